From an optimization exercise on the open Yosys and OpenROAD flow, aimed at small area; shortcuts taken in it are not production practice. Only simulation tests tie the RTL to the original design; equivalence was not proved. Order is by start time. A run may have started before the one above it ended, and the first run may already hold edits. Not every run is shown, and edits may drop behaviour that the tests do not exercise. No activity file was given, so power comes from the tool's default toggle rates.

===== design/flow/run.sh =====
#!/bin/bash
# synth_recipe.tcl (not shown) runs the flow's synth.tcl, then flattens the netlist and writes it again
# the make line also repeats each setting of config.mk as NAME=value (left out here)
make -C /OpenROAD-flow-scripts/flow DESIGN_CONFIG=/design/flow/config.mk WORK_HOME=/design/flow/orfs CLKGATE_MAP_FILE= SYNTH_SCRIPT=/design/flow/synth_recipe.tcl finish

===== design/flow/config.mk =====
export PLATFORM = sky130hd
export DESIGN_NAME = ted
export DESIGN_NICKNAME = ted
export VERILOG_FILES = /design/flow/design.v
export SDC_FILE = /design/flow/constraint.sdc
export NUM_CORES = 4
export LEC_CHECK = 0
export CAP_MARGIN = 20
export CORE_MARGIN = 2
export CORE_UTILIZATION = 40
export SLEW_MARGIN = 20

===== design/flow/constraint.sdc =====
create_clock -name core_clock -period 10.0 [get_ports {clk}]
set_input_delay 2.0000 -clock core_clock [delete_from_list [all_inputs] [get_ports {clk}]]
set_output_delay 2.0000 -clock core_clock [all_outputs]
set_load 0.01 [all_outputs]

===== design/flow/design.v =====
`timescale 1ns / 1ps
module ted
(
	input         clk,				 
	input         reset,
	input  [15:0] addr_in,
	output [15:0] addr_out,
	input   [7:0] data_in,
	output  [7:0] data_out,
	input         rw,
	output        cpuclk,			 
	output  [6:0] color,				 
	output        csync,
	output reg    hsync,
	output reg    vsync,
	output reg    hblank,
	output reg    vblank_out,
	input         wide,
	output        ce_pix,
	output        irq,
	output        ba,
	output reg    cs_io,
	output reg    cs_ram,
	output reg    cs0,
	output reg    cs1,
	output reg    aec,
	output  [4:0] snd,
	output        pal,
	input   [7:0] k,
	input   [1:0] tvmode,
	output        cpuenable			 
);
parameter TIMER1LO=6'h00;
parameter TIMER1HI=6'h01;
parameter TIMER2LO=6'h02;
parameter TIMER2HI=6'h03;
parameter TIMER3LO=6'h04;
parameter TIMER3HI=6'h05;
parameter CONTROL1=6'h06;
parameter CONTROL2=6'h07;
parameter KEYLATCH=6'h08;
parameter IRQ		=6'h09;
parameter IRQEN	=6'h0A;
parameter RASTER	=6'h0B;
parameter CURPOSHI=6'h0C;
parameter CURPOSLO=6'h0D;
parameter CH1FREQLO=6'h0E;
parameter CH2FREQLO=6'h0F;
parameter CH2FREQHI=6'h10;
parameter SOUNDCTRL=6'h11;
parameter BMAPBASE=6'h12;
parameter CHARBASE=6'h13;
parameter VIDEOBASE=6'h14;
parameter BGCOLOR0=6'h15;
parameter BGCOLOR1=6'h16;
parameter BGCOLOR2=6'h17;
parameter BGCOLOR3=6'h18;
parameter EXCOLOR=6'h19;
parameter CHARPOSRELOADHI=6'h1A;
parameter CHARPOSRELOADLO=6'h1B;
parameter VSCANPOSHI=6'h1C;
parameter VSCANPOSLO=6'h1D;
parameter HSCANPOS=6'h1E;
parameter FLASH_VERTSUB=6'h1F;
parameter ROMEN=6'h3E;
parameter RAMEN=6'h3F;
localparam IDLE=3'b000,THALT1=3'b001,THALT2=3'b010,THALT3=3'b011,TDMA=3'b100;
reg [2:0] dma_state,dma_nextstate;			 
reg [15:0] timer1,timer1_reload;													 
reg [15:0] timer2;																			 
reg [15:0] timer3;																			 
reg test,ecm,bmm,den,rsel;										 
reg [2:0] yscroll;																				 
reg bmm_reg,ecm_reg;																	 
reg reverse,stop,mcm,csel;									          
reg [2:0] xscroll;																				 
reg reverse_reg,mcm_reg;																 
reg [7:0] keylatch;																			 
reg Cnt1Irq,Cnt2Irq,Cnt3Irq,RasterIrq;
wire LPIrq=1'b1;				 
reg enCnt1Irq,enCnt2Irq,enCnt3Irq,enRasterIrq;
wire enLPIrq=1'b0; 	 
reg [8:0] RasterCmp;																			 
reg [9:0] CursorPos;																			 
reg [9:0] Ch1Freq;																			 
reg [9:0] Ch2Freq;																			 
reg damode,ch2noise,ch2en,ch1en;										 
reg [3:0] volume;																				 
reg [2:0] bmapbase;																			 
reg charrom;																						 
reg [5:0] charbase;																			 
reg clkmode;																						 
reg [4:0] vmbase;																				 
reg [6:0] bgcolor0,bgcolor1,bgcolor2,bgcolor3,excolor;	 
reg [9:0] CharPosReload;																	 
reg [8:0] vcounter;							   											 
reg [8:0] hcounter;							   											 
reg [4:0] FlashCount;																			 
reg [2:0] VertSubCount;																		 
reg [7:0] refreshcounter;
reg refresh;
reg [3:0] phicounter;				    			 
reg phi;												 
reg singleclock;									 
reg [8:0] hcounter_next;
reg [8:0] vcounter_next;
reg [8:0] videoline;								 
reg [7:0] dataout_reg;							 
reg [7:0] data_in_reg;									 
reg [5:0] addr_in_reg;									 
reg [6:0] colorreg;								 
reg ramen;											 
reg t1stop,t2stop,t3stop;			 
reg resetRasterIrq, resetCnt1Irq,resetCnt2Irq,resetCnt3Irq;  
reg RasterIrqDone;									 
reg enabledisplay;									 
reg badline2;										 
reg ext_fetch;										 
reg char_fetch;										 
reg dma_window;										 
reg char_window;									 
reg inc_flashcount_window;						 
reg inc_vertsub_window;							 
reg inc_vertline_window;							 
reg hpos_0,hpos_8,hpos_154,hpos_172,hpos_288,hpos_295,hpos_296,hpos_303,hpos_304;
reg hpos_312,hpos_320,hpos_336,hpos_343,hpos_348,hpos_352,hpos_359,hpos_380,hpos_382;
reg hpos_384,hpos_391,hpos_392,hpos_400,hpos_407,hpos_424,hpos_431,hpos_432,hpos_440,hpos_1,hpos_321;
reg inc_charpos;									 
reg [15:0] addr_out_reg;								 
reg [15:0] tedaddress;									 
reg datahold;										 
reg VertSubActive;									 
reg tedwrite_delay;								 
reg csyncreg,palreg,equalization,eq1,eq2;		 
reg [9:0] videocounter;							 
reg inc_videocounter;								 
reg [9:0] videocounter_reload;				 
reg [9:0] CharPosition;							 
reg CharPosLatch;									 
reg latch_window;									 
reg latch_charposition;							 
reg [7:0] attr_buf [0:39];								 
reg [7:0] char_buf [0:39];								 
reg [7:0] nextchar,currentchar,waitingchar,pixelchar;	 
reg [7:0] nextattr,currentattr,waitingattr,pixelattr;	
reg [7:0] nextpixels,currentpixels,waitingpixels;
reg [7:0] pixelshiftreg;							 
reg [5:0] shiftcount;								 
reg verticalscreen;								 
reg widescreen,narrowscreen;				 
reg videoshift;										 
reg nextcursor,currentcursor,waitingcursor;   
reg [6:0] pixelcolor;									 
reg doubleshift;									 
reg dotfetch;												 
reg dotfetch_reg;									 
reg [2:0] xscroll_latch;							 
reg [2:0] yscroll_latch;							 
reg vblank;							 
reg refresh_inc;									 
reg stopreg;											 
reg [1:0] audiocycle;								 
reg [9:0] ch1count,ch2count;			 
reg ch1state,ch2state;						 
reg ch1stateclk_prev,ch2stateclk_prev;
reg [7:0] noisegen;								 
reg [4:0] digivolume;								 
reg [17:0] watchdog_ch1,watchdog_ch2;	 
integer i;
integer j;
integer n;
wire dphi;													 
wire [8:0] EOS,VS_START,VS_STOP,EQ_START,EQ_STOP,VBLANK_START,VBLANK_STOP;		 
wire tick8;													 
wire blanking;												 
wire lowrom,highrom;										 
wire irqpos;												 
wire io,tedreg,tedwrite;								 
wire badline;												 
wire attr_fetch_line;									 
wire tedlatch;												 
wire [7:0] charpointer,attrpointer;
wire multicolor;											 
wire pixelscreen;											 
wire ch1clk,ch2clk;										 
wire ch1stateclk,ch2stateclk;							 
wire ch1audio,ch2audio;									 
wire noise;													 
wire watchdog_ch1max,watchdog_ch2max;				 
wire cycle_end=(phicounter==15)?1'b1:1'b0;				 
wire single_cycle_end=(cycle_end & phi)?1'b1:1'b0;	 
always @(posedge clk) begin									 
	phicounter<=phicounter+1'd1;
	if(reset) begin								 
		phicounter<=4'b0;
	end
end
assign cpuclk = singleclock?phi:dphi;						 
assign dphi = phicounter[3];									 
assign cpuenable=(single_cycle_end)?1'b1:					 
						(cycle_end && !singleclock)?1'b1:
						1'b0;
always @(posedge clk) begin									 
	if (cycle_end)	phi<=~phi;											
	if(reset) begin								 
		phi<=1'b0;
	end
end
always @(posedge clk)											 
	begin
	if(single_cycle_end)											 
		singleclock<=((enabledisplay & ext_fetch) | refresh | clkmode | stop);		 
		if(reset) begin								 
		singleclock<=1'b0;
	end
end
always @(posedge clk)
	begin
	if(single_cycle_end)
		stopreg<=stop;
		if(reset) begin								 
		stopreg<=1'b0;
	end
end
always @(posedge clk)											 
	begin
	if(hpos_296)
		ext_fetch<=0;
	else if(hpos_400)
		ext_fetch<=1;
		if(reset) begin								 
		ext_fetch<=1'b0;
	end
end
assign attr_fetch_line=(videoline>=0 && videoline<203);
always @(posedge clk)											 
	begin
	if(hpos_336)
		refresh<=0;
	else if(hpos_296)
		refresh<=1;
		if(reset) begin								 
		refresh<=1'b0;
	end
end
always @(posedge clk)											 
	begin
	if(hpos_343)
		refresh_inc<=0;
	else if(hpos_303)
		refresh_inc<=1;
		if(reset) begin								 
		refresh_inc<=1'b0;
	end
end
always @(posedge clk)
	begin
		if(single_cycle_end & (refresh_inc|stopreg))
					refreshcounter<=refreshcounter+1'd1;
		else	if(hpos_431 & (videoline==0|refresh_inc|stopreg))
			refreshcounter<=8'h00;
		if(reset) begin								 
		refreshcounter<=8'h00;
	end
end
assign tick8=(phicounter[1:0]==3)?1'b1:1'b0;  
assign ce_pix = tick8;
always @(posedge clk)
	begin
		hcounter<=hcounter_next;
		vcounter<=vcounter_next;
		if(hpos_392)
			videoline<=vcounter;
		if(reset) begin								 
		hcounter<=9'b0;
		vcounter<=9'b0;
		videoline<=9'b0;
	end
end
always @*									 
	begin
	hcounter_next=hcounter;
		if (tedlatch & addr_in_reg[5:0]==HSCANPOS)								 
			begin
				hcounter_next=hcounter+1'd1;
				hcounter_next[8:3]=~data_in_reg[7:2];		 
			end
		else if (tick8 & ~stopreg)
			begin
				if (hcounter==9'd455)
					hcounter_next=9'd0;
				else
					hcounter_next=hcounter+1'd1;
			end
	end
always @*									 
	begin
	vcounter_next=vcounter;
		if(tedwrite & addr_in[5:1]==5'b01110)								 
			begin
			if(addr_in[0]==0)
				vcounter_next={data_in[0],vcounter[7:0]};
			else vcounter_next={vcounter[8],data_in};
			end
		else if(inc_vertline_window & single_cycle_end)
				begin
					if (vcounter==EOS)
							vcounter_next=0;
					else	vcounter_next=vcounter+1'd1;
				end
	end
always @(posedge clk)
	begin
	if(hpos_384)
		inc_vertline_window<=1;
	else if (single_cycle_end)
		inc_vertline_window<=0;
		if(reset) begin								 
		inc_vertline_window<=1'b0;
	end
end
always @(posedge clk) begin
	if(tedwrite)												 
		begin
		if (addr_in[5:0]==TIMER1LO)
			begin
				timer1[7:0]<=data_in;
				timer1_reload[7:0]<=data_in;
				t1stop<=1;
			end
		if (addr_in[5:0]==TIMER1HI)
			begin
				timer1[15:8]<=data_in;
				timer1_reload[15:8]<=data_in;
				t1stop<=0;
			end
		end
	if(phicounter==7 && ~phi & ~t1stop & ~stopreg)			 
		begin															
		if(timer1==0)											
			timer1<=timer1_reload-1'd1;
		else
			timer1<=timer1-1'd1;
		end
	if(reset) begin
		t1stop <= 1;
		timer1 <= 16'hFFFF;
	end
	if(reset) begin								 
		timer1_reload<=16'b0;
	end
end
always @(posedge clk) begin
	if(tedwrite)													 
		begin
		if (addr_in[5:0]==TIMER2LO)
			begin
				timer2[7:0]<=data_in;
				t2stop<=1;
			end
		if (addr_in[5:0]==TIMER2HI)
			begin
				timer2[15:8]<=data_in;
				t2stop<=0;
			end
		end
	else if(phicounter==15 && phi==0 && t2stop==0 && stopreg==0)		 
	begin
		timer2<=timer2-1'd1;
	end
	if(reset) begin
		t2stop <= 1;
		timer2 <= 16'hFFFF;
	end
end
always @(posedge clk) begin
	if(tedwrite)
		begin
		if (addr_in[5:0]==TIMER3LO)							 
			begin
				timer3[7:0]<=data_in;
				t3stop<=1;
			end
		if (addr_in[5:0]==TIMER3HI)
			begin
				timer3[15:8]<=data_in;
				t3stop<=0;
			end
		end
	if(phicounter==7 && phi==1 && t3stop==0 && stopreg==0)				 
		begin
		timer3<=timer3-1'd1;
		end
	if(reset) begin
		t3stop <= 1;
		timer3 <= 16'hFFFF;
	end
end
assign irqpos=(phicounter==4 & ~phi)?1'b1:1'b0;
always @(posedge clk)
	begin
	if(reset|resetCnt1Irq)
		Cnt1Irq<=0;
	else if(irqpos && timer1==0)
		Cnt1Irq<=1;
	end
always @(posedge clk)
	begin
	if(reset|resetCnt2Irq)
		Cnt2Irq<=0;
	else if(irqpos && timer2==0)
		Cnt2Irq<=1;
	end
always @(posedge clk)
	begin
	if(reset|resetCnt3Irq)
		Cnt3Irq<=0;
	else if(irqpos && timer3==0) 
		Cnt3Irq<=1;
	end
always @(posedge clk)
	begin
	if (reset|resetRasterIrq)
		RasterIrq<=0;
	else	if (RasterCmp==vcounter)
		begin
		if(~RasterIrqDone & tick8)			 
			begin
			RasterIrq<=1;
			RasterIrqDone<=1;
			end
		end
	else RasterIrqDone<=0;
		if(reset) begin								 
		RasterIrqDone<=1'b0;
	end
end
assign irq=~((enCnt1Irq & Cnt1Irq)|(enCnt2Irq & Cnt2Irq)| (enCnt3Irq & Cnt3Irq) | (enRasterIrq & RasterIrq) | (enLPIrq & LPIrq));
always @(posedge clk)
	begin
		if((singleclock & ~phi) | (dma_state==TDMA))
			aec<=0;
		else aec<=1;
		if(reset) begin								 
		aec<=0;
	end
end
assign ba=(dma_state==IDLE)?1'b1:1'b0;
assign badline=((yscroll_latch==videoline[2:0]) & enabledisplay & attr_fetch_line)?1'b1:1'b0;			 
always @(posedge clk)
	begin
	if(inc_vertline_window & single_cycle_end)
		begin
		if(badline)
			badline2<=1;
		else if(badline2)
			badline2<=0;
		end
		if(reset) begin								 
		badline2<=1'b0;
	end
end
always @(posedge clk)										 
	begin
	if(single_cycle_end)
		yscroll_latch<=yscroll;
		if(reset) begin								 
		yscroll_latch<=3'b0;
	end
end
always @(posedge clk)
	begin
	if(videoline==0 && den==1)
		enabledisplay<=1;
	if(videoline==204)
		enabledisplay<=0;
		if(reset) begin								 
		enabledisplay<=1'b0;
	end
end
always @(posedge clk)					 
	begin
	if(videoline==9'd204)
		char_fetch<=0;
	else if(badline2)
		char_fetch<=1;
		if(reset) begin								 
		char_fetch<=1'b0;
	end
end
always @(posedge clk)					 
	begin
	if(hpos_296)
		inc_charpos<=0;
	else if(hpos_432)
		inc_charpos<=1;
		if(reset) begin								 
		inc_charpos<=1'b0;
	end
end
always @(posedge clk)					 
	begin
	latch_charposition<=0;
	if(hpos_288)
		latch_window<=1;
	else if(single_cycle_end & latch_window)
		begin
		latch_window<=0;
		latch_charposition<=1;			 
		end
		if(reset) begin								 
		latch_charposition<=1'b0;
		latch_window<=1'b0;
	end
end
always @(posedge clk)
	begin
	if(hpos_392)
		begin
		if(VertSubCount==6)
			CharPosLatch<=1;				 
		else 
			CharPosLatch<=0;
		end
		if(reset) begin								 
		CharPosLatch<=1'b0;
	end
end
always @(posedge clk)					 
	begin
	if(tedwrite & addr_in[5:0]==CHARPOSRELOADHI)
			CharPosReload[9:8]<=data_in[1:0];
	else if(tedwrite & addr_in[5:0]==CHARPOSRELOADLO)
			CharPosReload[7:0]<=data_in;
	else if(hpos_392 & videoline==EOS)		 
			CharPosReload<=0;
	else if(CharPosLatch & latch_charposition & VertSubActive)				 
			CharPosReload<=CharPosition;
		if(reset) begin								 
		CharPosReload<=10'b0;
	end
end
always @(posedge clk)									 
	begin
	if(hpos_392)											 
		CharPosition<=0;
	else
		begin
		if(hpos_432 & enabledisplay & VertSubActive)										 
			CharPosition<=CharPosReload;
		else if(inc_charpos & single_cycle_end)
			CharPosition<=CharPosition+1'd1;
		end
		if(reset) begin								 
		CharPosition<=10'b0;
	end
end
always @(posedge clk)
	begin
	dma_state<=dma_nextstate;
		if(reset) begin								 
		dma_state<=IDLE;
	end
end
always @*
	begin
	dma_nextstate=dma_state;
	case(dma_state)
	IDLE:		begin	
				if((badline|badline2) & dma_window)
					dma_nextstate=THALT1;
				end
	THALT1:	begin
				if((badline|badline2) & dma_window & single_cycle_end)
					dma_nextstate=THALT2;
				else if (~dma_window | ~(badline|badline2))
					dma_nextstate=IDLE;
				end
	THALT2:	begin
				if((badline|badline2) & dma_window & single_cycle_end)
					dma_nextstate=THALT3;
				else if (~dma_window | ~(badline|badline2))
					dma_nextstate=IDLE;
				end
	THALT3:	begin
				if((badline|badline2) & dma_window & single_cycle_end)
					dma_nextstate=TDMA;
				else if (~dma_window | ~(badline|badline2))
					dma_nextstate=IDLE;
				end
	TDMA:		begin
				if (~dma_window | ~(badline|badline2))
					dma_nextstate=IDLE;
				end
	default:	dma_nextstate=IDLE;
	endcase	
	end
always @(posedge clk)
	begin
	if(hpos_407 & tick8)
		dma_window<=1;
	else if(hpos_295 & tick8)
		dma_window<=0;
		if(reset) begin								 
		dma_window<=1'b0;
	end
end
always @(posedge clk)				 
	begin
	if(enabledisplay)
		begin
		if(hpos_296 | shiftcount==6'd40)
			inc_videocounter<=0;
		else if(hpos_432)
			inc_videocounter<=1;
		end
		if(reset) begin								 
		inc_videocounter<=1'b0;
	end
end
always @(posedge clk)
	begin
	if(hpos_392 & videoline==EOS)	 
		videocounter_reload<=0;
		else if(inc_videocounter && hcounter_next == 9'd432 && tick8)  
		videocounter_reload<=videocounter+1'd1;
	else if(VertSubCount==6 && latch_charposition && enabledisplay)			 
		videocounter_reload<=videocounter;
		if(reset) begin								 
		videocounter_reload<=10'b0;
	end
end	
always @(posedge clk)						 
	begin
	if(enabledisplay)
		begin
		if(hpos_432)
			videocounter<=videocounter_reload;
		else if(inc_videocounter & single_cycle_end)							 
			videocounter<=videocounter+1'd1;
		end
		if(reset) begin								 
		videocounter<=10'b0;
	end
end
always @(posedge clk)
	begin
	if(single_cycle_end)
		begin
		if(inc_videocounter)
			begin
			if(badline)	begin									 
				attr_buf[0]<=data_in;
				end
			else begin
				attr_buf[0]<=attr_buf[39];
				end
			for(i=1;i<40;i=i+1) begin
				attr_buf[i]<=attr_buf[i-1];
				end
			nextattr<=attr_buf[39];
			shiftcount<=shiftcount+1'd1;
			if(((CursorPos==CharPosition) && VertSubActive) || (CursorPos==0 && CharPosition==0))					 
				nextcursor<=1;
			else nextcursor<=0;
			end
		else begin
			nextattr<=0;
			shiftcount<=0;
			end
		end
		if(reset) begin								 
		for(i=0;i<=39;i=i+1) attr_buf[i]<=8'd0;
		nextattr<=8'b0;
		shiftcount<=6'b0;
		nextcursor<=1'b0;
	end
end
always @(posedge clk)
	begin
	if(single_cycle_end)
		begin
		if(inc_videocounter)
			begin
			if(badline2) begin
				char_buf[0]<=data_in;
				nextchar<=data_in;
				end
			else begin
				char_buf[0]<=char_buf[39];
				nextchar<=char_buf[39];
				end
			for(j=1;j<40;j=j+1) begin
				char_buf[j]<=char_buf[j-1];
				end
			end 	
		else begin
			nextchar<=0;
			end
		end
		if(reset) begin								 
		for(i=0;i<=39;i=i+1) char_buf[i]<=8'd0;
		nextchar<=8'b0;
	end
end
always @(posedge clk)							 
	begin
	if(hpos_304)
		char_window<=0;
	else if(hpos_440 & enabledisplay)
		char_window<=1;
		if(reset) begin								 
		char_window<=1'b0;
	end
end
always @(posedge clk)								 
	begin
	if(char_window)
		begin
		if(hpos_440)
			nextpixels<=0;
		else if(cycle_end & ~phi)
			nextpixels<=data_in;
		end
		if(reset) begin								 
		nextpixels<=8'b0;
	end
end
always @(posedge clk)
	begin
	if(hpos_392)					
		inc_vertsub_window<=1;
	else if(single_cycle_end)
		inc_vertsub_window<=0;
	if (hpos_380 & badline)													 
		VertSubActive<=1;
	else if (~enabledisplay)												 
		VertSubActive<=0;
		if(reset) begin								 
		inc_vertsub_window<=1'b0;
		VertSubActive<=1'b0;
	end
end
always @(posedge clk)
		begin
			if(tedwrite && addr_in[5:0]==FLASH_VERTSUB)					 
				VertSubCount<=data_in[2:0];
			else 
				if(inc_vertsub_window & single_cycle_end)					 
						if (videoline==0)											 
							VertSubCount<=3'd7;
						else if(enabledisplay & VertSubActive) 
							VertSubCount<=VertSubCount+1'd1;					 
			if(reset) begin								 
		VertSubCount<=3'b0;
	end
end
always @(posedge clk)
	begin
	if(hpos_348)
		inc_flashcount_window<=1;
	else if(single_cycle_end)
		inc_flashcount_window<=0;
	if(tedwrite && addr_in[5:0]==FLASH_VERTSUB)
			FlashCount[3:0]<=data_in[6:3];
	else if(videoline==205 & inc_flashcount_window & single_cycle_end)
			FlashCount<=FlashCount+1'd1;
		if(reset) begin								 
		inc_flashcount_window<=1'b0;
		FlashCount<=5'b0;
	end
end
always @(hcounter)
	begin
	hpos_0=0;
	hpos_1=0;
	hpos_8=0;
	hpos_154=0;
	hpos_172=0;
	hpos_288=0;
	hpos_295=0;
	hpos_296=0;
	hpos_303=0;
	hpos_304=0;
	hpos_312=0;
	hpos_320=0;
	hpos_321=0;
	hpos_336=0;
	hpos_343=0;
	hpos_348=0;
	hpos_352=0;
	hpos_359=0;
	hpos_380=0;
	hpos_382=0;
	hpos_384=0;
	hpos_391=0;
	hpos_392=0;
	hpos_400=0;
	hpos_407=0;
	hpos_424=0;
	hpos_431=0;
	hpos_432=0;
	hpos_440=0;
	case (hcounter)
				0:		hpos_0=1;				 
				1:    hpos_1=1;
				8:		hpos_8=1;				 
				154:  hpos_154=1;				 
				172:	hpos_172=1;				 
				288:	hpos_288=1;				 
				295:	hpos_295=1;				 
				296:	hpos_296=1;				 
				303:	hpos_303=1;				 
				304:  hpos_304=1;				 
				312:	hpos_312=1;				 
				320: 	hpos_320=1;				 
				321:  hpos_321=1;
				336:  hpos_336=1;				 
				343:	hpos_343=1;				 
				348:	hpos_348=1;				 
				352:	hpos_352=1;				 
				359:	hpos_359=1;				 
				380:	hpos_380=1;
				382:	hpos_382=1;				 
				384:	hpos_384=1;				 
				391: 	hpos_391=1;	
				392:	hpos_392=1;				 
				400:  hpos_400=1;				 
				407:	hpos_407=1;				 
				424:	hpos_424=1;				 
				431:	hpos_431=1;				 
				432:	hpos_432=1;				 
				440:  hpos_440=1;				 
				default:;
	endcase				
end
always @(posedge clk)									 
	begin
		if(rsel==1) begin
			if(videoline==9'd4)					 
				verticalscreen<=1;
			else if (videoline==9'd204)			 
				verticalscreen<=0;
		 end
		else begin
			if(videoline==9'd8)					 
				verticalscreen<=1;
			else if(videoline==9'd200)			 
				verticalscreen<=0;
		end
		if(reset) begin								 
		verticalscreen<=1'b0;
	end
end
always @(posedge clk)									 
	begin
		if(enabledisplay & verticalscreen) 
			begin 
				if(hpos_320 & tick8)
					widescreen<=0;
				else if (hpos_0 & tick8)
					widescreen<=1;
				if(hpos_312 & tick8)
					narrowscreen<=0;
				else if (hpos_8 & tick8)
					narrowscreen<=1;
			end
		if(reset) begin								 
		widescreen<=1'b0;
		narrowscreen<=1'b0;
	end
end
always @(posedge clk)
	begin
	if (hpos_312)
		videoshift<=0;
	else if(enabledisplay & hpos_440)
		videoshift<=1;
		if(reset) begin								 
		videoshift<=1'b0;
	end
end
always @(posedge clk)						 
	begin
	if(hpos_440)
		begin
		waitingattr<=0;
		waitingchar<=0;
		waitingpixels<=0;
		currentattr<=0;
		currentchar<=0;
		currentpixels<=0;
		end
	else if(cycle_end & videoshift)
		begin
		if(phi)
			begin
			currentchar<=nextchar;
			waitingchar<=currentchar;
			currentattr<=nextattr;
			waitingattr<=currentattr;
			waitingpixels<=currentpixels;
			currentcursor<=nextcursor;
			waitingcursor<=currentcursor;
			end
		else if(~phi)
			currentpixels<=nextpixels;
		end
		if(reset) begin								 
		waitingattr<=8'b0;
		waitingchar<=8'b0;
		waitingpixels<=8'b0;
		currentattr<=8'b0;
		currentchar<=8'b0;
		currentpixels<=8'b0;
		currentcursor<=1'b0;
		waitingcursor<=1'b0;
	end
end
wire cursor=(waitingcursor & ~FlashCount[4]);
always @(posedge clk)										 
	begin
	if (single_cycle_end)
		begin
		xscroll_latch<=xscroll;
		ecm<=ecm_reg;
		bmm<=bmm_reg;
		reverse<=reverse_reg;
		mcm<=mcm_reg;
		end
		if(reset) begin								 
		xscroll_latch<=3'b0;
		ecm<=1'b0;
		bmm<=1'b0;
		reverse<=1'b0;
		mcm<=1'b0;
	end
end
always @(posedge clk)										 
	begin
	if(videoshift | widescreen)												 
		begin
		if(tick8)									
			begin
				doubleshift<=~doubleshift;
				if(hcounter[2:0] == xscroll_latch)				 
					begin
					doubleshift<=0;
					if(cursor & ~bmm & ~ecm & ~mcm)		 
						pixelshiftreg<=waitingpixels^8'hFF;
					else pixelshiftreg<=waitingpixels;
					pixelattr<=waitingattr;					 
					pixelchar<=waitingchar;
					end
				else
					begin
					if(~multicolor)
						pixelshiftreg<={pixelshiftreg[6:0],1'b0};
					else if(doubleshift)											 
						pixelshiftreg<={pixelshiftreg[5:0],2'b0};
					end
			end
		end
	else pixelshiftreg<=0;									 
		if(reset) begin								 
		doubleshift<=1'b0;
		pixelshiftreg<=8'b0;
		pixelattr<=8'b0;
		pixelchar<=8'b0;
	end
end
assign pixelscreen=(csel)?widescreen:narrowscreen;					 
assign multicolor= mcm & (ecm | pixelattr[3] | bmm);			 
always @*									 
	begin
	pixelcolor=bgcolor0;
	if(pixelscreen & enabledisplay)
		begin
			if (~bmm & ~ecm) 				 
				begin
				if(~multicolor)					 
					begin
					if((reverse|mcm)?pixelshiftreg[7]:(pixelshiftreg[7]& ~(pixelattr[7] & FlashCount[4]))^pixelchar[7])
						pixelcolor=pixelattr[6:0];
					end
				else 
					begin						 
						case(pixelshiftreg[7:6])
							2'b00:	pixelcolor=bgcolor0;
							2'b01:	pixelcolor=bgcolor1;
							2'b10:	pixelcolor=bgcolor2;
							2'b11:	pixelcolor={pixelattr[6:4],1'b0,pixelattr[2:0]};
						endcase
					end				
				end
			else if (~mcm & ~bmm & ecm)		 
				begin
					if(pixelshiftreg[7])
						pixelcolor=pixelattr[6:0];
					else begin
						case(pixelchar[7:6])
							2'b00:	pixelcolor=bgcolor0;
							2'b01:	pixelcolor=bgcolor1;
							2'b10:	pixelcolor=bgcolor2;
							2'b11:	pixelcolor=bgcolor3;
						endcase
					end	
				end
			else if(~mcm & bmm & ~ecm)			 
				begin
				if(pixelshiftreg[7])
					pixelcolor={pixelattr[2:0],pixelchar[7:4]};
				else pixelcolor={pixelattr[6:4],pixelchar[3:0]};
				end
			else if(mcm & bmm & ~ecm)		  
				begin
				case(pixelshiftreg[7:6])
							2'b00:	pixelcolor=bgcolor0;
							2'b01:	pixelcolor={pixelattr[2:0],pixelchar[7:4]};
							2'b10:	pixelcolor={pixelattr[6:4],pixelchar[3:0]};
							2'b11:	pixelcolor=bgcolor1;
						endcase
				end
			else										 
				begin
				pixelcolor=7'b0;
				end
		end
	else
			pixelcolor=excolor;
	end
always @(posedge clk)						 
	begin
	if (tick8)
		if(~blanking)
		colorreg<=pixelcolor;
		else colorreg<=0;
		if(reset) begin								 
		colorreg<=7'b0;
	end
end
assign pal = !tvmode ? !palreg : tvmode[0];
assign EOS = pal?9'd311:9'd261;					 
assign VS_START = pal?9'd254:9'd229;			 
assign VS_STOP = pal?9'd257:9'd232; 			 
assign EQ_START = pal?9'd251:9'd226;			 
assign EQ_STOP = pal?9'd260:9'd235;				 
assign VBLANK_START = pal?9'd251:9'd226; 		 
assign VBLANK_STOP = pal?9'd269:9'd244;		 
always @(posedge clk)								 
	begin
	csyncreg<=(equalization)?(eq1&eq2)^vsync:hsync;
		if(reset) begin								 
		csyncreg<=1'b0;
	end
end
always @(posedge clk)								 
	begin
	if (videoline==VS_START && hpos_400)
		vsync<=1;
	else if (videoline==VS_STOP && hpos_400)
		vsync<=0;
		if(reset) begin								 
		vsync<=0;
	end
end
always @(posedge clk)								 
	begin
	if(videoline==EQ_START && hpos_400)
		equalization<=1;
	else if (videoline==EQ_STOP && hpos_400)
		equalization<=0;
		if(reset) begin								 
		equalization<=1'b0;
	end
end
always @(posedge clk)								 
	begin
	if(hpos_154)
		eq1<=0;
	else if (hpos_172)
		eq1<=1;
	if(hpos_382)
		eq2<=0;
	else if (hpos_400)
		eq2<=1;
		if(reset) begin								 
		eq1<=1'b1;
		eq2<=1'b1;
	end
end
always @(posedge clk)								 
	begin
	if(hpos_359)
		hsync<=0;
	else if (hpos_391)
		hsync<=1;
		if(reset) begin								 
		hsync<=0;
	end
end
always @(posedge clk) begin							 
	if((wide && hpos_1) || (~wide && hpos_424)) begin										
		if(videoline==VBLANK_STOP) vblank_out<=0;
		hblank<=0;
	end else if((wide && hpos_321) || (~wide && hpos_352)) begin		 
		if(videoline==VBLANK_START) vblank_out<=1;
		hblank<=1;
	end
	if(reset) begin								 
		vblank_out<=0;
		hblank<=0;
	end
end
always @(posedge clk)							 
	begin
	if(videoline==VBLANK_STOP)
		vblank<=0;
	else if(videoline==VBLANK_START)
		vblank<=1;
		if(reset) begin								 
		vblank<=1'b0;
	end
end
assign blanking=hblank|vblank;
assign csync=csyncreg;
assign color=colorreg;
always @(posedge clk)		 
	begin
case (phicounter)			 
	1:		begin	
				cs_io<=1;
				cs_ram<=1;
				cs0<=1;
				cs1<=1;
			end
	7:		if(io) cs_io<=0;
			else if(~tedreg) begin
				cs_ram<=0;
				if(rw & ((~ramen & ~dotfetch_reg) | (charrom & dotfetch_reg ))) begin	 
					cs0<=~lowrom;	          
					cs1<=~highrom;           
					cs_ram<=lowrom|highrom;  
				end
			end
	endcase
	if(reset) begin								 
		cs_io<=1;
		cs_ram<=1;
		cs0<=1;
		cs1<=1;
	end
	end
assign lowrom=(addr_in[15:14]==2'b10);							 
assign highrom=(addr_in[15:14]==2'b11);							 
assign io=(addr_in[15:8]==8'hFD || addr_in[15:8]==8'hFE);	 
assign tedreg=(addr_in[15:6]==10'b1111111100 && (addr_in[5]==0 || addr_in[5:1]==7'b11111));		 
assign addr_out=(~aec)?addr_out_reg:16'hffff;
always @(posedge clk)
	begin
		if(cycle_end)
			begin
			addr_out_reg<=tedaddress;
			dotfetch_reg<=dotfetch;
			end
		if(reset) begin								 
		addr_out_reg<=0;
		dotfetch_reg<=1'b0;
	end
end
assign charpointer=(inc_videocounter)?((badline2)?data_in:char_buf[39]):8'd0;	
always @*
	begin
	tedaddress=16'hffff;
	dotfetch=0;
	if(phi==0)						 
		begin
		if(dma_state==TDMA)
			tedaddress={vmbase,(badline)?1'b0:1'b1,videocounter};				 
		end
	else  
		begin						  
		if(refresh_inc|stopreg)				 
			tedaddress={8'hff,refreshcounter};
		else if(inc_charpos & char_fetch)
			begin
			dotfetch=1;
			if(~bmm)				 
				begin
				tedaddress=(~reverse)?{charbase[5:0],charpointer[6:0],VertSubCount}:{charbase[5:1],charpointer,VertSubCount};
				tedaddress[10:9]=(ecm)?2'b00:tedaddress[10:9];
				end
			else
				tedaddress={bmapbase,CharPosition,VertSubCount};	 
			end
		end
	end
assign tedwrite=tedreg&~rw&cycle_end;		 
assign tedlatch=tedwrite_delay & (phicounter==3);		 
always @(posedge clk)
	begin
		if(tedwrite)
			tedwrite_delay<=1;
		else if (phicounter==3)
			tedwrite_delay<=0;
		if(reset) begin								 
		tedwrite_delay<=1'b0;
	end
end
always @(posedge clk)
	begin
	if(reset) ramen <= 0;
	resetRasterIrq<=1'b0;
	resetCnt1Irq<=1'b0;
	resetCnt2Irq<=1'b0;
	resetCnt3Irq<=1'b0;
	if (tedwrite)											 
		begin
		data_in_reg<=data_in;
		addr_in_reg<=addr_in[5:0];
			case(addr_in[5:0])
				CONTROL1:	 
							begin
							test<=data_in[7];
							ecm_reg<=data_in[6];
							bmm_reg<=data_in[5];
							den<=data_in[4];
							rsel<=data_in[3];
							yscroll<=data_in[2:0];
							end
				CONTROL2:	 
							begin
							reverse_reg<=data_in[7];
							palreg<=data_in[6];
							stop<=data_in[5];
							mcm_reg<=data_in[4];
							csel<=data_in[3];
							xscroll<=data_in[2:0];
							end
				KEYLATCH:	 
							keylatch<=k[7:0];
				IRQ:			 
							begin
							resetCnt3Irq<=data_in[6];
							resetCnt2Irq<=data_in[4];
							resetCnt1Irq<=data_in[3];
							resetRasterIrq<=data_in[1];
							end
				IRQEN:		 
							begin
							enCnt3Irq<=data_in[6];
							enCnt2Irq<=data_in[4];
							enCnt1Irq<=data_in[3];
							enRasterIrq<=data_in[1];
							RasterCmp[8]<=data_in[0];
							end
				RASTER:		 
							RasterCmp[7:0]<=data_in;
				CURPOSHI:	 
							CursorPos[9:8]<=data_in[1:0];
				CURPOSLO:	 
							CursorPos[7:0]<=data_in;
				CH1FREQLO:	 
							Ch1Freq[7:0]<=data_in;
				CH2FREQLO:	 
							Ch2Freq[7:0]<=data_in;
				CH2FREQHI:	 
							Ch2Freq[9:8]<=data_in[1:0];
				SOUNDCTRL:	 
							begin
							damode<=data_in[7];
							ch2noise<=data_in[6];
							ch2en<=data_in[5];
							ch1en<=data_in[4];
							volume<=data_in[3:0];
							end
				BMAPBASE:	 
							begin
							bmapbase<=data_in[5:3];
							charrom<=data_in[2];
							Ch1Freq[9:8]<=data_in[1:0];
							end
				CHARBASE:	 
							begin
							charbase<=data_in[7:2];
							clkmode<=data_in[1];
							end
				VIDEOBASE:	 
							vmbase<=data_in[7:3];
				BGCOLOR0:	 
							bgcolor0<=7'h7f;
				BGCOLOR1:	 
							bgcolor1<=7'h7f;
				BGCOLOR2:	 
							bgcolor2<=7'h7f;
				BGCOLOR3:	 
							bgcolor3<=7'h7f;
				EXCOLOR:		 
							excolor<=7'h7f;
				ROMEN:		ramen<=1'b0;
				RAMEN:		ramen<=1'b1;
				default:;
			endcase
		end
	else if (tedlatch)			 
		case(addr_in_reg[5:0])
				BGCOLOR0:	 
							bgcolor0<=data_in_reg[6:0];
				BGCOLOR1:	 
							bgcolor1<=data_in_reg[6:0];
				BGCOLOR2:	 
							bgcolor2<=data_in_reg[6:0];
				BGCOLOR3:	 
							bgcolor3<=data_in_reg[6:0];
				EXCOLOR:		 
							excolor<=data_in_reg[6:0];
				default:;
		endcase
		if(reset) begin								 
		resetRasterIrq<=0;
		resetCnt1Irq<=0;
		resetCnt2Irq<=0;
		resetCnt3Irq<=0;
		data_in_reg<=0;
		addr_in_reg<=0;
		test<=1'b0;
		ecm_reg<=1'b0;
		bmm_reg<=1'b0;
		den<=1'b0;
		rsel<=1'b0;
		yscroll<=3'b0;
		reverse_reg<=1'b0;
		palreg<=1'b0;
		stop<=1'b0;
		mcm_reg<=1'b0;
		csel<=1'b0;
		xscroll<=3'b0;
		keylatch<=8'hff;
		enCnt3Irq<=1'b0;
		enCnt2Irq<=1'b0;
		enCnt1Irq<=1'b0;
		enRasterIrq<=1'b0;
		RasterCmp<=9'b0;
		CursorPos<=10'b0;
		Ch1Freq<=10'b0;
		Ch2Freq<=10'b0;
		damode<=1'b0;
		ch2noise<=1'b0;
		ch2en<=1'b0;
		ch1en<=1'b0;
		volume<=4'b0;
		bmapbase<=3'b0;
		charrom<=1'b0;
		charbase<=6'b0;
		clkmode<=1'b0;
		vmbase<=5'b0;
		bgcolor0<=7'b0;
		bgcolor1<=7'b0;
		bgcolor2<=7'b0;
		bgcolor3<=7'b0;
		excolor<=7'b0;
	end
end
always @(posedge clk)
	begin
	if(tedreg & rw)
		begin
		if(phicounter==7)										 
			begin
				case(addr_in[5:0])
				TIMER1LO:	 
							dataout_reg<=timer1[7:0];
				TIMER1HI:	 
							dataout_reg<=timer1[15:8];
				TIMER2LO:	 
							dataout_reg<=timer2[7:0];
				TIMER2HI:	 
							dataout_reg<=timer2[15:8];
				TIMER3LO:	 
							dataout_reg<=timer3[7:0];
				TIMER3HI:	 
							dataout_reg<=timer3[15:8];
				CONTROL1:	 
							begin
							dataout_reg[7]<=test;
							dataout_reg[6]<=ecm;
							dataout_reg[5]<=bmm;
							dataout_reg[4]<=den;
							dataout_reg[3]<=rsel;
							dataout_reg[2:0]<=yscroll;
							end
				CONTROL2:	 
							begin
							dataout_reg[7]<=reverse;
							dataout_reg[6]<=~pal;
							dataout_reg[5]<=stop;
							dataout_reg[4]<=mcm;
							dataout_reg[3]<=csel;
							dataout_reg[2:0]<=xscroll;
							end
				KEYLATCH:	 
							begin
							dataout_reg<=keylatch;
							end
				IRQ:			 
							begin
							dataout_reg[7]<=~irq;
							dataout_reg[6]<=Cnt3Irq;
							dataout_reg[4]<=Cnt2Irq;
							dataout_reg[3]<=Cnt1Irq;
							dataout_reg[2]<=LPIrq;			 
							dataout_reg[1]<=RasterIrq;
							end
				IRQEN:		 
							begin
							dataout_reg[6]<=enCnt3Irq;
							dataout_reg[4]<=enCnt2Irq;
							dataout_reg[3]<=enCnt1Irq;
							dataout_reg[2]<=enLPIrq;			 
							dataout_reg[1]<=enRasterIrq;
							dataout_reg[0]<=RasterCmp[8];
							end
				RASTER:		 
							dataout_reg<=RasterCmp[7:0];
				CURPOSHI:	 
							dataout_reg[1:0]<=CursorPos[9:8];
				CURPOSLO:	 
							dataout_reg<=CursorPos[7:0];
				CH1FREQLO:	 
							dataout_reg<=Ch1Freq[7:0];
				CH2FREQLO:	 
							dataout_reg<=Ch2Freq[7:0];
				CH2FREQHI:	 
							begin
							dataout_reg[7]<=1'b0;				 
							dataout_reg[1:0]<=Ch2Freq[9:8];
							end
				SOUNDCTRL:  
							begin
							dataout_reg[7]<=damode;
							dataout_reg[6]<=ch2noise;
							dataout_reg[5]<=ch2en;
							dataout_reg[4]<=ch1en;
							dataout_reg[3:0]<=volume;
							end
				BMAPBASE:   
							begin
							dataout_reg[5:3]<=bmapbase;
							dataout_reg[2]<=charrom;
							dataout_reg[1:0]<=Ch1Freq[9:8];
							end
				CHARBASE:   
							begin
							dataout_reg[7:2]<=charbase;
							dataout_reg[1]<=clkmode;
							dataout_reg[0]<=~ramen;
							end
				VIDEOBASE:  
							dataout_reg[7:3]<=vmbase;
				BGCOLOR0:  
							dataout_reg[6:0]<=bgcolor0;
				BGCOLOR1:  
							dataout_reg[6:0]<=bgcolor1;
				BGCOLOR2:  
							dataout_reg[6:0]<=bgcolor2;
				BGCOLOR3:  
							dataout_reg[6:0]<=bgcolor3;
				EXCOLOR:  
							dataout_reg[6:0]<=excolor;
				CHARPOSRELOADHI:  
							dataout_reg[1:0]<=CharPosReload[9:8];
				CHARPOSRELOADLO:  
							dataout_reg<=CharPosReload[7:0];
				VSCANPOSHI:	 
							dataout_reg[0]<=vcounter[8];
				VSCANPOSLO:  
							dataout_reg<=vcounter[7:0];
				HSCANPOS:	 
							dataout_reg<={hcounter[8:2],1'b0};
				FLASH_VERTSUB:  
							begin
							dataout_reg[6:3]<=FlashCount[3:0];
							dataout_reg[2:0]<=VertSubCount;
							end
				ROMEN:	 
							dataout_reg<=8'h00;
				RAMEN:	 
							dataout_reg<=8'h00;
				default:;
				endcase
			end
		else if(phicounter==10)								 
			datahold<=1;
		end
	if(phicounter==1)
		begin
		datahold<=0;
		dataout_reg<=8'hff;
		end
		if(reset) begin								 
		dataout_reg<=8'hff;
		datahold<=1'b0;
	end
end
assign data_out=(datahold)?dataout_reg:8'hff;
assign snd=(ch1audio ? digivolume : 5'd0)+(ch2audio ? digivolume : 5'd0);  
always @(posedge clk)						 
	begin
	if(single_cycle_end)
		audiocycle<=audiocycle+1'd1;
		if(reset) begin								 
		audiocycle<=2'b0;
	end
end
assign ch1clk=single_cycle_end&(audiocycle==2'b11);		 
assign ch2clk=single_cycle_end&(audiocycle==2'b01);		 
always @(posedge clk)
	begin
	if(ch1clk)
		begin
		if((ch1count==10'h3ff) || damode)
			ch1count<=Ch1Freq+1'd1;
		else	ch1count<=ch1count+1'd1;
		end
		if(reset) begin								 
		ch1count<=10'b0;
	end
end
assign ch1stateclk=(ch1count==10'h3ff)?1'b1:1'b0;
always @(posedge clk)	 
	begin
	ch1stateclk_prev<=ch1stateclk;
	if(damode|watchdog_ch1max)							 
		ch1state<=0;
	else if(~ch1stateclk_prev & ch1stateclk)		 
				ch1state<=~ch1state;						 
		if(reset) begin								 
		ch1stateclk_prev<=1'b0;
		ch1state<=1'b0;
	end
end
assign ch1audio=(ch1en)?~ch1state:1'b0;		 
always @(posedge clk)									 
	begin
	if((~ch1stateclk_prev & ch1stateclk)|watchdog_ch1max)		 
		watchdog_ch1<=0;
	else if(ch1clk)										 
		watchdog_ch1<=watchdog_ch1+1'd1;
		if(reset) begin								 
		watchdog_ch1<=18'b0;
	end
end
assign watchdog_ch1max=(watchdog_ch1==18'd188416)?1'b1:1'b0;	
always @(posedge clk)
	begin
	if(ch2clk)
		begin
		if((ch2count==10'h3ff) || damode)
			ch2count<=Ch2Freq+1'd1;
		else	ch2count<=ch2count+1'd1;
		end
		if(reset) begin								 
		ch2count<=10'b0;
	end
end
assign ch2stateclk=(ch2count==10'h3ff)?1'b1:1'b0;
always @(posedge clk)	 
	begin
	ch2stateclk_prev<=ch2stateclk;
	if(damode)												 
		ch2state<=0;
	else if(~ch2stateclk_prev & ch2stateclk)		 
				ch2state<=~ch2state;						 
		if(reset) begin								 
		ch2stateclk_prev<=1'b0;
		ch2state<=1'b0;
	end
end
assign ch2audio=(ch2en)?~ch2state:noise;		 
always @(posedge clk)									 
	begin
	if((~ch2stateclk_prev & ch2stateclk)|watchdog_ch2max)		 
		watchdog_ch2<=0;
	else if(ch2clk)										 
		watchdog_ch2<=watchdog_ch2+1'd1;
		if(reset) begin								 
		watchdog_ch2<=18'b0;
	end
end
assign watchdog_ch2max=(watchdog_ch2==18'd188416)?1'b1:1'b0;	
always @(posedge clk)
	begin
	if(damode)
		noisegen<=0;
	else if(~ch2stateclk_prev & ch2stateclk)
		begin
		for(n=1;n<8;n=n+1)
			begin
			noisegen[n]<=noisegen[n-1];
			end
		noisegen[0]<=1'b1^noisegen[7]^noisegen[5]^noisegen[4]^noisegen[1];
		end
		if(reset) begin								 
		noisegen<=8'b0;
	end
end
assign noise=(ch2noise)?noisegen[0]:1'b0;		 
always @*								 
	begin
	case (volume)
				0: digivolume=0;
				1: digivolume=1;
				2: digivolume=3;
				3: digivolume=5;
				4: digivolume=7;
				5: digivolume=9;
				6: digivolume=11;
				7: digivolume=13;
		default:	digivolume=15;
	endcase
	end
endmodule

==> Flow_metrics.wiki, run 1 <==
{| class="wikitable"
! Metric !! Value
|-
| Unrepaired setup endpoints after global routing || false
|-
| All-layer global routing usage || 23.0%
|-
| Number of warnings printed during yosys synthesis || 3
|-
| Sum of net half-perimeters after detailed placement || 102000 um
|-
| Deepest clock path buffer count || 3
|-
| H-tree lvl count || 3
|-
| Number of detailed-routing iterations run before antenna repair || 7
|-
| Period utilization || 56.5%
|-
| Avg WL per Cell || 19.2 um
|-
| Timing-limited maximum frequency || 177 MHz
|-
| Transition time of the tightest slew-check pin || 1.12 ns
|-
| Placer's final routability congestion estimate || 0.987
|-
| Placement-stage cell area || 0.0527 sq mm
|-
| Vias per std cell || roughly 5.5
|-
| Worst vdd ir || roughly 0.00015 V
|-
| DRC errors left || 0
|-
| Number of buffers inserted by post-CTS setup repair || 0
|-
| Post-synthesis sequential element count || 1191
|-
| Syn_area_per_cell || 7.81 sq um
|-
| Number of hold-repair buffers added at the cts stage || 0
|-
| PostCTS Resize Cnt || 0
|-
| Slew headroom || 24.7%
|-
| Result of the run || no timing/DRC/antenna violations
|-
| Critical Path Source Type || input pin
|-
| Crit path DAT || 3.65 ns
|-
| Die X || 361 um
|-
| Final setup viols || 0
|-
| Clock-pin slew reported for the worst setup and hold paths after clock tree synthesis || 0.07 ns
|-
| Floorplan die height || about 360 um
|-
| Clock insertion delay at the later pin of the skew report || 0.77 ns
|-
| Synth Net Count || approximately 6600
|-
| Finished Cell Area || 0.0569 sq mm
|-
| Crit. End Element || output port
|-
| Number of flops mapped to enable cells by yosys || 0
|-
| Count of pins over their slew limit || 0
|-
| WL final || between 150000 and 200000 um
|-
| Worst setup slack before clock tree synthesis || 3.99 ns
|-
| Primary FF master, synth || dfxtp_1
|-
| Setup slack of the critical path after layout || 4.35 ns
|-
| Register area share after synthesis || approximately 47%
|-
| Static leakage power || 0.0188 uW
|-
| Final core utilization || 45.2%
|-
| Worst setup path category || in -> out
|-
| First-pass GRT wire length || around 240000 um
|-
| Starting density of the core || 40.4%
|-
| Global route overflow || 0
|-
| Registers with the highest flip-flop counts || attr_buf: 320 flops, char_buf: 320 flops, watchdog_ch1: 18 flops
|-
| Worst Hold Class || reg -> reg
|-
| Share of final-layout standard cells stronger than drive strength 1 || 5.97%
|-
| Worst clock skew || 0.0586 ns
|-
| Fillers || 12500
|-
| Final hold violation count || 0
|-
| Time the final worst path needs with I/O delays and setup || 5.65 ns
|-
| Starting DRT DRC Count || 4731
|-
| Largest fanout on the critical path || 11
|-
| Number of clock sinks || 1191
|-
| Area of the die || 0.130 sq mm
|-
| Instance count of the mapped netlist || 6517
|-
| Layout area overhead || 11.9%
|-
| Initial antenna violation count || 3
|-
| Maximum number of pins on one net before global-route repair || 220
|-
| Buffer type at the clock tree root || clkbuf_16
|-
| Fraction of registers with async set or reset after synthesis || 0%
|-
| Number of port buffers || 89
|-
| Final Total Pwr || about 9800 uW
|-
| Residual antenna-violating net count after detailed routing || 0
|-
| Unique masters post-synth || 96
|-
| Number of placed I/O pins || 90
|-
| Vias post-DR || 44700
|-
| Post-synth design cell area || around 0.051 sq mm
|-
| Core Area || 0.126 sq mm
|-
| Vias in the first global route || 40700
|-
| TritonCTS clock tree || built
|-
| Summed negative setup slack over all endpoints || 0 ns
|-
| TritonCTS Buffers || 120
|-
| Number of core rows || 130
|-
| Net count reported at finish || 6391
|-
| Number of violations of the max-capacitance limit || 0
|-
| R2R setup slack || 5.60 ns
|-
| Data required time of the critical path || 8.00 ns
|-
| Pwr per Cell Area || roughly 170 mW/mm^2
|}
==> path summary, 6_finish.rpt <==
check,start,end,depth (start not counted)
hold reg to reg,resetCnt2Irq,Cnt2Irq,1
setup / recovery,tvmode[0],pal,4
setup reg to reg,phicounter[3],char_buf[3][4],7
hold / removal,resetCnt2Irq,Cnt2Irq,1
==> cells in the final DEF, fill, tap and decap left out, drive strengths merged, types with 34 or more instances in the layout <==
| cell | instances |
|---|---|
| inv | 64 |
| xnor2 | 75 |
| xor2 | 40 |
| nand4 | 46 |
| clkdlybuf4s50 | 88 |
| a31oi | 46 |
| a211oi | 71 |
| a22oi | 59 |
| dfxtp | 1191 |
| buf | 75 |
| nand2 | 1884 |
| o21ai | 127 |
| and3 | 59 |
| nand2b | 50 |
| clkbuf | 177 |
| ha | 36 |
| nand3 | 153 |
| and2 | 34 |
| mux2i | 91 |
| nor2 | 365 |
| nor3 | 120 |
| a21oi | 968 |
==> logic make-up after synthesis <==
| family | share of synthesized area (%) |
|---|---|
| fa+ha+maj | 0.924 |
| buf+inv | 4.15 |
| compound gates | 18.2 |
| xor+xnor | 1.98 |
| mux | 2.90 |
| flops | 46.9 |
| simple gates | 25.0 |
==> final cells by class <==
class                      instances  area, sq um  area share, %
antenna                            1         2.50        0.00439
clock buffer                     177         3510           6.16
clock inverter                    48          774           1.36
inverter                          61          229          0.402
multi-input combinational       4779        25000           43.9
sequential                      1191        23800           41.9
tap                             1650         2060           3.63
timing repair buffer             163         1540           2.70
==> metrics by stage <==
step | hold slack [ns] | cells
6_report | 0.387 | 8070
5_1_grt | 0.398 | 8069
4_1_cts | 0.389 | 8069
3_5_place_dp | 0.380 | 7844
3_3_place_gp | 0.375 | 7844
2_1_floorplan | 0.373 | 6517
==> metal layers <==
metal  vias to the layer above  track usage [%]  part of all wire, %
li1                      21900                -                    -
met1                     21100             32.4                   46
met2                      1438             34.8                   43
met3                       333             3.60                  6.8
met4                         2             9.92                  4.1
met5                         -                0                0.010
==> cells in the mapped netlist (all sizes together) (16+ instances only) <==
| cell | number | area share (%) |
|---|---|---|
| a21oi | 968 | 9.5 |
| and2 | 34 | 0.42 |
| nor3 | 120 | 1.2 |
| a211oi | 71 | 1.0 |
| a31oi | 46 | 0.57 |
| and3 | 59 | 0.73 |
| a221oi | 17 | 0.29 |
| mux2i | 91 | 1.8 |
| o22ai | 28 | 0.34 |
| nor4 | 29 | 0.41 |
| or2 | 31 | 0.38 |
| a32oi | 16 | 0.28 |
| nor2 | 365 | 2.7 |
| dfxtp | 1191 | 47 |
| buf | 52 | 0.50 |
| o31ai | 17 | 0.26 |
| mux4 | 20 | 0.89 |
| o21ai | 127 | 1.2 |
| a22oi | 59 | 0.87 |
| nand4 | 46 | 0.61 |
| nand3 | 153 | 1.5 |
| a21o | 21 | 0.31 |
| a22o | 20 | 0.34 |
| o21bai | 19 | 0.28 |
| ha | 36 | 0.89 |
| clkbuf | 434 | 3.2 |
| nand3b | 24 | 0.35 |
| nand4b | 17 | 0.29 |
| o211ai | 33 | 0.49 |
| xnor2 | 75 | 1.3 |
| nand2 | 1884 | 14 |
| or3 | 23 | 0.28 |
| nor2b | 33 | 0.41 |
| o221ai | 17 | 0.29 |
| xor2 | 40 | 0.69 |
| nand2b | 50 | 0.61 |
| inv | 61 | 0.45 |
==> worst max-delay path, stage by stage <==
cell and delay [ns]:
clkdlybuf4s50_1 0.39, o21ba_2 0.47, inv_2 0.17, clkdlybuf4s50_1 0.61
==> where the power goes <==
group | leakage, uW | internal (uW) | switching (uW) | total, uW
Combinational | 0.00716 | 59.1 | 174 | 233
Sequential | 0.00959 | 4750 | 6.46 | 4750
Clock | 0.00208 | 2810 | 1990 | 4800
Total | 0.0188 | 7610 | 2170 | 9780
==> inputs of run 2 (changes only) <==
--- a/design/flow/design.v
+++ b/design/flow/design.v
@@ -166,5 +166,5 @@
 reg [7:0] noisegen;								 
 reg [4:0] digivolume;								 
-reg [17:0] watchdog_ch1,watchdog_ch2;	 
+reg [17:0] watchdog_ch1;	 
 integer i;
 integer j;
@@ -187,5 +187,5 @@
 wire ch1audio,ch2audio;									 
 wire noise;													 
-wire watchdog_ch1max,watchdog_ch2max;				 
+wire watchdog_ch1max;				 
 wire cycle_end=(phicounter==15)?1'b1:1'b0;				 
 wire single_cycle_end=(cycle_end & phi)?1'b1:1'b0;	 
@@ -338,8 +338,5 @@
 	if(phicounter==7 && ~phi & ~t1stop & ~stopreg)			 
 		begin															
-		if(timer1==0)											
-			timer1<=timer1_reload-1'd1;
-		else
-			timer1<=timer1-1'd1;
+		timer1<=((timer1==0)?timer1_reload:timer1)-1'd1;
 		end
 	if(reset) begin
@@ -644,4 +641,21 @@
 	end
 end
+wire inc_videocounter_nx = reset ? 1'b0 :
+		(enabledisplay ? ((hpos_296 | shiftcount==6'd40) ? 1'b0 : (hpos_432 ? 1'b1 : inc_videocounter)) : inc_videocounter);
+wire buf_shift_nx = ~reset & (phicounter==4'd14) & phi & inc_videocounter_nx;
+reg buf_shift,buf_hold;
+always @(posedge clk) begin
+	buf_shift<=buf_shift_nx;
+	buf_hold<=~reset & ~buf_shift_nx;
+end
+always @(posedge clk)
+	begin
+	attr_buf[0]<=({8{buf_shift}} & (badline ? data_in : attr_buf[39])) | ({8{buf_hold}} & attr_buf[0]);
+	char_buf[0]<=({8{buf_shift}} & (badline2 ? data_in : char_buf[39])) | ({8{buf_hold}} & char_buf[0]);
+	for(i=1;i<40;i=i+1) begin
+		attr_buf[i]<=({8{buf_shift}} & attr_buf[i-1]) | ({8{buf_hold}} & attr_buf[i]);
+		char_buf[i]<=({8{buf_shift}} & char_buf[i-1]) | ({8{buf_hold}} & char_buf[i]);
+		end
+	end
 always @(posedge clk)
 	begin
@@ -650,13 +664,4 @@
 		if(inc_videocounter)
 			begin
-			if(badline)	begin									 
-				attr_buf[0]<=data_in;
-				end
-			else begin
-				attr_buf[0]<=attr_buf[39];
-				end
-			for(i=1;i<40;i=i+1) begin
-				attr_buf[i]<=attr_buf[i-1];
-				end
 			nextattr<=attr_buf[39];
 			shiftcount<=shiftcount+1'd1;
@@ -664,41 +669,19 @@
 				nextcursor<=1;
 			else nextcursor<=0;
+			if(badline2)
+				nextchar<=data_in;
+			else
+				nextchar<=char_buf[39];
 			end
 		else begin
 			nextattr<=0;
 			shiftcount<=0;
+			nextchar<=0;
 			end
 		end
-		if(reset) begin								 
-		for(i=0;i<=39;i=i+1) attr_buf[i]<=8'd0;
+		if(reset) begin
 		nextattr<=8'b0;
 		shiftcount<=6'b0;
 		nextcursor<=1'b0;
-	end
-end
-always @(posedge clk)
-	begin
-	if(single_cycle_end)
-		begin
-		if(inc_videocounter)
-			begin
-			if(badline2) begin
-				char_buf[0]<=data_in;
-				nextchar<=data_in;
-				end
-			else begin
-				char_buf[0]<=char_buf[39];
-				nextchar<=char_buf[39];
-				end
-			for(j=1;j<40;j=j+1) begin
-				char_buf[j]<=char_buf[j-1];
-				end
-			end 	
-		else begin
-			nextchar<=0;
-			end
-		end
-		if(reset) begin								 
-		for(i=0;i<=39;i=i+1) char_buf[i]<=8'd0;
 		nextchar<=8'b0;
 	end
@@ -1504,5 +1487,5 @@
 end
 assign data_out=(datahold)?dataout_reg:8'hff;
-assign snd=(ch1audio ? digivolume : 5'd0)+(ch2audio ? digivolume : 5'd0);  
+assign snd=(ch1audio & ch2audio) ? {digivolume[3:0],1'b0} : ((ch1audio | ch2audio) ? digivolume : 5'd0);  
 always @(posedge clk)						 
 	begin
@@ -1519,13 +1502,13 @@
 	if(ch1clk)
 		begin
-		if((ch1count==10'h3ff) || damode)
-			ch1count<=Ch1Freq+1'd1;
+		if((ch1count==10'h3fe) || damode)
+			ch1count<=Ch1Freq;
 		else	ch1count<=ch1count+1'd1;
 		end
 		if(reset) begin								 
-		ch1count<=10'b0;
+		ch1count<=10'h3ff;
 	end
 end
-assign ch1stateclk=(ch1count==10'h3ff)?1'b1:1'b0;
+assign ch1stateclk=(ch1count==10'h3fe)?1'b1:1'b0;
 always @(posedge clk)	 
 	begin
@@ -1546,23 +1529,23 @@
 		watchdog_ch1<=0;
 	else if(ch1clk)										 
-		watchdog_ch1<=watchdog_ch1+1'd1;
+		watchdog_ch1<={watchdog_ch1[16:0],~(watchdog_ch1[17]^watchdog_ch1[10])};
 		if(reset) begin								 
 		watchdog_ch1<=18'b0;
 	end
 end
-assign watchdog_ch1max=(watchdog_ch1==18'd188416)?1'b1:1'b0;	
+assign watchdog_ch1max=(watchdog_ch1==18'h2833d)?1'b1:1'b0;	
 always @(posedge clk)
 	begin
 	if(ch2clk)
 		begin
-		if((ch2count==10'h3ff) || damode)
-			ch2count<=Ch2Freq+1'd1;
+		if((ch2count==10'h3fe) || damode)
+			ch2count<=Ch2Freq;
 		else	ch2count<=ch2count+1'd1;
 		end
 		if(reset) begin								 
-		ch2count<=10'b0;
+		ch2count<=10'h3ff;
 	end
 end
-assign ch2stateclk=(ch2count==10'h3ff)?1'b1:1'b0;
+assign ch2stateclk=(ch2count==10'h3fe)?1'b1:1'b0;
 always @(posedge clk)	 
 	begin
@@ -1578,15 +1561,4 @@
 end
 assign ch2audio=(ch2en)?~ch2state:noise;		 
-always @(posedge clk)									 
-	begin
-	if((~ch2stateclk_prev & ch2stateclk)|watchdog_ch2max)		 
-		watchdog_ch2<=0;
-	else if(ch2clk)										 
-		watchdog_ch2<=watchdog_ch2+1'd1;
-		if(reset) begin								 
-		watchdog_ch2<=18'b0;
-	end
-end
-assign watchdog_ch2max=(watchdog_ch2==18'd188416)?1'b1:1'b0;	
 always @(posedge clk)
 	begin
--- a/design/flow/config.mk
+++ b/design/flow/config.mk
@@ -9,3 +9,4 @@
 export CORE_MARGIN = 2
 export CORE_UTILIZATION = 40
+export CTS_BUF_LIST = sky130_fd_sc_hd__clkbuf_4
 export SLEW_MARGIN = 20
==> Flow_metrics.wiki, run 2 <==
{| class="wikitable"
! Metric !! Value
|-
| Pwr per Cell Area || about 170 mW/mm^2
|-
| Post-synth design cell area || 0.0475 sq mm
|-
| Clock insertion delay at the later pin of the skew report || 1.21 ns
|-
| Sum of net half-perimeters after detailed placement || 94500 um
|-
| Clock-pin slew reported for the worst setup and hold paths after clock tree synthesis || 0.06 ns
|-
| Unrepaired setup endpoints after global routing || false
|-
| Buffer type at the clock tree root || clkbuf_4
|-
| Residual antenna-violating net count after detailed routing || 0
|-
| Instance count of the mapped netlist || a little over 5000
|-
| First-pass GRT wire length || between 200000 and 250000 um
|-
| Setup slack of the critical path after layout || 4.28 ns
|-
| Library cell with the highest instance count after synthesis || dfxtp_1
|-
| Time the final worst path needs with I/O delays and setup || between 5 and 6 ns
|-
| Deepest clock path buffer count || 4
|-
| Number of placed I/O pins || 90
|-
| Starting density of the core || 40.3%
|-
| H-tree lvl count || 5
|-
| Worst Hold Class || reg -> reg
|-
| Core Area || 0.118 sq mm
|-
| Worst vdd ir || 0.000133 V
|-
| Worst setup path category || in -> out
|-
| Layout area overhead || 11.7%
|-
| Result of the run || no timing/DRC/antenna violations
|-
| Avg WL per Cell || 20.9 um
|-
| Registers with the highest flip-flop counts || attr_buf: 320 flops, char_buf: 320 flops, watchdog_ch1: 18 flops
|-
| Starting DRT DRC Count || 4192
|-
| Syn_area_per_cell || 9.36 sq um
|-
| Number of port buffers || approximately 90
|-
| Finished Cell Area || 0.0530 sq mm
|-
| Number of clock sinks || 1193
|-
| Synth Net Count || 5142
|-
| Worst setup slack before clock tree synthesis || between 4 and 5 ns
|-
| Most common library cell in the layout ignoring fill and taps || dfxtp_1
|-
| Placement-stage cell area || 0.0492 sq mm
|-
| Vias in the first global route || 37200
|-
| Number of warnings printed during yosys synthesis || 3
|-
| Number of flops mapped to enable cells by yosys || 0
|-
| Register area share after synthesis || 50.3%
|-
| Min Hold Slack || 0.363 ns
|-
| Final setup viols || 0
|-
| TritonCTS clock tree || built
|-
| Most area-hungry cell type in the Yosys netlist || dfxtp_1
|-
| Vias per std cell || 5.79
|-
| Cell-by-cell listing of the critical path || clkdlybuf4s50_1 -> o21ba_2 -> clkinv_1 -> clkdlybuf4s50_1
|-
| Area of the die || roughly 0.12 sq mm
|-
| Timing-limited maximum frequency || 175 MHz
|-
| Cell repeated most along the worst path || clkdlybuf4s50_1
|-
| Net count reported at finish || 5206
|-
| CP max stage cell || clkdlybuf4s50_1
|-
| Period utilization || between 50% and 60%
|-
| DRC errors left || 0
|-
| Post-synthesis sequential element count || 1193
|-
| WL final || 144000 um
|-
| Crit. End Element || output port
|-
| Number of hold-repair buffers added at the cts stage || 0
|-
| Largest fanout on the critical path || 11
|-
| Commonest cells after routing, fill and taps aside || dfxtp_1, a22o_1, nand2_1
|-
| Slew headroom || between 20% and 30%
|-
| Maximum number of pins on one net before global-route repair || ~240
|-
| Count of pins over their slew limit || 0
|-
| TritonCTS Buffers || 328
|-
| Floorplan die height || about 350 um
|-
| Placer's final routability congestion estimate || 1.03
|-
| Primary FF master, synth || dfxtp_1
|-
| Transition time of the tightest slew-check pin || between 1 and 1.5 ns
|-
| Initial antenna violation count || 10
|-
| Fraction of registers with async set or reset after synthesis || 0%
|-
| All-layer global routing usage || 23.0%
|-
| Crit path DAT || 3.72 ns
|-
| Number of buffers inserted by post-CTS setup repair || 0
|-
| Final hold violation count || 0
|-
| Share of final-layout standard cells stronger than drive strength 1 || 12.6%
|-
| Summed negative setup slack over all endpoints || 0 ns
|-
| Portion of synthesized cell area occupied by the leading cell type || 50.3%
|-
| Number of violations of the max-capacitance limit || 0
|-
| Data required time of the critical path || 8.00 ns
|-
| Worst clock skew || 0.121 ns
|-
| Maximum cell stage delay along the critical path || 0.56 ns
|-
| Unique masters post-synth || 95
|-
| Number of detailed-routing iterations run before antenna repair || 7
|-
| Cell types with the largest area share after synthesis || dfxtp_1, a22o_1, nand2_1
|-
| Die X || 349 um
|-
| Critical Path Source Type || input pin
|-
| Most numerous cell types in the synthesized netlist || dfxtp_1, a22o_1, nand2_1
|-
| PostCTS Resize Cnt || 0
|-
| Vias post-DR || around 40000
|-
| Static leakage power || 0.0198 uW
|-
| Number of core rows || 126
|-
| Global route overflow || 0
|}
[run 2: cell types whose count changed in the layout (fill, tap and decap cells not counted), sizes merged, moves of 36 or more]
cell | before | now
o21ai | 127 | 88
clkbuf | 177 | 453
nand2 | 1884 | 619
clkinv | 25 | 61
a22o | 20 | 668
a21oi | 968 | 365
[run 2: logic make-up (layout without fill, tap and decap cells)]
kind of cell               count (synthesis)  in the layout  synth area share [%]
other                                      0             12                     0
muxes                                    119            119                  3.13
adders and majority gates                 30             30                 0.791
and+or+nand+nor                         1644           1644                  16.4
AOI/OAI and AO/OA                       1541           1541                  24.0
buffers and inverters                    462            716                  3.78
xor gates and xnor gates                  85             85                  1.57
DFF                                     1193           1193                  50.3
[run 2: final timing paths]
check                   from               to  slack [ns]  cells after the start
max reg2reg       timer1[11]       timer1[10]        5.78                     12
max                tvmode[0]              pal        4.28                      4
min reg2reg  char_buf[14][6]  char_buf[15][6]        0.36                      1
min          char_buf[14][6]  char_buf[15][6]        0.36                      1
[run 2: final cells by class]
cell class,instances,area (sq um)
Antenna cell,12,30.0
Fill cell,11600,64900
Timing Repair Buffer,152,1390
Multi-Input combinational cell,3419,21800
Clock inverter,67,394
Tap cell,1536,1920
Sequential cell,1193,23900
Clock buffer,453,3400
Inverter,44,165
[run 2: where the power goes]
group          switching, uW  leakage, uW  internal, uW
clock network           1970      0.00228          2190
registers               11.7      0.00961          4750
logic                    172      0.00787          61.8
total                   2160       0.0198          7010
[run 2: routing by layer]
metal,global-route usage [%],routed length (um)
met1,31.7,63400
met2,33.8,61500
met3,5.68,12900
met4,10.8,6140
met5,0,9
[run 2: stage by stage]
stage / total power, uW / util, % / instances
detailed placement: 5100 / 41.7 / 6344
floorplan: 5010 / - / 5074
global route: 9570 / 45.0 / 6875
global placement: 5100 / 41.7 / 6344
CTS: 9310 / 44.9 / 6864
finish: 9170 / 45.0 / 6876
[run 2: critical path: cells and delay by family]
kind	cells	cell delay [ns]
AO/OA/AOI/OAI	1	0.45
buffers and inverters	3	1.27
==> inputs of run 3 (changes only) <==
--- a/design/flow/design.v
+++ b/design/flow/design.v
@@ -955,72 +955,38 @@
 assign pixelscreen=(csel)?widescreen:narrowscreen;					 
 assign multicolor= mcm & (ecm | pixelattr[3] | bmm);			 
-always @*									 
+wire onscreen=pixelscreen & enabledisplay;
+wire ps7=pixelshiftreg[7], ps6=pixelshiftreg[6];
+wire m_text=~bmm & ~ecm;							 
+wire m_ecm=~mcm & ~bmm & ecm;						 
+wire m_bmp=~mcm & bmm & ~ecm;						 
+wire m_mcbmp=mcm & bmm & ~ecm;					 
+wire mc_text=m_text & multicolor;
+wire st_text=m_text & ~multicolor;
+wire st_fg=(reverse|mcm) ? ps7 : ((ps7 & ~(pixelattr[7] & FlashCount[4])) ^ pixelchar[7]);
+wire s_attr=onscreen & ((st_text & st_fg) | (mc_text & ps7 & ps6) | (m_ecm & ps7));
+wire s_attr_b3=onscreen & ((st_text & st_fg) | (m_ecm & ps7));		 
+wire s_bmp1=onscreen & ((m_bmp & ps7) | (m_mcbmp & ~ps7 & ps6));
+wire s_bmp0=onscreen & ((m_bmp & ~ps7) | (m_mcbmp & ps7 & ~ps6));
+wire s_bg0=onscreen & ((st_text & ~st_fg) | ((mc_text | m_mcbmp) & ~ps7 & ~ps6) | (m_ecm & ~ps7 & ~pixelchar[7] & ~pixelchar[6]));
+wire s_bg1=onscreen & ((mc_text & ~ps7 & ps6) | (m_mcbmp & ps7 & ps6) | (m_ecm & ~ps7 & ~pixelchar[7] & pixelchar[6]));
+wire s_bg2=onscreen & ((mc_text & ps7 & ~ps6) | (m_ecm & ~ps7 & pixelchar[7] & ~pixelchar[6]));
+wire s_bg3=onscreen & m_ecm & ~ps7 & pixelchar[7] & pixelchar[6];
+wire s_ex=~onscreen;
+always @*
 	begin
-	pixelcolor=bgcolor0;
-	if(pixelscreen & enabledisplay)
-		begin
-			if (~bmm & ~ecm) 				 
-				begin
-				if(~multicolor)					 
-					begin
-					if((reverse|mcm)?pixelshiftreg[7]:(pixelshiftreg[7]& ~(pixelattr[7] & FlashCount[4]))^pixelchar[7])
-						pixelcolor=pixelattr[6:0];
-					end
-				else 
-					begin						 
-						case(pixelshiftreg[7:6])
-							2'b00:	pixelcolor=bgcolor0;
-							2'b01:	pixelcolor=bgcolor1;
-							2'b10:	pixelcolor=bgcolor2;
-							2'b11:	pixelcolor={pixelattr[6:4],1'b0,pixelattr[2:0]};
-						endcase
-					end				
-				end
-			else if (~mcm & ~bmm & ecm)		 
-				begin
-					if(pixelshiftreg[7])
-						pixelcolor=pixelattr[6:0];
-					else begin
-						case(pixelchar[7:6])
-							2'b00:	pixelcolor=bgcolor0;
-							2'b01:	pixelcolor=bgcolor1;
-							2'b10:	pixelcolor=bgcolor2;
-							2'b11:	pixelcolor=bgcolor3;
-						endcase
-					end	
-				end
-			else if(~mcm & bmm & ~ecm)			 
-				begin
-				if(pixelshiftreg[7])
-					pixelcolor={pixelattr[2:0],pixelchar[7:4]};
-				else pixelcolor={pixelattr[6:4],pixelchar[3:0]};
-				end
-			else if(mcm & bmm & ~ecm)		  
-				begin
-				case(pixelshiftreg[7:6])
-							2'b00:	pixelcolor=bgcolor0;
-							2'b01:	pixelcolor={pixelattr[2:0],pixelchar[7:4]};
-							2'b10:	pixelcolor={pixelattr[6:4],pixelchar[3:0]};
-							2'b11:	pixelcolor=bgcolor1;
-						endcase
-				end
-			else										 
-				begin
-				pixelcolor=7'b0;
-				end
-		end
-	else
-			pixelcolor=excolor;
+	pixelcolor=({7{s_attr}} & {pixelattr[6:4],pixelattr[3] & s_attr_b3,pixelattr[2:0]})
+		| ({7{s_bmp1}} & {pixelattr[2:0],pixelchar[7:4]})
+		| ({7{s_bmp0}} & {pixelattr[6:4],pixelchar[3:0]})
+		| ({7{s_bg0}} & bgcolor0)
+		| ({7{s_bg1}} & bgcolor1)
+		| ({7{s_bg2}} & bgcolor2)
+		| ({7{s_bg3}} & bgcolor3)
+		| ({7{s_ex}} & excolor);
 	end
 always @(posedge clk)						 
 	begin
-	if (tick8)
-		if(~blanking)
-		colorreg<=pixelcolor;
-		else colorreg<=0;
-		if(reset) begin								 
-		colorreg<=7'b0;
+	if (tick8 | reset)
+		colorreg<=pixelcolor & {7{~(blanking | reset)}};
 	end
-end
 assign pal = !tvmode ? !palreg : tvmode[0];
 assign EOS = pal?9'd311:9'd261;					 
@@ -1191,299 +1157,127 @@
 	end
 end
+wire [7:0] wdata=data_in & {8{~reset}};				 
+wire wr=tedwrite;
+wire [5:0] wa=addr_in[5:0];
+wire ld_ctrl1=reset | (wr && wa==CONTROL1);
+wire ld_ctrl2=reset | (wr && wa==CONTROL2);
+wire ld_key=reset | (wr && wa==KEYLATCH);
+wire ld_irqen=reset | (wr && wa==IRQEN);
+wire ld_raster=reset | (wr && wa==RASTER);
+wire ld_curhi=reset | (wr && wa==CURPOSHI);
+wire ld_curlo=reset | (wr && wa==CURPOSLO);
+wire ld_ch1lo=reset | (wr && wa==CH1FREQLO);
+wire ld_ch2lo=reset | (wr && wa==CH2FREQLO);
+wire ld_ch2hi=reset | (wr && wa==CH2FREQHI);
+wire ld_snd=reset | (wr && wa==SOUNDCTRL);
+wire ld_bmap=reset | (wr && wa==BMAPBASE);
+wire ld_charb=reset | (wr && wa==CHARBASE);
+wire ld_video=reset | (wr && wa==VIDEOBASE);
+wire ld_ram=reset | (wr && wa[5:1]==5'b11111);
+wire ld_inreg=reset | wr;
+wire [6:0] cdata={7{~reset}} & ({7{wr}} | data_in_reg[6:0]);
+wire ld_bg0=reset | (wr && wa==BGCOLOR0) | (tedlatch && addr_in_reg==BGCOLOR0);
+wire ld_bg1=reset | (wr && wa==BGCOLOR1) | (tedlatch && addr_in_reg==BGCOLOR1);
+wire ld_bg2=reset | (wr && wa==BGCOLOR2) | (tedlatch && addr_in_reg==BGCOLOR2);
+wire ld_bg3=reset | (wr && wa==BGCOLOR3) | (tedlatch && addr_in_reg==BGCOLOR3);
+wire ld_ex=reset | (wr && wa==EXCOLOR) | (tedlatch && addr_in_reg==EXCOLOR);
 always @(posedge clk)
 	begin
-	if(reset) ramen <= 0;
+	if(ld_inreg) begin data_in_reg<=wdata; addr_in_reg<=wa & {6{~reset}}; end
+	if(ld_ctrl1) {test,ecm_reg,bmm_reg,den,rsel,yscroll}<=wdata;
+	if(ld_ctrl2) {reverse_reg,palreg,stop,mcm_reg,csel,xscroll}<=wdata;
+	if(ld_key) keylatch<=k | {8{reset}};
+	if(ld_irqen) {enCnt3Irq,enCnt2Irq,enCnt1Irq,enRasterIrq,RasterCmp[8]}<={wdata[6],wdata[4],wdata[3],wdata[1],wdata[0]};
+	if(ld_raster) RasterCmp[7:0]<=wdata;
+	if(ld_curhi) CursorPos[9:8]<=wdata[1:0];
+	if(ld_curlo) CursorPos[7:0]<=wdata;
+	if(ld_ch1lo) Ch1Freq[7:0]<=wdata;
+	if(ld_ch2lo) Ch2Freq[7:0]<=wdata;
+	if(ld_ch2hi) Ch2Freq[9:8]<=wdata[1:0];
+	if(ld_snd) {damode,ch2noise,ch2en,ch1en,volume}<=wdata;
+	if(ld_bmap) {bmapbase,charrom,Ch1Freq[9:8]}<=wdata[5:0];
+	if(ld_charb) {charbase,clkmode}<=wdata[7:1];
+	if(ld_video) vmbase<=wdata[7:3];
+	if(ld_ram) ramen<=~reset & wa[0];
+	if(ld_bg0) bgcolor0<=cdata;
+	if(ld_bg1) bgcolor1<=cdata;
+	if(ld_bg2) bgcolor2<=cdata;
+	if(ld_bg3) bgcolor3<=cdata;
+	if(ld_ex) excolor<=cdata;
+	end
+always @(posedge clk)									 
+	begin
 	resetRasterIrq<=1'b0;
 	resetCnt1Irq<=1'b0;
 	resetCnt2Irq<=1'b0;
 	resetCnt3Irq<=1'b0;
-	if (tedwrite)											 
+	if (wr && wa==IRQ)
 		begin
-		data_in_reg<=data_in;
-		addr_in_reg<=addr_in[5:0];
-			case(addr_in[5:0])
-				CONTROL1:	 
-							begin
-							test<=data_in[7];
-							ecm_reg<=data_in[6];
-							bmm_reg<=data_in[5];
-							den<=data_in[4];
-							rsel<=data_in[3];
-							yscroll<=data_in[2:0];
-							end
-				CONTROL2:	 
-							begin
-							reverse_reg<=data_in[7];
-							palreg<=data_in[6];
-							stop<=data_in[5];
-							mcm_reg<=data_in[4];
-							csel<=data_in[3];
-							xscroll<=data_in[2:0];
-							end
-				KEYLATCH:	 
-							keylatch<=k[7:0];
-				IRQ:			 
-							begin
-							resetCnt3Irq<=data_in[6];
-							resetCnt2Irq<=data_in[4];
-							resetCnt1Irq<=data_in[3];
-							resetRasterIrq<=data_in[1];
-							end
-				IRQEN:		 
-							begin
-							enCnt3Irq<=data_in[6];
-							enCnt2Irq<=data_in[4];
-							enCnt1Irq<=data_in[3];
-							enRasterIrq<=data_in[1];
-							RasterCmp[8]<=data_in[0];
-							end
-				RASTER:		 
-							RasterCmp[7:0]<=data_in;
-				CURPOSHI:	 
-							CursorPos[9:8]<=data_in[1:0];
-				CURPOSLO:	 
-							CursorPos[7:0]<=data_in;
-				CH1FREQLO:	 
-							Ch1Freq[7:0]<=data_in;
-				CH2FREQLO:	 
-							Ch2Freq[7:0]<=data_in;
-				CH2FREQHI:	 
-							Ch2Freq[9:8]<=data_in[1:0];
-				SOUNDCTRL:	 
-							begin
-							damode<=data_in[7];
-							ch2noise<=data_in[6];
-							ch2en<=data_in[5];
-							ch1en<=data_in[4];
-							volume<=data_in[3:0];
-							end
-				BMAPBASE:	 
-							begin
-							bmapbase<=data_in[5:3];
-							charrom<=data_in[2];
-							Ch1Freq[9:8]<=data_in[1:0];
-							end
-				CHARBASE:	 
-							begin
-							charbase<=data_in[7:2];
-							clkmode<=data_in[1];
-							end
-				VIDEOBASE:	 
-							vmbase<=data_in[7:3];
-				BGCOLOR0:	 
-							bgcolor0<=7'h7f;
-				BGCOLOR1:	 
-							bgcolor1<=7'h7f;
-				BGCOLOR2:	 
-							bgcolor2<=7'h7f;
-				BGCOLOR3:	 
-							bgcolor3<=7'h7f;
-				EXCOLOR:		 
-							excolor<=7'h7f;
-				ROMEN:		ramen<=1'b0;
-				RAMEN:		ramen<=1'b1;
-				default:;
-			endcase
+		resetCnt3Irq<=data_in[6];
+		resetCnt2Irq<=data_in[4];
+		resetCnt1Irq<=data_in[3];
+		resetRasterIrq<=data_in[1];
 		end
-	else if (tedlatch)			 
-		case(addr_in_reg[5:0])
-				BGCOLOR0:	 
-							bgcolor0<=data_in_reg[6:0];
-				BGCOLOR1:	 
-							bgcolor1<=data_in_reg[6:0];
-				BGCOLOR2:	 
-							bgcolor2<=data_in_reg[6:0];
-				BGCOLOR3:	 
-							bgcolor3<=data_in_reg[6:0];
-				EXCOLOR:		 
-							excolor<=data_in_reg[6:0];
-				default:;
-		endcase
-		if(reset) begin								 
+	if(reset) begin
 		resetRasterIrq<=0;
 		resetCnt1Irq<=0;
 		resetCnt2Irq<=0;
 		resetCnt3Irq<=0;
-		data_in_reg<=0;
-		addr_in_reg<=0;
-		test<=1'b0;
-		ecm_reg<=1'b0;
-		bmm_reg<=1'b0;
-		den<=1'b0;
-		rsel<=1'b0;
-		yscroll<=3'b0;
-		reverse_reg<=1'b0;
-		palreg<=1'b0;
-		stop<=1'b0;
-		mcm_reg<=1'b0;
-		csel<=1'b0;
-		xscroll<=3'b0;
-		keylatch<=8'hff;
-		enCnt3Irq<=1'b0;
-		enCnt2Irq<=1'b0;
-		enCnt1Irq<=1'b0;
-		enRasterIrq<=1'b0;
-		RasterCmp<=9'b0;
-		CursorPos<=10'b0;
-		Ch1Freq<=10'b0;
-		Ch2Freq<=10'b0;
-		damode<=1'b0;
-		ch2noise<=1'b0;
-		ch2en<=1'b0;
-		ch1en<=1'b0;
-		volume<=4'b0;
-		bmapbase<=3'b0;
-		charrom<=1'b0;
-		charbase<=6'b0;
-		clkmode<=1'b0;
-		vmbase<=5'b0;
-		bgcolor0<=7'b0;
-		bgcolor1<=7'b0;
-		bgcolor2<=7'b0;
-		bgcolor3<=7'b0;
-		excolor<=7'b0;
 	end
-end
+	end
+reg [7:0] rdval;									 
+always @*
+	begin
+	case(addr_in[5:0])
+	TIMER1LO:			rdval=timer1[7:0];
+	TIMER1HI:			rdval=timer1[15:8];
+	TIMER2LO:			rdval=timer2[7:0];
+	TIMER2HI:			rdval=timer2[15:8];
+	TIMER3LO:			rdval=timer3[7:0];
+	TIMER3HI:			rdval=timer3[15:8];
+	CONTROL1:			rdval={test,ecm,bmm,den,rsel,yscroll};
+	CONTROL2:			rdval={reverse,~pal,stop,mcm,csel,xscroll};
+	KEYLATCH:			rdval=keylatch;
+	IRQ:					rdval={~irq,Cnt3Irq,1'b1,Cnt2Irq,Cnt1Irq,LPIrq,RasterIrq,1'b1};
+	IRQEN:				rdval={1'b1,enCnt3Irq,1'b1,enCnt2Irq,enCnt1Irq,enLPIrq,enRasterIrq,RasterCmp[8]};
+	RASTER:				rdval=RasterCmp[7:0];
+	CURPOSHI:			rdval={6'h3f,CursorPos[9:8]};
+	CURPOSLO:			rdval=CursorPos[7:0];
+	CH1FREQLO:			rdval=Ch1Freq[7:0];
+	CH2FREQLO:			rdval=Ch2Freq[7:0];
+	CH2FREQHI:			rdval={6'h1f,Ch2Freq[9:8]};
+	SOUNDCTRL:			rdval={damode,ch2noise,ch2en,ch1en,volume};
+	BMAPBASE:			rdval={2'b11,bmapbase,charrom,Ch1Freq[9:8]};
+	CHARBASE:			rdval={charbase,clkmode,~ramen};
+	VIDEOBASE:			rdval={vmbase,3'b111};
+	BGCOLOR0:			rdval={1'b1,bgcolor0};
+	BGCOLOR1:			rdval={1'b1,bgcolor1};
+	BGCOLOR2:			rdval={1'b1,bgcolor2};
+	BGCOLOR3:			rdval={1'b1,bgcolor3};
+	EXCOLOR:				rdval={1'b1,excolor};
+	CHARPOSRELOADHI:	rdval={6'h3f,CharPosReload[9:8]};
+	CHARPOSRELOADLO:	rdval=CharPosReload[7:0];
+	VSCANPOSHI:			rdval={7'h7f,vcounter[8]};
+	VSCANPOSLO:			rdval=vcounter[7:0];
+	HSCANPOS:			rdval={hcounter[8:2],1'b0};
+	FLASH_VERTSUB:		rdval={1'b1,FlashCount[3:0],VertSubCount};
+	ROMEN:				rdval=8'h00;
+	RAMEN:				rdval=8'h00;
+	default:				rdval=8'hff;
+	endcase
+	end
+wire dout_ff=reset | (phicounter==4'd1);
+wire dout_ld=dout_ff | (tedreg & rw & (phicounter==4'd7));
 always @(posedge clk)
 	begin
-	if(tedreg & rw)
-		begin
-		if(phicounter==7)										 
-			begin
-				case(addr_in[5:0])
-				TIMER1LO:	 
-							dataout_reg<=timer1[7:0];
-				TIMER1HI:	 
-							dataout_reg<=timer1[15:8];
-				TIMER2LO:	 
-							dataout_reg<=timer2[7:0];
-				TIMER2HI:	 
-							dataout_reg<=timer2[15:8];
-				TIMER3LO:	 
-							dataout_reg<=timer3[7:0];
-				TIMER3HI:	 
-							dataout_reg<=timer3[15:8];
-				CONTROL1:	 
-							begin
-							dataout_reg[7]<=test;
-							dataout_reg[6]<=ecm;
-							dataout_reg[5]<=bmm;
-							dataout_reg[4]<=den;
-							dataout_reg[3]<=rsel;
-							dataout_reg[2:0]<=yscroll;
-							end
-				CONTROL2:	 
-							begin
-							dataout_reg[7]<=reverse;
-							dataout_reg[6]<=~pal;
-							dataout_reg[5]<=stop;
-							dataout_reg[4]<=mcm;
-							dataout_reg[3]<=csel;
-							dataout_reg[2:0]<=xscroll;
-							end
-				KEYLATCH:	 
-							begin
-							dataout_reg<=keylatch;
-							end
-				IRQ:			 
-							begin
-							dataout_reg[7]<=~irq;
-							dataout_reg[6]<=Cnt3Irq;
-							dataout_reg[4]<=Cnt2Irq;
-							dataout_reg[3]<=Cnt1Irq;
-							dataout_reg[2]<=LPIrq;			 
-							dataout_reg[1]<=RasterIrq;
-							end
-				IRQEN:		 
-							begin
-							dataout_reg[6]<=enCnt3Irq;
-							dataout_reg[4]<=enCnt2Irq;
-							dataout_reg[3]<=enCnt1Irq;
-							dataout_reg[2]<=enLPIrq;			 
-							dataout_reg[1]<=enRasterIrq;
-							dataout_reg[0]<=RasterCmp[8];
-							end
-				RASTER:		 
-							dataout_reg<=RasterCmp[7:0];
-				CURPOSHI:	 
-							dataout_reg[1:0]<=CursorPos[9:8];
-				CURPOSLO:	 
-							dataout_reg<=CursorPos[7:0];
-				CH1FREQLO:	 
-							dataout_reg<=Ch1Freq[7:0];
-				CH2FREQLO:	 
-							dataout_reg<=Ch2Freq[7:0];
-				CH2FREQHI:	 
-							begin
-							dataout_reg[7]<=1'b0;				 
-							dataout_reg[1:0]<=Ch2Freq[9:8];
-							end
-				SOUNDCTRL:  
-							begin
-							dataout_reg[7]<=damode;
-							dataout_reg[6]<=ch2noise;
-							dataout_reg[5]<=ch2en;
-							dataout_reg[4]<=ch1en;
-							dataout_reg[3:0]<=volume;
-							end
-				BMAPBASE:   
-							begin
-							dataout_reg[5:3]<=bmapbase;
-							dataout_reg[2]<=charrom;
-							dataout_reg[1:0]<=Ch1Freq[9:8];
-							end
-				CHARBASE:   
-							begin
-							dataout_reg[7:2]<=charbase;
-							dataout_reg[1]<=clkmode;
-							dataout_reg[0]<=~ramen;
-							end
-				VIDEOBASE:  
-							dataout_reg[7:3]<=vmbase;
-				BGCOLOR0:  
-							dataout_reg[6:0]<=bgcolor0;
-				BGCOLOR1:  
-							dataout_reg[6:0]<=bgcolor1;
-				BGCOLOR2:  
-							dataout_reg[6:0]<=bgcolor2;
-				BGCOLOR3:  
-							dataout_reg[6:0]<=bgcolor3;
-				EXCOLOR:  
-							dataout_reg[6:0]<=excolor;
-				CHARPOSRELOADHI:  
-							dataout_reg[1:0]<=CharPosReload[9:8];
-				CHARPOSRELOADLO:  
-							dataout_reg<=CharPosReload[7:0];
-				VSCANPOSHI:	 
-							dataout_reg[0]<=vcounter[8];
-				VSCANPOSLO:  
-							dataout_reg<=vcounter[7:0];
-				HSCANPOS:	 
-							dataout_reg<={hcounter[8:2],1'b0};
-				FLASH_VERTSUB:  
-							begin
-							dataout_reg[6:3]<=FlashCount[3:0];
-							dataout_reg[2:0]<=VertSubCount;
-							end
-				ROMEN:	 
-							dataout_reg<=8'h00;
-				RAMEN:	 
-							dataout_reg<=8'h00;
-				default:;
-				endcase
-			end
-		else if(phicounter==10)								 
-			datahold<=1;
-		end
+	if(dout_ld)
+		dataout_reg<=rdval | {8{dout_ff}};
+	if(tedreg & rw & (phicounter==4'd10))		 
+		datahold<=1;
 	if(phicounter==1)
-		begin
 		datahold<=0;
-		dataout_reg<=8'hff;
-		end
-		if(reset) begin								 
-		dataout_reg<=8'hff;
+	if(reset)
 		datahold<=1'b0;
 	end
-end
 assign data_out=(datahold)?dataout_reg:8'hff;
 assign snd=(ch1audio & ch2audio) ? {digivolume[3:0],1'b0} : ((ch1audio | ch2audio) ? digivolume : 5'd0);  
--- a/design/flow/config.mk
+++ b/design/flow/config.mk
@@ -8,5 +8,8 @@
 export CAP_MARGIN = 20
 export CORE_MARGIN = 2
-export CORE_UTILIZATION = 40
-export CTS_BUF_LIST = sky130_fd_sc_hd__clkbuf_4
+export CORE_UTILIZATION = 70
+export CTS_BUF_LIST = sky130_fd_sc_hd__clkbuf_16
+export CTS_CLUSTER_DIAMETER = 100
+export CTS_CLUSTER_SIZE = 24
+export PLACE_DENSITY = 0.85
 export SLEW_MARGIN = 20
==> Flow_metrics.wiki, run 3 <==
{| class="wikitable"
! Metric !! Value
|-
| Result of the run || no timing/DRC/antenna violations
|-
| Area of the die || between 0.06 and 0.07 sq mm
|-
| TritonCTS Buffers || 56
|-
| Library cell with the highest instance count after synthesis || dfxtp_1
|-
| Largest delay contributor family on the critical path || buffers and inverters
|-
| Period utilization || 61.4%
|-
| Number of detailed-routing iterations run before antenna repair || 8
|-
| Largest fanout on the critical path || 11
|-
| Share of final-layout standard cells stronger than drive strength 1 || 4.73%
|-
| Crit path DAT || 4.14 ns
|-
| Placer's final routability congestion estimate || 1.13
|-
| Fraction of registers with async set or reset after synthesis || 0%
|-
| Fillers || 4477
|-
| Worst vdd ir || 0.000155 V
|-
| Count of buffering cells on the critical path with inverters included || 3
|-
| R2R setup slack || 5.76 ns
|-
| Final hold violation count || 0
|-
| Worst setup path category || in -> out
|-
| Timing-limited maximum frequency || 163 MHz
|-
| Buffer type at the clock tree root || clkbuf_16
|-
| Number of violations of the max-capacitance limit || 0
|-
| Sum of net half-perimeters after detailed placement || slightly below 90000 um
|-
| PostCTS Resize Cnt || 0
|-
| Most common library cell in the layout ignoring fill and taps || dfxtp_1
|-
| Crit. End Element || output port
|-
| Net count reported at finish || 4492
|-
| Number of hold-repair buffers added at the cts stage || 0
|-
| Clock-pin slew reported for the worst setup and hold paths after clock tree synthesis || 0.09 ns
|-
| Die X || 260 um
|-
| Avg WL per Cell || 24.4 um
|-
| Number of core rows || between 90 and 100
|-
| Number of flops mapped to enable cells by yosys || 156
|-
| Number of clock sinks || approximately 1200
|-
| H-tree lvl count || 2
|-
| Clock insertion delay at the later pin of the skew report || 0.69 ns
|-
| Cell types with the largest area share after synthesis || dfxtp_1, a22o_1, edfxtp_1
|-
| Count of pins over their slew limit || 0
|-
| Portion of synthesized cell area occupied by the leading cell type || 45.1%
|-
| Initial antenna violation count || 3
|-
| Post-synth design cell area || 0.0460 sq mm
|-
| Vias per std cell || 6.81
|-
| Global route overflow || 0
|-
| Worst Hold Class || reg -> reg
|-
| Commonest cells after routing, fill and taps aside || dfxtp_1, a22o_1, nand2_1
|-
| Final setup viols || 0
|-
| Slew headroom || between 20% and 30%
|-
| Unrepaired setup endpoints after global routing || false
|-
| Number of port buffers || 89
|-
| Maximum cell stage delay along the critical path || 0.67 ns
|-
| Final core utilization || 75.2%
|-
| Deepest clock path buffer count || 3
|-
| Cell-by-cell listing of the critical path || clkdlybuf4s50_1 -> nor2_1 -> nor2_1 -> inv_1 -> clkdlybuf4s50_1
|-
| Most numerous cell types in the synthesized netlist || dfxtp_1, a22o_1, nand2_1
|-
| Register area share after synthesis || 55.3%
|-
| Finished Cell Area || 0.0487 sq mm
|-
| Data required time of the critical path || ~8 ns
|-
| Summed negative setup slack over all endpoints || 0 ns
|-
| Vias post-DR || around 36000
|-
| All-layer global routing usage || 37.3%
|-
| Transition time of the tightest slew-check pin || around 1.1 ns
|-
| Primary FF master, synth || dfxtp_1
|-
| DRC errors left || 0
|-
| Critical Path Source Type || input pin
|-
| Residual antenna-violating net count after detailed routing || 0
|-
| Synth Net Count || 4639
|-
| CP max stage cell || nor2_1
|-
| Most area-hungry cell type in the Yosys netlist || dfxtp_1
|-
| Placement-stage cell area || 0.0471 sq mm
|-
| Number of buffers inserted by post-CTS setup repair || 0
|-
| Worst clock skew || ~0.029 ns
|-
| Floorplan die height || 260 um
|-
| Layout area overhead || 5.80%
|-
| TritonCTS clock tree || built
|-
| Maximum number of pins on one net before global-route repair || 246
|-
| WL final || 130000 um
|-
| Vias in the first global route || approximately 33000
|-
| Unique masters post-synth || 96
|-
| Pwr per Cell Area || 160 mW/mm^2
|-
| Time the final worst path needs with I/O delays and setup || 6.14 ns
|-
| Starting DRT DRC Count || 4548
|-
| Registers with the highest flip-flop counts || attr_buf: 320 flops, char_buf: 320 flops, watchdog_ch1: 18 flops
|-
| Static leakage power || 0.0176 uW
|-
| Post-synthesis sequential element count || between 1000 and 1500
|-
| Number of warnings printed during yosys synthesis || 3
|-
| Placed cell count || 5221
|-
| Instance count of the mapped netlist || 4571
|-
| Starting density of the core || between 70% and 80%
|-
| Number of placed I/O pins || 90
|-
| First-pass GRT wire length || roughly 200000 um
|-
| Syn_area_per_cell || 10.1 sq um
|-
| Number of standard cells in the final layout excluding fillers || 5298
|-
| Core Area || between 0.06 and 0.07 sq mm
|}
-- run 3: power by group --
| part | total, uW | switching, uW | internal [uW] |
|---|---|---|---|
| logic | 297 | 209 | 88.5 |
| clock network | 2530 | 1490 | 1040 |
| registers | 4980 | 72.6 | 4910 |
-- run 3: final timing paths --
check	cells after the start	to	from
max	5	pal	tvmode[1]
min	1	Cnt2Irq	resetCnt2Irq
max reg2reg	12	timer1[14]	timer1[6]
min reg2reg	1	Cnt2Irq	resetCnt2Irq
-- run 3: through the flow --
step / total power, uW / hold slack [ns] / setup WS (ns)
6_report: 7810 / 0.404 / 3.86
5_1_grt: 7990 / 0.418 / 3.73
4_1_cts: 7810 / 0.400 / 3.90
3_5_place_dp: 5370 / 0.387 / 3.90
3_3_place_gp: 5370 / 0.374 / 3.99
2_1_floorplan: 5220 / 0.373 / 5.36
-- run 3: cell type report --
type | count | area (sq um) | area share [%]
sequential | 1193 | 25500 | 52.3
inverter | 56 | 210 | 0.432
tap | 855 | 1070 | 2.20
timing repair buffer | 137 | 1320 | 2.70
clock buffer | 57 | 1430 | 2.93
antenna | 3 | 7.51 | 0.0154
clock inverter | 17 | 131 | 0.270
multi-input combinational | 2980 | 19100 | 39.2
-- run 3: kinds of logic (layout without fill, tap and decap cells) --
kind of cell / count (synthesis) / after routing / share of synthesized area [%]
AOI/OAI and AO/OA: 1458 / 1458 / 23.9
xor gates and xnor gates: 80 / 80 / 1.52
adders and majority gates: 30 / 30 / 0.816
buffers and inverters: 398 / 267 / 3.34
DFF: 1193 / 1193 / 55.3
muxes: 54 / 54 / 1.22
other: 0 / 3 / 0
and+or+nand+nor: 1358 / 1358 / 13.9
-- run 3: per-layer routing --
layer	up-vias	global-route usage [%]	share of wire, %
met5	-	0	0.030
met4	6	16.7	5.3
met3	404	8.69	11
met2	1840	55.7	43
met1	17300	52.0	41
li1	16600	-	-
==> inputs of run 4 (changes only) <==
==> design/flow/flow/run.sh (new file) <==
#!/bin/bash
export BUFFER_PORTS_ARGS="-buffer_cell sky130_fd_sc_hd__buf_1"
bash standard.sh > standard.log 2>&1
==> design/flow/standard.sh (new file) <==
#!/bin/bash
# synth_recipe.tcl (not shown) runs the flow's synth.tcl, then flattens the netlist and writes it again
# the make line also repeats each setting of config.mk as NAME=value (left out here)
make -C /OpenROAD-flow-scripts/flow DESIGN_CONFIG=/design/flow/config.mk WORK_HOME=/design/flow/orfs CLKGATE_MAP_FILE= SYNTH_SCRIPT=/design/flow/synth_recipe.tcl "${@:-finish}"
removed: design/flow/run.sh
==> Flow_metrics.wiki, run 4 <==
{| class="wikitable"
! Metric !! Value
|-
| Placer's final routability congestion estimate || 1.10
|-
| Most area-hungry cell type in the Yosys netlist || dfxtp_1
|-
| First-pass GRT wire length || 196000 um
|-
| Post-synthesis sequential element count || 1193
|-
| TritonCTS clock tree || built
|-
| Maximum cell stage delay along the critical path || 0.73 ns
|-
| Layout area overhead || 4.44%
|-
| DRC errors left || 0
|-
| Pwr per Cell Area || 161 mW/mm^2
|-
| Period utilization || 55.1%
|-
| Critical Path Source Type || input pin
|-
| CP max stage cell || nor2_1
|-
| Maximum number of pins on one net before global-route repair || ~270
|-
| Most common library cell in the layout ignoring fill and taps || dfxtp_1
|-
| Startpoint of the lowest-slack hold path || resetCnt3Irq
|-
| Worst vdd ir || roughly 0.00015 V
|-
| Syn_area_per_cell || 10.1 sq um
|-
| Unique masters post-synth || 96
|-
| Portion of synthesized cell area occupied by the leading cell type || 45.1%
|-
| Number of core rows || 93
|-
| Worst clock skew || 0.0202 ns
|-
| R2R depth || 12
|-
| Primary FF master, synth || dfxtp_1
|-
| Unrepaired setup endpoints after global routing || false
|-
| Die X || about 260 um
|-
| Fraction of registers with async set or reset after synthesis || 0%
|-
| TritonCTS Buffers || between 50 and 60
|-
| Initial antenna violation count || 7
|-
| Area of the die || 0.0678 sq mm
|-
| WL final || 130000 um
|-
| Number of placed I/O pins || 90
|-
| Critical path destination || pal
|-
| Final setup viols || 0
|-
| Instance count of the mapped netlist || 4571
|-
| Synth Net Count || ~4600
|-
| Static leakage power || approximately 0.017 uW
|-
| Buffer type at the clock tree root || clkbuf_16
|-
| Worst setup path category || in -> out
|-
| Summed negative setup slack over all endpoints || 0 ns
|-
| Sum of net half-perimeters after detailed placement || 89600 um
|-
| Commonest cells after routing, fill and taps aside || dfxtp_1, a22o_1, nand2_1
|-
| Deepest clock path buffer count || 3
|-
| Fillers || 4524
|-
| Vias post-DR || approximately 36000
|-
| Vias in the first global route || 33000
|-
| Clock insertion delay at the later pin of the skew report || about 0.7 ns
|-
| First element of the critical path || tvmode[1]
|-
| Count of pins over their slew limit || 0
|-
| PostCTS Resize Cnt || 0
|-
| Most numerous cell types in the synthesized netlist || dfxtp_1, a22o_1, nand2_1
|-
| Endpoint of the worst register-to-register path || timer1[14]
|-
| Starting density of the core || 71.1%
|-
| Result of the run || no timing/DRC/antenna violations
|-
| Number of violations of the max-capacitance limit || 0
|-
| Cell types with the largest area share after synthesis || dfxtp_1, a22o_1, edfxtp_1
|-
| Timing-limited maximum frequency || around 180 MHz
|-
| Vias per std cell || 6.80
|-
| Floorplan die height || roughly 260 um
|-
| Number of buffers inserted by post-CTS setup repair || 0
|-
| Transition time of the tightest slew-check pin || 1.17 ns
|-
| Starting DRT DRC Count || roughly 5100
|-
| Registers with the highest flip-flop counts || attr_buf: 320 flops, char_buf: 320 flops, watchdog_ch1: 18 flops
|-
| Residual antenna-violating net count after detailed routing || 0
|-
| Number of hold-repair buffers added at the cts stage || 0
|-
| Share of final-layout standard cells stronger than drive strength 1 || ~4.8%
|-
| All-layer global routing usage || 37.3%
|-
| Crit path DAT || 3.51 ns
|-
| Post-synth design cell area || 0.0460 sq mm
|-
| Time the final worst path needs with I/O delays and setup || 5.51 ns
|-
| Global route overflow || 0
|-
| Worst Hold Class || reg -> reg
|-
| Final core utilization || 74.3%
|-
| Library cell with the highest instance count after synthesis || dfxtp_1
|-
| Number of port buffers || around 90
|-
| H-tree lvl count || 2
|-
| Number of flops mapped to enable cells by yosys || 156
|-
| Core Area || around 0.065 sq mm
|-
| Number of warnings printed during yosys synthesis || 3
|-
| Slew headroom || 22.1%
|-
| Register area share after synthesis || between 50% and 60%
|-
| Largest fanout on the critical path || 11
|-
| Clock-pin slew reported for the worst setup and hold paths after clock tree synthesis || 0.10 ns
|-
| Number of clock sinks || 1193
|-
| Net count reported at finish || 4493
|-
| Number of detailed-routing iterations run before antenna repair || 8
|-
| Crit. End Element || output port
|-
| Cell-by-cell listing of the critical path || buf_1 -> nor2_1 -> nor2_1 -> inv_1 -> buf_1
|-
| Final hold violation count || 0
|-
| Data required time of the critical path || ~8 ns
|-
| Launch point of the worst reg-to-reg path || timer1[6]
|-
| Avg WL per Cell || 24.5 um
|-
| R2R setup slack || around 5.8 ns
|-
| Final Total Pwr || 7720 uW
|}
-- run 4: logic make-up after synthesis --
group,synth area share [%]
AOI/OAI and AO/OA,23.9
DFF,55.3
buffers and inverters,3.34
and+or+nand+nor,13.9
xor gates and xnor gates,1.52
muxes,1.22
adders and majority gates,0.816
-- run 4: worst min path at each step --
| stage | to | slack [ns] | cells after the start |
|---|---|---|---|
| 2_1_floorplan | Cnt1Irq | 0.37 | 1 |
| 3_3_place_gp | Cnt3Irq | 0.37 | 1 |
| 3_5_place_dp | Cnt3Irq | 0.39 | 1 |
| 4_1_cts | Cnt3Irq | 0.40 | 1 |
| 5_1_grt | Cnt2Irq | 0.42 | 1 |
| 6_report | Cnt3Irq | 0.40 | 1 |
-- run 4: layout make-up --
| cell class | instances | area, sq um | area share (%) |
|---|---|---|---|
| antenna | 2 | 5.00 | 0.0104 |
| multi-input combinational | 2980 | 19100 | 39.7 |
| clock inverter | 15 | 97.6 | 0.203 |
| inverter | 56 | 210 | 0.437 |
| tap | 855 | 1070 | 2.23 |
| sequential | 1193 | 25500 | 53.0 |
| timing repair buffer | 139 | 771 | 1.60 |
| clock buffer | 55 | 1380 | 2.86 |
-- run 4: metal layers --
metal  share of wire [%]  wire length (um)  GRT usage, %
met1                  41             52600          51.5
met2                  43             55700          55.1
met3                  11             14400          8.98
met4                 5.4              7030          18.3
met5               0.027                35             0
-- run 4: where the power goes --
group,internal [uW],switching [uW],total (uW)
clock,997,1460,2460
combinational,67.7,211,279
sequential,4910,73.3,4980
-- run 4: through the flow --
| step | std cells | worst slack (ns) | area, sq um | hold WS [ns] |
|---|---|---|---|---|
| after CTS | 5293 | 4.57 | 48000 | 0.399 |
| after global placement | 5222 | 4.59 | 46500 | 0.375 |
| final | 5295 | 4.49 | 48100 | 0.400 |
| after global routing | 5294 | 4.45 | 48000 | 0.416 |
| after floorplan | 4571 | 5.36 | 46000 | 0.373 |
| after detailed placement | 5223 | 4.46 | 46600 | 0.388 |
-- run 4: critical path: cells and delay by family --
kind	cells	cell delay, ns
simple gates	2	0.77
buf+inv	3	0.73
==> inputs of run 5 (changes only) <==
--- a/design/flow/design.v
+++ b/design/flow/design.v
@@ -142,5 +142,5 @@
 reg [7:0] attr_buf [0:39];								 
 reg [7:0] char_buf [0:39];								 
-reg [7:0] nextchar,currentchar,waitingchar,pixelchar;	 
+reg [7:0] currentchar,waitingchar,pixelchar;	 
 reg [7:0] nextattr,currentattr,waitingattr,pixelattr;	
 reg [7:0] nextpixels,currentpixels,waitingpixels;
@@ -669,14 +669,10 @@
 				nextcursor<=1;
 			else nextcursor<=0;
-			if(badline2)
-				nextchar<=data_in;
-			else
-				nextchar<=char_buf[39];
 			end
 		else begin
 			nextattr<=0;
 			shiftcount<=0;
-			nextchar<=0;
 			end
+		nextchar_valid<=inc_videocounter;
 		end
 		if(reset) begin
@@ -684,7 +680,9 @@
 		shiftcount<=6'b0;
 		nextcursor<=1'b0;
-		nextchar<=8'b0;
+		nextchar_valid<=1'b0;
 	end
 end
+reg nextchar_valid;
+wire [7:0] nextchar=char_buf[0] & {8{nextchar_valid}};
 always @(posedge clk)							 
 	begin
==> Flow_metrics.wiki, run 5 <==
{| class="wikitable"
! Metric !! Value
|-
| Global route overflow || 0
|-
| Most area-hungry cell type in the Yosys netlist || dfxtp_1
|-
| Time the final worst path needs with I/O delays and setup || 5.37 ns
|-
| Timing-limited maximum frequency || 186 MHz
|-
| Synthesized-area fraction occupied by ao, oa, aoi and oai cells || 23.6%
|-
| Number of standard cells in the final layout excluding fillers || about 5300
|-
| Crit. End Element || flip-flop
|-
| Crit path DAT || 5.92 ns
|-
| Data required time of the critical path || 10.55 ns
|-
| DRC errors left || 0
|-
| Floorplan die height || 260 um
|-
| First-pass GRT wire length || 193000 um
|-
| TritonCTS Buffers || 56
|-
| Fraction of synthesized cell area in xor and xnor cells || 1.55%
|-
| R2R setup slack || 5.98 ns
|-
| Worst clock skew || 0.0441 ns
|-
| Worst setup path category || in -> reg
|-
| Unique masters post-synth || 89
|-
| Primary FF master, synth || dfxtp_1
|-
| Vias per std cell || 6.82
|-
| Sw Share || approximately 23%
|-
| H-tree lvl count || 2
|-
| Clk network pwr share || 32.6%
|-
| Cell-internal power || 5990 uW
|-
| Maximum number of pins on one net before global-route repair || 279
|-
| Pwr per Cell Area || 162 mW/mm^2
|-
| Layout area overhead || 4.63%
|-
| NetSw || 1750 uW
|-
| Summed negative setup slack over all endpoints || 0 ns
|-
| Residual antenna-violating net count after detailed routing || 0
|-
| Startpoint of the lowest-slack hold path || resetCnt3Irq
|-
| Number of placed I/O pins || 90
|-
| Critical Path Source Type || input pin
|-
| Number of clock sinks || 1186
|-
| Post-synthesis sequential element count || 1186
|-
| Post-synth design cell area || 0.0457 sq mm
|-
| Deepest clock path buffer count || 3
|-
| Dominant combinational cell family by area after synthesis || compound AO/OA/AOI/OAI gates
|-
| Worst Hold Class || reg -> reg
|-
| Number of port buffers || ~90
|-
| Number of flops mapped to enable cells by yosys || around 160
|-
| Clock-pin slew reported for the worst setup and hold paths after clock tree synthesis || 0.10 ns
|-
| Starting DRT DRC Count || 5293
|-
| Number of buffers inserted by post-CTS setup repair || 0
|-
| Avg WL per Cell || between 20 and 25 um
|-
| Starting density of the core || 70.9%
|-
| Number of violations of the max-capacitance limit || 0
|-
| Static leakage power || ~0.017 uW
|-
| Number of core rows || 93
|-
| Number of hold-repair buffers added at the cts stage || 0
|-
| Slew headroom || 18.3%
|-
| Portion of synthesized cell area occupied by the leading cell type || approximately 45%
|-
| Worst Hold Endpoint || Cnt3Irq
|-
| Fraction of registers with async set or reset after synthesis || 0%
|-
| Fillers || 4635
|-
| Net count reported at finish || around 4500
|-
| Transition time of the tightest slew-check pin || 1.21 ns
|-
| TritonCTS clock tree || built
|-
| Final setup viols || 0
|-
| Sum of net half-perimeters after detailed placement || 87600 um
|-
| Most numerous cell types in the synthesized netlist || dfxtp_1, a22o_1, nand2_1
|-
| Cell types with the largest area share after synthesis || dfxtp_1, a22o_1, edfxtp_1
|-
| Clock insertion delay at the later pin of the skew report || slightly below 0.7 ns
|-
| Syn_area_per_cell || 10.1 sq um
|-
| Vias in the first global route || 32500
|-
| Worst vdd ir || between 0.00015 and 0.0002 V
|-
| Library cell with the highest instance count after synthesis || dfxtp_1
|-
| Core Area || approximately 0.064 sq mm
|-
| Count of pins over their slew limit || 0
|-
| PostCTS Resize Cnt || 0
|-
| Most common library cell in the layout ignoring fill and taps || dfxtp_1
|-
| Share of final-layout standard cells stronger than drive strength 1 || 4.67%
|-
| Initial antenna violation count || 2
|-
| Synthesized-area fraction occupied by adder cells || 0.821%
|-
| Launch point of the worst reg-to-reg path || phicounter[0]
|-
| Hold-critical path depth || 1
|-
| Endpoint of the worst register-to-register path || CharPosReload[6]
|-
| Final hold violation count || 0
|-
| Period utilization || 53.7%
|-
| Power share of the combinational group || 3.4%
|-
| Register area share after synthesis || a little under three fifths
|-
| Buffer type at the clock tree root || clkbuf_16
|-
| Die X || approximately 260 um
|-
| Commonest cells after routing, fill and taps aside || dfxtp_1, a22o_1, nand2_1
|-
| Unrepaired setup endpoints after global routing || false
|-
| Number of detailed-routing iterations run before antenna repair || 9
|-
| Placed cell count || 5189
|-
| Result of the run || no timing/DRC/antenna violations
|-
| Largest fanout on the critical path || 28
|-
| Sequential power share || 64.0%
|-
| Placer's final routability congestion estimate || 1.07
|-
| Vias post-DR || around 36000
|-
| Area of the die || around 0.067 sq mm
|-
| Portion of netlist area occupied by mux cells || 1.68%
|-
| Instance count of the mapped netlist || 4536
|-
| Registers with the highest flip-flop counts || attr_buf: 320 flops, char_buf: 320 flops, watchdog_ch1: 18 flops
|-
| WL final || 127000 um
|-
| All-layer global routing usage || 36.7%
|-
| Number of warnings printed during yosys synthesis || 3
|-
| R2R depth || 11
|-
| Synth Net Count || 4604
|-
| Synthesized-area fraction occupied by and/or/nand/nor cells || 13.6%
|}
[run 5: changes by cell type after synthesis, sizes merged, moves of 8 or more]
cell    previous run  this run
mux2i             37        48
inv               55        65
a211oi            60        48
or4               10        20
a22o             675       663
a21oi            301       310
mux2              17        25
nor2b             30        17
and2              26        18
nand3            106       128
a32oi             18         6
nand2            534       491
[run 5: kinds of logic (layout without fill, tap and decap cells)]
| kind of cell | Yosys count | after routing |
|---|---|---|
| XOR/XNOR | 81 | 81 |
| AO/OA/AOI/OAI | 1440 | 1440 |
| adder cells (fa/ha/maj) | 30 | 30 |
| flip-flops | 1186 | 1186 |
| multiplexers | 73 | 73 |
| AND/OR/NAND/NOR | 1318 | 1318 |
| other | 0 | 1 |
| buffers and inverters | 408 | 281 |
[run 5: stage by stage]
step           total power [uW]  hold WS [ns]  instance area [sq um]  utilization [%]  setup slack, ns
4_1_cts                    7730         0.394                  47800             74.2             4.76
3_3_place_gp               5310         0.377                  46200             71.7             4.22
6_report                   7730         0.393                  47800             74.2             4.63
3_5_place_dp               5310         0.380                  46200             71.7             4.08
5_1_grt                    7920         0.408                  47800             74.2             4.36
2_1_floorplan              5180         0.373                  45700                -             5.37
[run 5: critical path: stages]
cell	delay [ns]
buf_1	0.57
nand4_2	0.30
a2111oi_4	0.73
and2_2	0.67
buf_4	0.44
nand2_4	0.15
a31oi_2	0.64
nor2_1	0.11
a311oi_1	0.27
[run 5: worst max path at each step]
stage | from | endpoint | slack (ns)
floorplan | tvmode[1] | pal | 5.37
global placement | addr_in[1] | CharPosReload[0] | 4.22
detailed placement | addr_in[1] | CharPosReload[5] | 4.08
CTS | addr_in[1] | CharPosReload[5] | 4.76
global route | addr_in[1] | CharPosReload[5] | 4.36
finish | addr_in[1] | CharPosReload[6] | 4.63
[run 5: area by class of cell]
cell class	count	area, sq um	share of cell area [%]
Sequential cell	1186	25300	52.9
Multi-Input combinational cell	2942	18900	39.5
Clock buffer	57	1430	2.98
Tap cell	855	1070	2.24
Timing Repair Buffer	142	768	1.61
Inverter	65	244	0.510
Clock inverter	17	128	0.267
Antenna cell	1	2.50	0.00523
[run 5: power by group through the flow]
stage               Clock [uW]  Combinational, uW  Sequential, uW
floorplan                    0                170            5010
global placement             0                252            5060
detailed placement           0                255            5050
CTS                       2530                256            4940
global route              2690                279            4950
finish                    2520                265            4950
[run 5: routing by layer]
| layer | track usage [%] | vias to the layer above | wire length [um] |
|---|---|---|---|
| met3 | 6.93 | 352 | 14300 |
| met1 | 52.3 | 17200 | 51600 |
| met5 | 0 | - | 0 |
| met4 | 16.7 | 0 | 6640 |
| li1 | - | 16500 | - |
| met2 | 54.6 | 1904 | 54700 |
==> inputs of run 6 (changes only) <==
--- a/design/flow/design.v
+++ b/design/flow/design.v
@@ -320,4 +320,6 @@
 	end
 end
+wire [15:0] tdec_in=phicounter[3] ? timer2 : (phi ? timer3 : ((timer1==16'd0) ? timer1_reload : timer1));
+wire [15:0] tdec_out=tdec_in-1'd1;
 always @(posedge clk) begin
 	if(tedwrite)												 
@@ -338,5 +340,5 @@
 	if(phicounter==7 && ~phi & ~t1stop & ~stopreg)			 
 		begin															
-		timer1<=((timer1==0)?timer1_reload:timer1)-1'd1;
+		timer1<=tdec_out;
 		end
 	if(reset) begin
@@ -364,5 +366,5 @@
 	else if(phicounter==15 && phi==0 && t2stop==0 && stopreg==0)		 
 	begin
-		timer2<=timer2-1'd1;
+		timer2<=tdec_out;
 	end
 	if(reset) begin
@@ -387,5 +389,5 @@
 	if(phicounter==7 && phi==1 && t3stop==0 && stopreg==0)				 
 		begin
-		timer3<=timer3-1'd1;
+		timer3<=tdec_out;
 		end
 	if(reset) begin
@@ -1172,5 +1174,6 @@
 wire ld_charb=reset | (wr && wa==CHARBASE);
 wire ld_video=reset | (wr && wa==VIDEOBASE);
-wire ld_ram=reset | (wr && wa[5:1]==5'b11111);
+wire wr_ram=wr && wa[5:1]==5'b11111;
+wire ld_ram=reset | wr_ram;
 wire ld_inreg=reset | wr;
 wire [6:0] cdata={7{~reset}} & ({7{wr}} | data_in_reg[6:0]);
@@ -1197,5 +1200,5 @@
 	if(ld_charb) {charbase,clkmode}<=wdata[7:1];
 	if(ld_video) vmbase<=wdata[7:3];
-	if(ld_ram) ramen<=~reset & wa[0];
+	if(ld_ram) ramen<=wr_ram & wa[0];				 
 	if(ld_bg0) bgcolor0<=cdata;
 	if(ld_bg1) bgcolor1<=cdata;
@@ -1370,17 +1373,6 @@
 end
 assign noise=(ch2noise)?noisegen[0]:1'b0;		 
-always @*								 
-	begin
-	case (volume)
-				0: digivolume=0;
-				1: digivolume=1;
-				2: digivolume=3;
-				3: digivolume=5;
-				4: digivolume=7;
-				5: digivolume=9;
-				6: digivolume=11;
-				7: digivolume=13;
-		default:	digivolume=15;
-	endcase
-	end
+wire [2:0] volume_m1=volume[2:0]-3'd1;
+always @*
+	digivolume=volume[3] ? 5'd15 : ((volume[2:0]==3'd0) ? 5'd0 : {1'b0,volume_m1,1'b1});
 endmodule
==> design/flow/flow/run.sh (replaced) <==
#!/bin/bash
# The standard layout (standard.sh) with two changes:
#  - the logic is mapped by ABC with an area-oriented script (flow/abc_area_map.script)
#    in place of ORFS's delay-oriented abc_speed.script; everything else in synthesis,
#    including the flip-flop mapping, is ORFS's own;
#  - port buffers use the smallest buffer cell.
set -e
rm -rf scripts_local
cp -r "$FLOW_HOME/scripts" scripts_local
cp flow/abc_area_map.script scripts_local/abc_speed.script
export SCRIPTS_DIR="$PWD/scripts_local"
export BUFFER_PORTS_ARGS="-buffer_cell sky130_fd_sc_hd__buf_1"
bash standard.sh > standard.log 2>&1
==> design/flow/flow/abc_area_map.script (new file) <==
strash
ifraig
scorr
dc2
strash
&get -n
&st
&dch
&nf -a -R 1000
&st
&syn2
&dch
&nf -a -R 1000
&st
&syn2
&dch
&nf -a -R 1000
&st
&dch -f
&nf -a -R 1000
&put
topo
==> Flow_metrics.wiki, run 6 <==
{| class="wikitable"
! Metric !! Value
|-
| WL final || 118000 um
|-
| Setup slack of the critical path after layout || about 3.6 ns
|-
| Floorplan die height || 252 um
|-
| Worst vdd ir || roughly 0.00017 V
|-
| Static leakage power || 0.0168 uW
|-
| Number of hold-repair buffers added at the cts stage || 0
|-
| Vias post-DR || 34500
|-
| Number of flops mapped to enable cells by yosys || 156
|-
| Largest fanout on the critical path || 13
|-
| Clock-pin slew reported for the worst setup and hold paths after clock tree synthesis || 0.10 ns
|-
| Register area share after synthesis || 58.5%
|-
| TritonCTS clock tree || built
|-
| Worst setup path category || in -> reg
|-
| CP max stage cell || nor3_1
|-
| Portion of synthesized cell area occupied by the leading cell type || 47.6%
|-
| Most area-hungry cell type in the Yosys netlist || dfxtp_1
|-
| Die X || 252 um
|-
| Net count reported at finish || roughly 4300
|-
| Clock insertion delay at the later pin of the skew report || 0.66 ns
|-
| Cell-by-cell listing of the critical path || buf_1 -> nand2_1 -> o21ai_0 -> and3_1 -> nor2b_1 -> nand2_1 -> nor3_1 -> nor2_1 -> a21oi_1 -> nor2_1 -> nor3_1
|-
| Final hold violation count || 0
|-
| NetSw || 1710 uW
|-
| TritonCTS Buffers || 55
|-
| DRC errors left || 0
|-
| Number of port buffers || a little under 90
|-
| Time the final worst path needs with I/O delays and setup || 6.38 ns
|-
| Unrepaired setup endpoints after global routing || false
|-
| Primary FF master, synth || dfxtp_1
|-
| Min Hold Slack || just under 0.4 ns
|-
| PostCTS Resize Cnt || 0
|-
| First-pass GRT wire length || ~180000 um
|-
| Instance count of the mapped netlist || ~4000
|-
| H-tree lvl count || 2
|-
| Cell-internal power || 5940 uW
|-
| Routed length on met1 || about 48000 um
|-
| Buffer type at the clock tree root || clkbuf_16
|-
| Number of buffers inserted by post-CTS setup repair || 0
|-
| Layout area overhead || 7.64%
|-
| Starting DRT DRC Count || 5155
|-
| Area of the die || between 0.06 and 0.07 sq mm
|-
| Post-synth design cell area || 0.0431 sq mm
|-
| Global route overflow || 0
|-
| Maximum number of pins on one net before global-route repair || 266
|-
| Number of violations of the max-capacitance limit || 0
|-
| Core Area || 0.0614 sq mm
|-
| Highest metal layer used by the detailed router || met5
|-
| Finished Cell Area || 0.0464 sq mm
|-
| Count of buffering cells on the critical path with inverters included || 1
|-
| Registers with the highest flip-flop counts || attr_buf: 320 flops, char_buf: 320 flops, watchdog_ch1: 18 flops
|-
| Pwr per Cell Area || between 150 and 200 mW/mm^2
|-
| All-layer global routing usage || between 30% and 40%
|-
| Fillers || 4396
|-
| Result of the run || no timing/DRC/antenna violations
|-
| Period utilization || 63.8%
|-
| Critical Path Source Type || input pin
|-
| Vias in the first global route || 31200
|-
| Starting density of the core || between 70% and 80%
|-
| Number of placed I/O pins || 90
|-
| Worst clock skew || 0.0230 ns
|-
| Maximum cell stage delay along the critical path || 1.01 ns
|-
| Worst Hold Class || reg -> reg
|-
| Count of pins over their slew limit || 0
|-
| Slew headroom || 23.8%
|-
| Worst setup slack before clock tree synthesis || 3.32 ns
|-
| Syn_area_per_cell || 10.7 sq um
|-
| Share of final-layout standard cells stronger than drive strength 1 || about 2.9%
|-
| Most common library cell in the layout ignoring fill and taps || dfxtp_1
|-
| Library cell with the highest instance count after synthesis || dfxtp_1
|-
| Summed negative setup slack over all endpoints || 0 ns
|-
| Number of detailed-routing iterations run before antenna repair || 10
|-
| Unique masters post-synth || 64
|-
| Vias per std cell || 6.83
|-
| Deepest clock path buffer count || 3
|-
| Sequential power share || between 60% and 70%
|-
| Routed length on met3 || between 10000 and 15000 um
|-
| Cell types with the largest area share after synthesis || dfxtp_1, a22o_1, edfxtp_1
|-
| Data required time of the critical path || roughly 11 ns
|-
| Placement-stage cell area || roughly 0.045 sq mm
|-
| Commonest cells after routing, fill and taps aside || dfxtp_1, a22o_1, nand2_1
|-
| Crit path DAT || about 7.0 ns
|-
| Initial antenna violation count || 5
|-
| Sum of net half-perimeters after detailed placement || ~80000 um
|-
| Transition time of the tightest slew-check pin || 1.13 ns
|-
| Number of warnings printed during yosys synthesis || 3
|-
| Final setup viols || 0
|-
| Timing-limited maximum frequency || 157 MHz
|-
| Power share of the combinational group || ~3.3%
|-
| Largest delay contributor family on the critical path || simple AND/OR/NAND/NOR gates
|-
| Crit. End Element || flip-flop
|-
| Final Total Pwr || around 7600 uW
|-
| Number of core rows || 91
|-
| Placer's final routability congestion estimate || 1.08
|-
| Avg WL per Cell || ~23 um
|-
| Clk network pwr share || 32.3%
|-
| Number of clock sinks || 1182
|-
| Most numerous cell types in the synthesized netlist || dfxtp_1, a22o_1, nand2_1
|-
| Synth Net Count || 4110
|-
| Residual antenna-violating net count after detailed routing || 0
|-
| Fraction of registers with async set or reset after synthesis || 0%
|-
| Met2 wirelength from detailed routing || 51200 um
|-
| Sw Share || 22.3%
|-
| Post-synthesis sequential element count || 1182
|}
[run 6: logic make-up (layout without fill, tap and decap cells)]
kind of cell | Yosys count | count (layout) | share of synthesized area, %
XOR/XNOR | 73 | 73 | 1.48
multiplexers | 21 | 21 | 0.537
buffers and inverters | 61 | 271 | 0.531
AO/OA/AOI/OAI | 1482 | 1482 | 25.3
AND/OR/NAND/NOR | 1199 | 1199 | 12.9
other | 0 | 1 | 0
adder cells (fa/ha/maj) | 27 | 27 | 0.783
flip-flops | 1182 | 1182 | 58.5
[run 6: power by group through the flow]
stage,logic [uW],registers (uW),clock network [uW]
after floorplan,108,5020,0
after global placement,238,5030,0
after detailed placement,239,5030,0
after CTS,241,4920,2490
after global routing,264,4930,2630
final,250,4930,2470
[run 6: cell type report]
type                       count  area [sq um]  share of cell area, %
timing repair buffer         139           754                   1.62
antenna                        1          2.50                0.00539
tap                          790           988                   2.13
inverter                      61           229                  0.493
multi-input combinational   2802         17700                   38.2
clock inverter                15          95.1                  0.205
sequential                  1182         25200                   54.3
clock buffer                  56          1400                   3.02
[run 6: per-layer routing]
layer,GRT usage [%],vias to the layer above
met3,6.89,408
met2,53.8,1709
met5,0,-
li1,-,15900
met4,20.4,6
met1,49.5,16500
[run 6: worst register-to-register path, delay by kind of cell, from the launching register on]
kind                     cells  cell delay [ns]
AND/OR/NAND/NOR              6             2.40
flip-flops                   1             0.45
adder cells (fa/ha/maj)      1             0.18
AO/OA/AOI/OAI                1             0.66
buffers and inverters        2             0.71
[run 6: final timing paths]
kind | slack [ns] | cells after the start | from | endpoint
max | 3.62 | 11 | addr_in[2] | CharPosReload[7]
min | 0.39 | 1 | resetCnt2Irq | Cnt2Irq
max reg2reg | 5.54 | 10 | phicounter[0] | CharPosReload[7]
min reg2reg | 0.39 | 1 | resetCnt2Irq | Cnt2Irq
[run 6: stage by stage]
step | instances | util [%]
5_1_grt | 5046 | 75.7
3_5_place_dp | 4973 | 73.2
2_1_floorplan | 4045 | -
4_1_cts | 5044 | 75.6
3_3_place_gp | 4973 | 73.2
6_report | 5046 | 75.7
==> inputs of run 7 (changes only) <==
==> design/flow/run.sh (new file) <==
#!/bin/bash
# synth_recipe.tcl (not shown) runs the flow's synth.tcl, then flattens the netlist and writes it again
# the make line also repeats each setting of config.mk as NAME=value (left out here)
make -C /OpenROAD-flow-scripts/flow DESIGN_CONFIG=/design/flow/config.mk WORK_HOME=/design/flow/orfs CLKGATE_MAP_FILE= SYNTH_SCRIPT=/design/flow/synth_recipe.tcl finish
removed: design/flow/flow/run.sh
removed: design/flow/flow/abc_area_map.script
removed: design/flow/standard.sh
==> Flow_metrics.wiki, run 7 <==
{| class="wikitable"
! Metric !! Value
|-
| Crit path DAT || roughly 4.2 ns
|-
| Floorplan die height || 259 um
|-
| Pwr per Cell Area || 160 mW/mm^2
|-
| Number of buffers inserted by post-CTS setup repair || 0
|-
| Cell-internal power || ~6000 uW
|-
| Buffer type at the clock tree root || clkbuf_16
|-
| Share of final-layout standard cells stronger than drive strength 1 || 5.11%
|-
| Commonest cells after routing, fill and taps aside || dfxtp_1, a22o_1, nand2_1
|-
| Primary FF master, synth || dfxtp_1
|-
| Residual antenna-violating net count after detailed routing || 0
|-
| Result of the run || no timing/DRC/antenna violations
|-
| Data required time of the critical path || 8.00 ns
|-
| Number of core rows || just over 90
|-
| Clk network pwr share || 32.5%
|-
| Vias in the first global route || 32300
|-
| Time the final worst path needs with I/O delays and setup || 6.24 ns
|-
| Post-synthesis sequential element count || 1182
|-
| Slew headroom || 28.5%
|-
| Area of the die || roughly 0.067 sq mm
|-
| Most numerous cell types in the synthesized netlist || dfxtp_1, a22o_1, nand2_1
|-
| Diodes inserted || 0
|-
| Crit. End Element || output port
|-
| First-pass GRT wire length || approximately 180000 um
|-
| Summed negative setup slack over all endpoints || 0 ns
|-
| Clock-pin slew reported for the worst setup and hold paths after clock tree synthesis || 0.10 ns
|-
| Fraction of registers with async set or reset after synthesis || 0%
|-
| Min Hold Slack || between 0.3 and 0.4 ns
|-
| Number of standard cells in the final layout excluding fillers || ~5200
|-
| Transition time of the tightest slew-check pin || 1.07 ns
|-
| Number of violations of the max-capacitance limit || 0
|-
| Number of warnings printed during yosys synthesis || 3
|-
| Vias post-DR || roughly 35000
|-
| Worst setup slack before clock tree synthesis || approximately 4 ns
|-
| Final setup viols || 0
|-
| Count of pins over their slew limit || 0
|-
| Initial antenna violation count || 2
|-
| Starting DRT DRC Count || between 4000 and 5000
|-
| Final hold violation count || 0
|-
| Syn_area_per_cell || just over 10 sq um
|-
| Sum of net half-perimeters after detailed placement || 80500 um
|-
| Clock insertion delay at the later pin of the skew report || ~0.69 ns
|-
| Fillers || ~4600
|-
| Sw Share || about 22%
|-
| Final core utilization || 74.9%
|-
| Maximum number of pins on one net before global-route repair || between 100 and 150
|-
| Static leakage power || 0.0175 uW
|-
| Number of port buffers || 89
|-
| Die X || 259 um
|-
| Unrepaired setup endpoints after global routing || false
|-
| H-tree lvl count || 2
|-
| Core Area || 0.0643 sq mm
|-
| Portion of synthesized cell area occupied by the leading cell type || between 40% and 50%
|-
| Worst vdd ir || 0.000163 V
|-
| Power share of the combinational group || 3.6%
|-
| PostCTS Resize Cnt || 0
|-
| Hold-critical path depth || 1
|-
| NetSw || 1720 uW
|-
| Cell types with the largest area share after synthesis || dfxtp_1, a22o_1, edfxtp_1
|-
| Vias per std cell || about 6.8
|-
| Placer's final routability congestion estimate || 1.02
|-
| Most common library cell in the layout ignoring fill and taps || dfxtp_1
|-
| Avg WL per Cell || 22.9 um
|-
| Unique masters post-synth || 99
|-
| Worst Hold Class || reg -> reg
|-
| Most area-hungry cell type in the Yosys netlist || dfxtp_1
|-
| Deepest clock path buffer count || 3
|-
| Net count reported at finish || 4432
|-
| Number of placed I/O pins || 90
|-
| Starting density of the core || roughly 70%
|-
| Register area share after synthesis || about 55%
|-
| Layout area overhead || 5.92%
|-
| Global route overflow || 0
|-
| TritonCTS clock tree || built
|-
| Library cell with the highest instance count after synthesis || dfxtp_1
|-
| Synth Net Count || 4567
|-
| Critical Path Source Type || input pin
|-
| R2R depth || 10
|-
| Largest fanout on the critical path || 14
|-
| Registers with the highest flip-flop counts || attr_buf: 320 flops, char_buf: 320 flops, watchdog_ch1: 18 flops
|-
| WL final || approximately 120000 um
|-
| Worst setup path category || in -> out
|-
| DRC errors left || 0
|-
| Instance count of the mapped netlist || around 4500
|-
| Period utilization || 62.4%
|-
| Number of hold-repair buffers added at the cts stage || 0
|-
| Sequential power share || around 64%
|-
| TritonCTS Buffers || 55
|-
| All-layer global routing usage || roughly 35%
|-
| Number of flops mapped to enable cells by yosys || 156
|-
| Worst clock skew || around 0.039 ns
|-
| Number of clock sinks || roughly 1200
|-
| Setup slack of the critical path after layout || 3.76 ns
|-
| Number of detailed-routing iterations run before antenna repair || 19
|-
| Post-synth design cell area || 0.0455 sq mm
|-
| Placed cell count || between 5000 and 6000
|-
| Timing-limited maximum frequency || 160 MHz
|}
-- run 7: cell count changes in the layout (fill, tap and decap cells not counted), moves of 54 or more --
cell             previous run  this run
buf_1                      88         0
clkdlybuf4s50_1             0        88
clkinv_1                   61         1
nand2_1                   375       534
nand3_1                    78       133
nor2_1                    346       276
o21ai_0                   153        99
-- run 7: logic make-up after synthesis --
kind of cell             after synthesis  share of synthesized area, %
AO/OA/AOI/OAI                       1403                          23.2
AND/OR/NAND/NOR                     1345                          13.9
flip-flops                          1182                          55.4
buffers and inverters                386                          3.29
XOR/XNOR                              81                          1.58
multiplexers                          77                          1.81
adder cells (fa/ha/maj)               28                         0.764
-- run 7: worst paths after layout --
path	startpoint	to	slack (ns)
worst max-delay path	tvmode[1]	pal	3.76
worst min-delay path	resetCnt1Irq	Cnt1Irq	0.40
worst min register to register	resetCnt1Irq	Cnt1Irq	0.40
worst max register to register	phicounter[0]	FlashCount[4]	5.73
-- run 7: stage by stage --
stage	instance area, sq um	power, uW
2_1_floorplan	45500	5160
3_3_place_gp	46600	5290
3_5_place_dp	46600	5290
4_1_cts	48100	7710
5_1_grt	48200	7890
6_report	48200	7700
-- run 7: critical path, cell delays in order --
cell	delay [ns]
clkdlybuf4s50_1	0.45
nor2_1	0.04
nor2_1	0.63
inv_1	0.42
clkdlybuf4s50_1	0.68
-- run 7: routing by layer --
metal / GRT usage, % / wire length (um) / share of wire, % / up-vias
li1: - / - / - / 16300
met1: 46.9 / 48300 / 40 / 16900
met2: 51.7 / 51700 / 43 / 1812
met3: 7.45 / 12300 / 10 / 460
met4: 19.7 / 7640 / 6.4 / 4
met5: 0 / 26 / 0.022 / -
-- run 7: final cells by class --
| type | instances | area [sq um] | share of cell area [%] |
|---|---|---|---|
| sequential | 1182 | 25200 | 52.3 |
| timing repair buffer | 144 | 1320 | 2.74 |
| inverter | 50 | 188 | 0.389 |
| tap | 855 | 1070 | 2.22 |
| clock inverter | 18 | 159 | 0.330 |
| multi-input combinational | 2934 | 18900 | 39.1 |
| clock buffer | 55 | 1380 | 2.85 |
-- run 7: power groups by stage --
| stage | clock, uW | sequential [uW] | combinational (uW) |
|---|---|---|---|
| after floorplan | 0 | 4990 | 166 |
| after global placement | 0 | 5020 | 261 |
| after detailed placement | 0 | 5020 | 265 |
| after CTS | 2530 | 4910 | 266 |
| after global routing | 2680 | 4920 | 288 |
| final | 2510 | 4920 | 276 |

static timing again, ports no longer ideal:
How much do the figures lean on ideal ports? The routed layouts below were timed once more, with nothing changed but the port constraints. Step 1 assumes that a clkbuf_16 drives the clock port and a buf_2 every other input. Step 2 times the ports against the registers' clock, not the clock port: input delays grow and output delays shrink by t, the midpoint of the rising clock arrivals with the driver on. Three values: no drivers, after step 1, after step 2; two values: the first two.
run	t, ns	setup WS [ns]	worst hold slack (ns)	worst slew at a driven data input, ns
run 1	0.824	4.348 / 4.322 / 3.774	0.387 / 0.387 / 0.387	0.11
run 2	1.235	4.279 / 4.257 / 4.203	0.363 / 0.363 / 0.363	0.10
run 3	0.744	3.863 / 3.830 / 3.830	0.404 / 0.404 / 0.404	0.07
run 4	0.730	4.495 / 4.470 / 4.286	0.400 / 0.400 / 0.400	0.07
run 5	0.725	4.629 / 4.669 / 3.944	0.393 / 0.393 / 0.393	0.07
run 6	0.706	3.623 / 3.646 / 2.940	0.394 / 0.394 / 0.394	0.11
run 7	0.734	3.763 / 3.733 / 3.733	0.396 / 0.396 / 0.396	0.07
After both steps every run listed still meets setup and hold. For run 5, which loses most, drivers alone change the setup slack by +0.040 ns; drivers and shift together by -0.685 ns.
